This design comes from an exercise in tuning for small area on the open sky130 flow, not from production work.
At most, simulation tests tie the RTL to the original design; equivalence was not proved.
The runs stand in the order in which they began. Some may have run side by side, so a run need not build on the results above it, and the first need not be the original design.
Not every run is shown, and edits may drop behaviour that the tests do not exercise.
For runs 2 to 4 and 9, only the layout was checked, not whether the RTL still works.
Power figures rest on the tool's default switching activity, not on a simulated workload.

File: flow/design.v
module pattern_comparator #(
    parameter WIDTH = 32
)(
    input i_clk,
    input i_rst_n,
    input i_Type_comp,
    input [1:0] i_state,
    input i_enable_buffer,
    input enable_pattern_comparitor,
    input wire [WIDTH-1:0] i_local_gen_0, i_local_gen_1, i_local_gen_2, i_local_gen_3,
    input wire [WIDTH-1:0] i_local_gen_4, i_local_gen_5, i_local_gen_6, i_local_gen_7,
    input wire [WIDTH-1:0] i_local_gen_8, i_local_gen_9, i_local_gen_10, i_local_gen_11,
    input wire [WIDTH-1:0] i_local_gen_12, i_local_gen_13, i_local_gen_14, i_local_gen_15,
    input wire [WIDTH-1:0] i_Data_by_0, i_Data_by_1, i_Data_by_2, i_Data_by_3,
    input wire [WIDTH-1:0] i_Data_by_4, i_Data_by_5, i_Data_by_6, i_Data_by_7,
    input wire [WIDTH-1:0] i_Data_by_8, i_Data_by_9, i_Data_by_10, i_Data_by_11,
    input wire [WIDTH-1:0] i_Data_by_12, i_Data_by_13, i_Data_by_14, i_Data_by_15,
    input [11:0] i_Max_error_Threshold_per_lane,
    input [15:0] i_Max_error_Threshold_aggregate,
    output reg [15:0] o_per_lane_error,
    output wire o_error_done
);
    reg [15:0] DONE_PATTERN;
    reg [15:0] o_error_counter;
    reg [4:0] lane_success_count [15:0];  
    integer i, j;
    reg [11:0] bit_mismatch_temp [15:0];
    reg [11:0] mismatch_count [15:0];
    wire [15:0] lane_mismatch_part_1;
    wire [15:0] lane_mismatch_part_2;
    reg [WIDTH-1:0] bit_mismatch_or;
    reg [5:0] comb_bit_count;
    reg [15:0] o_per_lane_error_reg;
    reg i_enable_buffer_reg;
    localparam IDLE         = 2'b00;
    localparam CLEAR_LFSR   = 2'b01;
    localparam PATTERN_LFSR = 2'b10;
    localparam PER_LANE_IDE = 2'b11;
    assign lane_mismatch_part_1[0]  = enable_pattern_comparitor ? ((i_Data_by_0[15:0]  == i_local_gen_0[15:0])  ? 1 : 0) : 0;
    assign lane_mismatch_part_1[1]  = enable_pattern_comparitor ? ((i_Data_by_1[15:0]  == i_local_gen_1[15:0])  ? 1 : 0) : 0;
    assign lane_mismatch_part_1[2]  = enable_pattern_comparitor ? ((i_Data_by_2[15:0]  == i_local_gen_2[15:0])  ? 1 : 0) : 0;
    assign lane_mismatch_part_1[3]  = enable_pattern_comparitor ? ((i_Data_by_3[15:0]  == i_local_gen_3[15:0])  ? 1 : 0) : 0;
    assign lane_mismatch_part_1[4]  = enable_pattern_comparitor ? ((i_Data_by_4[15:0]  == i_local_gen_4[15:0])  ? 1 : 0) : 0;
    assign lane_mismatch_part_1[5]  = enable_pattern_comparitor ? ((i_Data_by_5[15:0]  == i_local_gen_5[15:0])  ? 1 : 0) : 0;
    assign lane_mismatch_part_1[6]  = enable_pattern_comparitor ? ((i_Data_by_6[15:0]  == i_local_gen_6[15:0])  ? 1 : 0) : 0;
    assign lane_mismatch_part_1[7]  = enable_pattern_comparitor ? ((i_Data_by_7[15:0]  == i_local_gen_7[15:0])  ? 1 : 0) : 0;
    assign lane_mismatch_part_1[8]  = enable_pattern_comparitor ? ((i_Data_by_8[15:0]  == i_local_gen_8[15:0])  ? 1 : 0) : 0;
    assign lane_mismatch_part_1[9]  = enable_pattern_comparitor ? ((i_Data_by_9[15:0]  == i_local_gen_9[15:0])  ? 1 : 0) : 0;
    assign lane_mismatch_part_1[10] = enable_pattern_comparitor ? ((i_Data_by_10[15:0] == i_local_gen_10[15:0]) ? 1 : 0) : 0;
    assign lane_mismatch_part_1[11] = enable_pattern_comparitor ? ((i_Data_by_11[15:0] == i_local_gen_11[15:0]) ? 1 : 0) : 0;
    assign lane_mismatch_part_1[12] = enable_pattern_comparitor ? ((i_Data_by_12[15:0] == i_local_gen_12[15:0]) ? 1 : 0) : 0;
    assign lane_mismatch_part_1[13] = enable_pattern_comparitor ? ((i_Data_by_13[15:0] == i_local_gen_13[15:0]) ? 1 : 0) : 0;
    assign lane_mismatch_part_1[14] = enable_pattern_comparitor ? ((i_Data_by_14[15:0] == i_local_gen_14[15:0]) ? 1 : 0) : 0;
    assign lane_mismatch_part_1[15] = enable_pattern_comparitor ? ((i_Data_by_15[15:0] == i_local_gen_15[15:0]) ? 1 : 0) : 0;
    assign lane_mismatch_part_2[0]  = enable_pattern_comparitor ? ((i_Data_by_0[31:16]  == i_local_gen_0[31:16])  ? 1 : 0) : 0;
    assign lane_mismatch_part_2[1]  = enable_pattern_comparitor ? ((i_Data_by_1[31:16]  == i_local_gen_1[31:16])  ? 1 : 0) : 0;
    assign lane_mismatch_part_2[2]  = enable_pattern_comparitor ? ((i_Data_by_2[31:16]  == i_local_gen_2[31:16])  ? 1 : 0) : 0;
    assign lane_mismatch_part_2[3]  = enable_pattern_comparitor ? ((i_Data_by_3[31:16]  == i_local_gen_3[31:16])  ? 1 : 0) : 0;
    assign lane_mismatch_part_2[4]  = enable_pattern_comparitor ? ((i_Data_by_4[31:16]  == i_local_gen_4[31:16])  ? 1 : 0) : 0;
    assign lane_mismatch_part_2[5]  = enable_pattern_comparitor ? ((i_Data_by_5[31:16]  == i_local_gen_5[31:16])  ? 1 : 0) : 0;
    assign lane_mismatch_part_2[6]  = enable_pattern_comparitor ? ((i_Data_by_6[31:16]  == i_local_gen_6[31:16])  ? 1 : 0) : 0;
    assign lane_mismatch_part_2[7]  = enable_pattern_comparitor ? ((i_Data_by_7[31:16]  == i_local_gen_7[31:16])  ? 1 : 0) : 0;
    assign lane_mismatch_part_2[8]  = enable_pattern_comparitor ? ((i_Data_by_8[31:16]  == i_local_gen_8[31:16])  ? 1 : 0) : 0;
    assign lane_mismatch_part_2[9]  = enable_pattern_comparitor ? ((i_Data_by_9[31:16]  == i_local_gen_9[31:16])  ? 1 : 0) : 0;
    assign lane_mismatch_part_2[10] = enable_pattern_comparitor ? ((i_Data_by_10[31:16] == i_local_gen_10[31:16]) ? 1 : 0) : 0;
    assign lane_mismatch_part_2[11] = enable_pattern_comparitor ? ((i_Data_by_11[31:16] == i_local_gen_11[31:16]) ? 1 : 0) : 0;
    assign lane_mismatch_part_2[12] = enable_pattern_comparitor ? ((i_Data_by_12[31:16] == i_local_gen_12[31:16]) ? 1 : 0) : 0;
    assign lane_mismatch_part_2[13] = enable_pattern_comparitor ? ((i_Data_by_13[31:16] == i_local_gen_13[31:16]) ? 1 : 0) : 0;
    assign lane_mismatch_part_2[14] = enable_pattern_comparitor ? ((i_Data_by_14[31:16] == i_local_gen_14[31:16]) ? 1 : 0) : 0;
    assign lane_mismatch_part_2[15] = enable_pattern_comparitor ? ((i_Data_by_15[31:16] == i_local_gen_15[31:16]) ? 1 : 0) : 0;
    assign o_error_done = enable_pattern_comparitor ? ((o_error_counter > i_Max_error_Threshold_aggregate) ? 0 : 1) : 1;
    always @(*) begin
        if (enable_pattern_comparitor && i_Type_comp) begin
            for (i = 0; i < 16; i = i + 1) begin
                mismatch_count[i] = 0;
                for (j = 0; j < WIDTH; j = j + 1) begin
                    case (i)
                        0:  mismatch_count[i] = mismatch_count[i] + (i_Data_by_0[j]  ^ i_local_gen_0[j]);
                        1:  mismatch_count[i] = mismatch_count[i] + (i_Data_by_1[j]  ^ i_local_gen_1[j]);
                        2:  mismatch_count[i] = mismatch_count[i] + (i_Data_by_2[j]  ^ i_local_gen_2[j]);
                        3:  mismatch_count[i] = mismatch_count[i] + (i_Data_by_3[j]  ^ i_local_gen_3[j]);
                        4:  mismatch_count[i] = mismatch_count[i] + (i_Data_by_4[j]  ^ i_local_gen_4[j]);
                        5:  mismatch_count[i] = mismatch_count[i] + (i_Data_by_5[j]  ^ i_local_gen_5[j]);
                        6:  mismatch_count[i] = mismatch_count[i] + (i_Data_by_6[j]  ^ i_local_gen_6[j]);
                        7:  mismatch_count[i] = mismatch_count[i] + (i_Data_by_7[j]  ^ i_local_gen_7[j]);
                        8:  mismatch_count[i] = mismatch_count[i] + (i_Data_by_8[j]  ^ i_local_gen_8[j]);
                        9:  mismatch_count[i] = mismatch_count[i] + (i_Data_by_9[j]  ^ i_local_gen_9[j]);
                        10: mismatch_count[i] = mismatch_count[i] + (i_Data_by_10[j] ^ i_local_gen_10[j]);
                        11: mismatch_count[i] = mismatch_count[i] + (i_Data_by_11[j] ^ i_local_gen_11[j]);
                        12: mismatch_count[i] = mismatch_count[i] + (i_Data_by_12[j] ^ i_local_gen_12[j]);
                        13: mismatch_count[i] = mismatch_count[i] + (i_Data_by_13[j] ^ i_local_gen_13[j]);
                        14: mismatch_count[i] = mismatch_count[i] + (i_Data_by_14[j] ^ i_local_gen_14[j]);
                        15: mismatch_count[i] = mismatch_count[i] + (i_Data_by_15[j] ^ i_local_gen_15[j]);
                    endcase
                end
            end
        end else begin
            for (i = 0; i < 16; i = i + 1) begin
                mismatch_count[i] = 0;
            end
        end
    end
    always @(*) begin
        if (enable_pattern_comparitor) begin
            comb_bit_count = 0;
            for (j = 0; j < WIDTH; j = j + 1) begin
                bit_mismatch_or[j] = (i_Data_by_0[j]  ^ i_local_gen_0[j])  |
                                     (i_Data_by_1[j]  ^ i_local_gen_1[j])  |
                                     (i_Data_by_2[j]  ^ i_local_gen_2[j])  |
                                     (i_Data_by_3[j]  ^ i_local_gen_3[j])  |
                                     (i_Data_by_4[j]  ^ i_local_gen_4[j])  |
                                     (i_Data_by_5[j]  ^ i_local_gen_5[j])  |
                                     (i_Data_by_6[j]  ^ i_local_gen_6[j])  |
                                     (i_Data_by_7[j]  ^ i_local_gen_7[j])  |
                                     (i_Data_by_8[j]  ^ i_local_gen_8[j])  |
                                     (i_Data_by_9[j]  ^ i_local_gen_9[j])  |
                                     (i_Data_by_10[j] ^ i_local_gen_10[j]) |
                                     (i_Data_by_11[j] ^ i_local_gen_11[j]) |
                                     (i_Data_by_12[j] ^ i_local_gen_12[j]) |
                                     (i_Data_by_13[j] ^ i_local_gen_13[j]) |
                                     (i_Data_by_14[j] ^ i_local_gen_14[j]) |
                                     (i_Data_by_15[j] ^ i_local_gen_15[j]);
                comb_bit_count = comb_bit_count + bit_mismatch_or[j];
            end
        end else begin
            comb_bit_count = 0;
            for (j = 0; j < WIDTH; j = j + 1) begin
                bit_mismatch_or[j] = 0;
            end
        end
    end
    always @(posedge i_clk or negedge i_rst_n) begin
        if (!i_rst_n) begin
            for (i = 0; i < 16; i = i + 1) begin
                bit_mismatch_temp[i] <= 0;
            end
        end else if (i_state == CLEAR_LFSR) begin
            for (i = 0; i < 16; i = i + 1) begin
                bit_mismatch_temp[i] <= 0;
            end
        end else if (enable_pattern_comparitor) begin
            for (i = 0; i < 16; i = i + 1) begin
                bit_mismatch_temp[i] <= bit_mismatch_temp[i] + mismatch_count[i];
            end
        end else begin
            for (i = 0; i < 16; i = i + 1) begin
                bit_mismatch_temp[i] <= bit_mismatch_temp[i];
            end
        end
    end
    always @(posedge i_clk or negedge i_rst_n) begin
        if (!i_rst_n) begin
            o_error_counter    <= 0;
            o_per_lane_error_reg   <= 16'hFFFF;
            DONE_PATTERN       <=0;
            for (i = 0; i < 16; i = i + 1) begin
                lane_success_count[i] <= 0;  
            end
        end else if (enable_pattern_comparitor) begin
            case (i_state)
                IDLE: begin
                    for (i = 0; i < 16; i = i + 1) begin
                        lane_success_count[i] <= 0;  
                    end
                    if (i_Type_comp) begin
                        for (i = 0; i < 16; i = i + 1) begin
                            if (o_per_lane_error_reg[i] == 0) begin
                                o_per_lane_error_reg[i] <= 0;
                            end else if (bit_mismatch_temp[i] > i_Max_error_Threshold_per_lane) begin
                                o_per_lane_error_reg[i] <= 0;
                            end else begin
                                o_per_lane_error_reg[i] <= 1;
                            end
                        end
                    end else begin
                        o_error_counter <= o_error_counter + comb_bit_count;
                    end
                end
                CLEAR_LFSR: begin
                    o_error_counter    <= 0;
                    o_per_lane_error_reg   <= 16'hFFFF;
                    for (i = 0; i < 16; i = i + 1) begin
                        lane_success_count[i] <= 0;  
                    end
                end
                PATTERN_LFSR: begin
                    if (i_Type_comp) begin
                        for (i = 0; i < 16; i = i + 1) begin
                            if (o_per_lane_error_reg[i] == 0) begin
                                o_per_lane_error_reg[i] <= 0;
                            end else if (bit_mismatch_temp[i] > i_Max_error_Threshold_per_lane) begin
                                o_per_lane_error_reg[i] <= 0;
                            end else begin
                                o_per_lane_error_reg[i] <= 1;
                            end
                        end
                    end else begin
                        o_error_counter <= o_error_counter + comb_bit_count;
                    end
                end
                PER_LANE_IDE: begin
                    if (i_enable_buffer) begin
                        for (i = 0; i < 16; i = i + 1) begin
                            if (!lane_mismatch_part_2[i]) begin
                                lane_success_count[i] <= 0;
                            end else if (lane_success_count[i] == 15) begin
                                if (lane_mismatch_part_1[i]) begin
                                    lane_success_count[i] <= 16;
                                end else begin
                                    lane_success_count[i] <= 0;
                                end
                            end else if (!lane_mismatch_part_1[i] && lane_mismatch_part_2[i]) begin
                                lane_success_count[i] <= 1;
                            end else begin
                                lane_success_count[i] <= lane_success_count[i] + 
                                                        (lane_mismatch_part_1[i] & lane_mismatch_part_2[i]);
                            end
                            if (lane_success_count[i] >= 16 ) begin 
                                DONE_PATTERN[i]<=1;
                            end
                            if (DONE_PATTERN[i]) begin
                                o_per_lane_error_reg[i]<=1;
                            end else begin 
                                o_per_lane_error_reg[i]<=0;   
                            end
                        end
                    end
                end
                default: begin
                    o_error_counter   <= o_error_counter;
                    o_per_lane_error_reg  <= o_per_lane_error_reg;
                    for (i = 0; i < 16; i = i + 1) begin
                        lane_success_count[i] <= lane_success_count[i];
                    end
                end
            endcase
        end else begin
            o_error_counter   <= o_error_counter;
            o_per_lane_error_reg  <= o_per_lane_error_reg;
            for (i = 0; i < 16; i = i + 1) begin
                lane_success_count[i] <= lane_success_count[i];  
            end
        end
    end
always @ (posedge i_clk or negedge i_rst_n) begin
    if (!i_rst_n) begin
        i_enable_buffer_reg <= 0;
    end else begin
        i_enable_buffer_reg <= i_enable_buffer;
    end
end
assign negedge_enable_buffer_detected = (!i_enable_buffer && i_enable_buffer_reg);
wire cond_1 = negedge_enable_buffer_detected && (i_state == PATTERN_LFSR || i_state == PER_LANE_IDE);
always @ (posedge i_clk or negedge i_rst_n) begin
    if (!i_rst_n) begin
        o_per_lane_error <= 0;
    end else if (cond_1) begin
        o_per_lane_error <= o_per_lane_error_reg;
    end
end
endmodule
File: flow/run.sh
#!/bin/bash
# synth_recipe.tcl (not shown) runs the flow's synth.tcl, then flattens the netlist and writes it again
# the make line also repeats each setting of config.mk as NAME=value (left out here)
make -C /OpenROAD-flow-scripts/flow DESIGN_CONFIG=/design/flow/config.mk WORK_HOME=/design/flow/orfs CLKGATE_MAP_FILE= SYNTH_SCRIPT=/design/flow/synth_recipe.tcl finish
File: flow/config.mk
export PLATFORM = sky130hd
export DESIGN_NAME = pattern_comparator
export DESIGN_NICKNAME = pattern_comparator
export VERILOG_FILES = /design/flow/design.v
export SDC_FILE = /design/flow/constraint.sdc
export NUM_CORES = 4
export LEC_CHECK = 0
export CAP_MARGIN = 20
export CORE_MARGIN = 2
export CORE_UTILIZATION = 40
export SLEW_MARGIN = 20
File: flow/constraint.sdc
create_clock -name core_clock -period 18.0 [get_ports {i_clk}]
set_input_delay 3.6000 -clock core_clock [delete_from_list [all_inputs] [get_ports {i_clk}]]
set_output_delay 3.6000 -clock core_clock [all_outputs]
set_load 0.01 [all_outputs]
==> summary.txt, run 1 <==
* Status: finished clean
* Full die area at 0.261 mm2
* Setup Crit Path Kind: in2reg
* Vias in the first global route at 95,000
* Clk buf depth at 3
* Die X at 511 um
* Arr. time, crit path at between 15 and 20 ns
* Synth-to-Final Area Change at 18.6%
* Clock sinks at 337
* Synth Area in Adders at 19.1%
* Reg2Reg Depth at 14
* Clock latency on the worst-skew pair at 0.66 ns
* XOR/XNOR Fraction of Synth Area at about a quarter
* Max-slew violations at 0
* Post-detail-place hpwl at 373,000 um
* DR vias/cell at 5.80
* Post-Synth Simple-Gate Area at 23.0%
* Buffers on Ports at 1,075
* Hold Path Class: reg2reg
* CORE AREA at around 0.26 mm2
* Num ports at 1,076
* DIE HEIGHT at about 500 um
* Final min period at between 15 and 20 ns
* Hold path endpoint: DONE_PATTERN[10]$_DFFE_PN0P_
* Reg-to-Reg End: bit_mismatch_temp[0][11]$_DFFE_PN0P_
* Final setup viols at 0
* Drt initial violations at 9,166
* Post-Synthesis Cells at 13,000
* EDFF count, synth at 0
* Worst Tran Pin Value at ~1.4 ns
* Max-cap viol count at 0
* # nets final at 16,800
* CP max-delay cell: fa_1
* Reg2Reg Setup Slack at roughly 15 ns
* Post-synthesis cell area at slightly above 0.1 mm2
* Layout cells sized above 1 at 6.74%
* First-pass GRT wire length at 627,000 um
* Most frequent cells in the layout: 1,419 x ha_1, 1,161 x nand2_1, 1,126 x nor2_1, 1,106 x xnor2_1, 1,088 x xor2_1
* Setup TNS at 0 ns
* Commonest non-fill, non-tap cell in the layout: ha_1
* Global Route Usage Sum at 32.1%
* Fin area at 0.122 mm2
* Gr ovfl total at 0
* Hold Vio Cnt, Final at 0
* DR pass1 iterations at 9
* Largest register FFs at ~190
* GPL Wtd Cong at between 1 and 1.5
* Drt drc at 0
* Slew headroom at approximately 6.7%
* Via count at 103,000
* Utilization after layout at 47.6%
* Mux cell area share after synthesis at 4.93%
* # rows at 186
* Crit end category: flop
* Post-DRT Antenna Nets at 0
* Routed wire length at roughly 440,000 um
* Post-Syn Area per Cell at 7.89 um2
* Max stage delay on crit path at roughly 0.55 ns
* CTS Buf Count at 44
* Hold Path Cell Cnt at 1
* WP data required at 18.51 ns
* Top FF cell, synth: dfrtp_1
* Clk Tree Root Cell: clkbuf_16
* Area fraction in compound gates after synthesis at 16.4%
* Fmax at slightly below 0.06 GHz
* Worst Clk Skew at 0.0314 ns
* Yosys warnings at 5
* WL/cell at about 25 um
* Non-filler cells, final at approximately 18,000
* Hold_sp: DONE_PATTERN[10]$_DFFE_PN0P_
* Crit start category: input port
* Combinational family with the most area after synthesis: XOR/XNOR gates
* Critical-path maximum fanout at 4
* Hold-fix buffers, CTS at 0
* Dpl cells at 17,600
* CTS tree: built
* #FFs+latches synth at 337
* Area post-placement at about 0.12 mm2
* Clock-pin slew on the worst setup and hold paths at 0.06 ns
* Async SR Flop Fraction at 100%
* Period Utilization, post-route at 96.2%
* Largest net degree at the start of global routing at about 130
* Post-synth cell types at 127
* Reg-to-Reg Start: bit_mismatch_temp[0][1]$_DFFE_PN0P_
* Most used cell, CP: ha_1
* Starting Density at 40.1%
* Initial antenna violation count at between 70 and 80
* Seq/Total Area, Yosys at around 8.2%
* CTS H-tree lvls at 2
==> logic make-up after synthesis <==
group                      count (synthesis)
DFF                                      337
other                                      1
buffers and inverters                    688
muxes                                    493
adders and majority gates               1546
and+or+nand+nor                         4751
AOI/OAI and AO/OA                       2616
xor gates and xnor gates                2594
==> metrics by stage <==
| stage | hold WS (ns) | setup slack [ns] |
|---|---|---|
| after floorplan | 0.423 | 1.56 |
| after global placement | 0.440 | -0.0135 |
| after detailed placement | 0.445 | -0.0993 |
| after CTS | 0.459 | 0.559 |
| after global routing | 0.474 | -0.0164 |
| final | 0.456 | 0.690 |
==> cell usage after synthesis, types with 218 or more instances <==
cell / number / area (um2)
a21o_1: 243 / 1820
a21oi_1: 673 / 3370
and3_1: 218 / 1360
dfrtp_1: 321 / 8030
ha_1: 1419 / 17800
inv_1: 410 / 1540
mux2i_1: 399 / 3990
nand2_1: 1162 / 4360
nand3_1: 509 / 2550
nand4_1: 219 / 1370
nor2_1: 1129 / 4240
nor3_1: 353 / 1770
nor4_1: 247 / 1550
o21ai_0: 634 / 3170
xnor2_1: 1140 / 9980
xor2_1: 1131 / 9910
==> layer usage <==
layer  global-route usage, %  wire (um)  vias up  share of wire [%]
li1                        -          -    49700                  -
met1                    40.1     180000    48300                 41
met2                    51.1     190000     3840                 44
met3                    4.55      30200      710                6.9
met4                    22.0      35500       20                8.1
met5                       0        126        -              0.029
==> area by class of cell <==
| class | count | area (um2) |
|---|---|---|
| multi-input combinational | 12000 | 92500 |
| clock inverter | 24 | 287 |
| timing repair buffer | 1429 | 13500 |
| sequential | 337 | 8450 |
| clock buffer | 57 | 1210 |
| tap | 3384 | 4230 |
| antenna | 41 | 103 |
| inverter | 410 | 1540 |
| fill | 25600 | 134000 |
==> what timing repair did <==
item | 4_1_cts | 5_1_grt
gates resized for setup | 0 | 76
buffers inserted | 0 | 3
endpoints found under the setup margin | 0 | 20
==> worst max-delay path: cells and delay by family <==
family	cells	cell delay, ns
adders and majority gates	28	9.32
AOI/OAI and AO/OA	9	1.46
xor gates and xnor gates	7	1.45
and+or+nand+nor	6	1.07
buffers and inverters	4	0.90
==> worst max-delay path by stage <==
stage | from | slack (ns) | to | cells past startpoint
6_report | i_Data_by_11[2] | 0.69 | bit_mismatch_temp[11][11]$_DFFE_PN0P_ | 54
5_1_grt | i_Data_by_13[1] | -0.02 | bit_mismatch_temp[13][11]$_DFFE_PN0P_ | 55
4_1_cts | i_Data_by_13[1] | 0.56 | bit_mismatch_temp[13][11]$_DFFE_PN0P_ | 54
3_5_place_dp | i_Data_by_13[1] | -0.1 | bit_mismatch_temp[13][11]$_DFFE_PN0P_ | 54
3_3_place_gp | i_Data_by_13[1] | -0.01 | bit_mismatch_temp[13][11]$_DFFE_PN0P_ | 54
2_1_floorplan | i_local_gen_14[2] | 1.56 | bit_mismatch_temp[14][11]$_DFFE_PN0P_ | 51
Power of run 1 is not shown: default switching activity piles up to over one toggle a cycle in this logic, so the estimate is an artifact.
==> inputs of run 2 (changes only) <==
==> flow/design.v (replaced) <==
module pc_fa (input a, input b, input c, output s, output co);
    assign s  = a ^ b ^ c;
    assign co = (a & b) | (c & (a ^ b));
endmodule
module pc_ha (input a, input b, output s, output co);
    assign s  = a ^ b;
    assign co = a & b;
endmodule
module pc_pop7 (input [6:0] x, output [2:0] y);
    wire [1:0] a, b;
    wire c1;
    pc_fa f0 (.a(x[0]), .b(x[1]), .c(x[2]), .s(a[0]), .co(a[1]));
    pc_fa f1 (.a(x[3]), .b(x[4]), .c(x[5]), .s(b[0]), .co(b[1]));
    pc_fa f2 (.a(a[0]), .b(b[0]), .c(x[6]), .s(y[0]), .co(c1));
    pc_fa f3 (.a(a[1]), .b(b[1]), .c(c1),   .s(y[1]), .co(y[2]));
endmodule
module pc_pop15 (input [14:0] x, output [3:0] y);
    wire [2:0] a, b;
    wire [1:0] c;
    pc_pop7 p0 (.x(x[6:0]),  .y(a));
    pc_pop7 p1 (.x(x[13:7]), .y(b));
    pc_fa f0 (.a(a[0]), .b(b[0]), .c(x[14]), .s(y[0]), .co(c[0]));
    pc_fa f1 (.a(a[1]), .b(b[1]), .c(c[0]),  .s(y[1]), .co(c[1]));
    pc_fa f2 (.a(a[2]), .b(b[2]), .c(c[1]),  .s(y[2]), .co(y[3]));
endmodule
module pc_pop32 (input [31:0] x, output [4:0] y, output zlo, output zhi);
    wire [3:0] a, b;
    wire [2:0] c;
    pc_pop15 p0 (.x(x[14:0]),  .y(a));
    pc_pop15 p1 (.x(x[30:16]), .y(b));
    pc_fa f0 (.a(a[0]), .b(b[0]), .c(x[15]), .s(y[0]), .co(c[0]));
    pc_fa f1 (.a(a[1]), .b(b[1]), .c(c[0]),  .s(y[1]), .co(c[1]));
    pc_fa f2 (.a(a[2]), .b(b[2]), .c(c[1]),  .s(y[2]), .co(c[2]));
    pc_fa f3 (.a(a[3]), .b(b[3]), .c(c[2]),  .s(y[3]), .co(y[4]));
    assign zlo = ~(|a | x[15]);
    assign zhi = ~(|b | x[31]);
endmodule
module pc_acc #(parameter W = 12) (
    input [W-1:0] acc, input [4:0] p, input ci, input g, input clr, output [W-1:0] s);
    wire          ge = g & ~clr;
    wire [W-1:0]  a  = acc & {W{~clr}};
    wire [4:0]    pg = p & {5{ge}};
    wire [W:0]    c;
    assign c[0] = ci & ge;
    genvar k;
    generate
        for (k = 0; k < 5; k = k + 1) begin : g_fa
            pc_fa f (.a(a[k]), .b(pg[k]), .c(c[k]), .s(s[k]), .co(c[k+1]));
        end
        for (k = 5; k < W - 1; k = k + 1) begin : g_ha
            pc_ha h (.a(a[k]), .b(c[k]), .s(s[k]), .co(c[k+1]));
        end
    endgenerate
    assign s[W-1] = a[W-1] ^ c[W-1];
endmodule
module pc_gt #(parameter W = 12) (input [W-1:0] a, input [W-1:0] bn, output gt);
    wire [W:0] c;
    assign c[1] = a[0] & bn[0];
    genvar k;
    generate
        for (k = 1; k < W; k = k + 1) begin : g_c
            assign c[k+1] = (a[k] & bn[k]) | (c[k] & (a[k] | bn[k]));
        end
    endgenerate
    assign gt = c[W];
endmodule
module pc_lane_next (
    input  [11:0] acc,
    input  [4:0]  p,
    input         pc,
    input         acc_en,    
    input         acc_clr,   
    input  [11:0] thr_n,     
    input         hi,        
    input         lo,        
    input  [4:0]  id,
    input         r,
    input         r_set,     
    input         r_chk,     
    input         id_upd,    
    input         id_clr,    
    output [11:0] acc_d,
    output reg [4:0] id_d,
    output reg    r_d
);
    pc_acc #(.W(12)) u_acc (.acc(acc), .p(p), .ci(pc), .g(acc_en), .clr(acc_clr), .s(acc_d));
    wire over;
    pc_gt #(.W(12)) u_gt (.a(acc), .bn(thr_n), .gt(over));
    wire done = id[4] & id[0];
    always @(*) begin
        if (id_upd) begin
            if (id[4])
                id_d = 5'd17;
            else if (hi & lo)
                id_d = id + 5'd1;
            else if (hi & (id[3:0] != 4'hf))
                id_d = 5'd1;
            else
                id_d = 5'd0;
        end else if (id_clr & ~done)
            id_d = 5'd0;
        else
            id_d = id;
    end
    always @(*) begin
        if (r_set)
            r_d = 1'b1;
        else if (r_chk)
            r_d = r & ~over;
        else if (id_upd)
            r_d = done;
        else
            r_d = r;
    end
endmodule
module pattern_comparator #(
    parameter WIDTH = 32
)(
    input i_clk,
    input i_rst_n,
    input i_Type_comp,
    input [1:0] i_state,
    input i_enable_buffer,
    input enable_pattern_comparitor,
    input wire [WIDTH-1:0] i_local_gen_0, i_local_gen_1, i_local_gen_2, i_local_gen_3,
    input wire [WIDTH-1:0] i_local_gen_4, i_local_gen_5, i_local_gen_6, i_local_gen_7,
    input wire [WIDTH-1:0] i_local_gen_8, i_local_gen_9, i_local_gen_10, i_local_gen_11,
    input wire [WIDTH-1:0] i_local_gen_12, i_local_gen_13, i_local_gen_14, i_local_gen_15,
    input wire [WIDTH-1:0] i_Data_by_0, i_Data_by_1, i_Data_by_2, i_Data_by_3,
    input wire [WIDTH-1:0] i_Data_by_4, i_Data_by_5, i_Data_by_6, i_Data_by_7,
    input wire [WIDTH-1:0] i_Data_by_8, i_Data_by_9, i_Data_by_10, i_Data_by_11,
    input wire [WIDTH-1:0] i_Data_by_12, i_Data_by_13, i_Data_by_14, i_Data_by_15,
    input [11:0] i_Max_error_Threshold_per_lane,
    input [15:0] i_Max_error_Threshold_aggregate,
    output reg [15:0] o_per_lane_error,
    output wire o_error_done
);
    wire en = enable_pattern_comparitor;
    wire [31:0] x [0:15];
    assign x[0] = i_Data_by_0 ^ i_local_gen_0;
    assign x[1] = i_Data_by_1 ^ i_local_gen_1;
    assign x[2] = i_Data_by_2 ^ i_local_gen_2;
    assign x[3] = i_Data_by_3 ^ i_local_gen_3;
    assign x[4] = i_Data_by_4 ^ i_local_gen_4;
    assign x[5] = i_Data_by_5 ^ i_local_gen_5;
    assign x[6] = i_Data_by_6 ^ i_local_gen_6;
    assign x[7] = i_Data_by_7 ^ i_local_gen_7;
    assign x[8] = i_Data_by_8 ^ i_local_gen_8;
    assign x[9] = i_Data_by_9 ^ i_local_gen_9;
    assign x[10] = i_Data_by_10 ^ i_local_gen_10;
    assign x[11] = i_Data_by_11 ^ i_local_gen_11;
    assign x[12] = i_Data_by_12 ^ i_local_gen_12;
    assign x[13] = i_Data_by_13 ^ i_local_gen_13;
    assign x[14] = i_Data_by_14 ^ i_local_gen_14;
    assign x[15] = i_Data_by_15 ^ i_local_gen_15;
    wire [31:0] rest = x[1] | x[2] | x[3] | x[4] | x[5] | x[6] | x[7] | x[8] | x[9] | x[10] | x[11] | x[12] | x[13] | x[14] | x[15];
    wire [31:0] x0m = x[0] | (rest & {32{~i_Type_comp}});
    wire acc_en  = en & i_Type_comp;
    wire acc_clr = (i_state == 2'b01);
    wire r_set   = en & (i_state == 2'b01);
    wire r_chk   = en & ~i_state[0] & i_Type_comp;
    wire id_upd  = en & (i_state == 2'b11) & i_enable_buffer;
    wire id_clr  = en & ~i_state[1];
    wire e_add   = en & ~i_state[0] & ~i_Type_comp;
    wire [11:0] thr_n = ~i_Max_error_Threshold_per_lane;
    reg  [11:0] acc [0:15];
    reg  [4:0]  id  [0:15];
    reg  [15:0] r;
    wire [11:0] acc_d [0:15];
    wire [4:0]  id_d  [0:15];
    wire [15:0] r_d;
    wire [4:0]  pcnt  [0:15];
    wire [15:0] zlo, zhi, hi, lo;
    assign hi[0] = ~|x[0][31:16];
    assign lo[0] = ~|x[0][15:0];
    assign hi[15:1] = zhi[15:1];
    assign lo[15:1] = zlo[15:1];
    genvar n;
    generate
        for (n = 0; n < 16; n = n + 1) begin : g_lane
            wire [31:0] xp = (n == 0) ? x0m : x[n];
            pc_pop32 u_pop (.x(xp), .y(pcnt[n]), .zlo(zlo[n]), .zhi(zhi[n]));
            pc_lane_next u_next (
                .acc(acc[n]), .p(pcnt[n]), .pc(xp[31]),
                .acc_en(acc_en), .acc_clr(acc_clr), .thr_n(thr_n),
                .hi(hi[n]), .lo(lo[n]), .id(id[n]), .r(r[n]),
                .r_set(r_set), .r_chk(r_chk), .id_upd(id_upd), .id_clr(id_clr),
                .acc_d(acc_d[n]), .id_d(id_d[n]), .r_d(r_d[n])
            );
            always @(posedge i_clk or negedge i_rst_n) begin
                if (!i_rst_n) begin
                    acc[n] <= 12'd0;
                    id[n]  <= 5'd0;
                    r[n]   <= 1'b1;
                end else begin
                    acc[n] <= acc_d[n];
                    id[n]  <= id_d[n];
                    r[n]   <= r_d[n];
                end
            end
        end
    endgenerate
    reg  [15:0] err_cnt;
    wire [15:0] err_d;
    pc_acc #(.W(16)) u_eacc (.acc(err_cnt), .p(pcnt[0]), .ci(x0m[31]), .g(e_add), .clr(r_set), .s(err_d));
    always @(posedge i_clk or negedge i_rst_n) begin
        if (!i_rst_n)
            err_cnt <= 16'd0;
        else
            err_cnt <= err_d;
    end
    wire err_over;
    pc_gt #(.W(16)) u_egt (.a(err_cnt), .bn(~i_Max_error_Threshold_aggregate), .gt(err_over));
    assign o_error_done = ~(en & err_over);
    reg enbuf_q;
    always @(posedge i_clk or negedge i_rst_n) begin
        if (!i_rst_n)
            enbuf_q <= 1'b0;
        else
            enbuf_q <= i_enable_buffer;
    end
    always @(posedge i_clk or negedge i_rst_n) begin
        if (!i_rst_n)
            o_per_lane_error <= 16'd0;
        else if (~i_enable_buffer & enbuf_q & i_state[1])
            o_per_lane_error <= r;
    end
endmodule
--- a/flow/config.mk
+++ b/flow/config.mk
@@ -6,6 +6,8 @@
 export NUM_CORES = 4
 export LEC_CHECK = 0
+export ABC_CLOCK_PERIOD_IN_PS = 18000
 export CAP_MARGIN = 20
 export CORE_MARGIN = 2
 export CORE_UTILIZATION = 40
 export SLEW_MARGIN = 20
+export SYNTH_HIERARCHICAL = 1
==> summary.txt, run 2 <==
* # rows at 106
* Fail Step: I/O pin placement
* Yosys warnings at 12
* Post-Syn Area per Cell at 11.6 um2
* Starting Density at between 40% and 50%
* Tool error: [ERROR PPL-0024] Number of IO pins (1076) exceeds maximum number of available positions (1062). Increase the die perimeter from 1178.68um to 1463.36um.
* DIE HEIGHT at between 200 and 300 um
* Post-synthesis cell area at 0.0338 mm2
* Die X at 295 um
* Status: stopped before the end
* Post-Synthesis Cells at about 2,900
==> inputs of run 3 (changes only) <==
--- a/flow/config.mk
+++ b/flow/config.mk
@@ -8,6 +8,6 @@
 export ABC_CLOCK_PERIOD_IN_PS = 18000
 export CAP_MARGIN = 20
-export CORE_MARGIN = 2
-export CORE_UTILIZATION = 40
+export CORE_AREA = 3 3 557 137
+export DIE_AREA = 0 0 560 140
 export SLEW_MARGIN = 20
 export SYNTH_HIERARCHICAL = 1
==> summary.txt, run 3 <==
* Status: stopped before the end
* Fail Step: global routing
* Tool error: [ERROR GRT-0116] Global routing finished with congestion. Check the congestion regions in the DRC Viewer.
* Post-Syn Area per Cell at between 10 and 15 um2
* Num ports at about 1,100
* Gr ovfl total at 17
* Dpl cells at 4,987
* CTS resizes at 0
* Post-detail-place hpwl at 200,000 um
* # rows at 48
* GPL Wtd Cong at ~1.7
* Clock sinks at 321
* Starting Density at 46.8%
* Vias in the first global route at 35,800
* DIE HEIGHT at between 100 and 150 um
* Clk buf depth at 3
* Placement Setup Slack at 5.45 ns
* Global Route Usage Sum at about 58%
* CTS H-tree lvls at 1
* Clk Tree Root Cell: clkbuf_16
* CTS Buf Count at 26
* Largest net degree at the start of global routing at 94
* Post-CTS Setup Inserts at 0
* First-pass GRT wire length at 300,000 um
* Buffers on Ports at 1,075
* Yosys warnings at 12
* Post-synthesis cell area at 0.0338 mm2
* Die X at between 500 and 600 um
* Post-Synthesis Cells at 2,911
* Hold-fix buffers, CTS at 0
-- run 3: per-layer routing --
metal,GRT usage [%],overflow
met1,70.2,10
met2,66.5,0
met3,54.5,7
met4,13.7,0
met5,42.1,0
-- run 3: per-stage QoR --
step | cell area [um2] | utilization, % | hold slack, ns
after floorplan | 33800 | - | 0.497
after global placement | 45900 | 63.5 | 0.489
after detailed placement | 45900 | 63.5 | 0.498
after CTS | 46800 | 64.8 | 0.513
-- run 3: how the worst max path moves through the flow --
stage / from / end / slack, ns / cells after the start
floorplan: i_local_gen_7[0] / err_cnt[15]$_DFF_PN0_ / 7.61 / 25
global placement: i_local_gen_7[3] / err_cnt[15]$_DFF_PN0_ / 5.50 / 26
detailed placement: i_local_gen_7[0] / err_cnt[15]$_DFF_PN0_ / 5.45 / 26
CTS: i_local_gen_7[0] / err_cnt[15]$_DFF_PN0_ / 6.04 / 26
==> inputs of run 4 (changes only) <==
==> flow/flow/run.sh (new file) <==
#!/bin/bash
# Standard ORFS layout with the port buffers made from the smallest buffer cell.
set -uo pipefail
export BUFFER_PORTS_ARGS="-buffer_cell sky130_fd_sc_hd__buf_1"
bash standard.sh synth > make_synth.log 2>&1 || exit 1
bash standard.sh finish > make_finish.log 2>&1 || exit 1
==> flow/standard.sh (new file) <==
#!/bin/bash
# synth_recipe.tcl (not shown) runs the flow's synth.tcl, then flattens the netlist and writes it again
# the make line also repeats each setting of config.mk as NAME=value (left out here)
make -C /OpenROAD-flow-scripts/flow DESIGN_CONFIG=/design/flow/config.mk WORK_HOME=/design/flow/orfs CLKGATE_MAP_FILE= SYNTH_SCRIPT=/design/flow/synth_recipe.tcl "${@:-finish}"
--- a/flow/config.mk
+++ b/flow/config.mk
@@ -8,6 +8,6 @@
 export ABC_CLOCK_PERIOD_IN_PS = 18000
 export CAP_MARGIN = 20
-export CORE_AREA = 3 3 557 137
-export DIE_AREA = 0 0 560 140
+export CORE_AREA = 3 3 477 197
+export DIE_AREA = 0 0 480 200
 export SLEW_MARGIN = 20
 export SYNTH_HIERARCHICAL = 1
removed: flow/run.sh
==> summary.txt, run 4 <==
* Most flop-heavy register: acc
* DR vias/cell at 5.85
* Setup Crit Path Kind: in2reg
* Clock latency on the worst-skew pair at 0.63 ns
* Clock power frac at 11.8%
* Power Density at 145 mW/mm2
* Die X at 480 um
* End point of the critical path: err_cnt[15]$_DFF_PN0_
* Largest net degree at the start of global routing at 93
* Synth-to-Final Area Change at 20.7%
* Worst Clk Skew at 0.0176 ns
* Max-cap viol count at 0
* Post-DRT Antenna Nets at 1
* Num ports at about 1,100
* Routed wire length at 214,000 um
* CTS H-tree lvls at 1
* Initial antenna violation count at 65
* Worst Tran Pin Value at about 1.4 ns
* Placement Setup Slack at around 6.0 ns
* Hold-fix buffers, CTS at 0
* Most frequent cells in the layout: 1,073 x buf_1, 501 x fa_1, 481 x xor2_1, 305 x dfrtp_1, 188 x nor2b_1
* Clock sinks at 321
* LEAKAGE at 16.8 nW
* Clk buf depth at 3
* WL/cell at 39.7 um
* Hold Vio Cnt, Final at 0
* Full die area at 0.0960 mm2
* Slew headroom at roughly 9.0%
* Post-CTS Setup Inserts at 0
* CORE AREA at approximately 0.09 mm2
* Worst setup margin at 6.30 ns
* Reg2Reg Setup Slack at around 13 ns
* Worst Setup SP: i_local_gen_8[3]
* Reg-to-Reg Start: err_cnt[0]$_DFF_PN0_
* Reg-to-Reg End: err_cnt[15]$_DFF_PN0_
* Post-Syn Area per Cell at 11.6 um2
* Via count at between 30,000 and 40,000
* # nets final at ~5,700
* Commonest non-fill, non-tap cell in the layout: buf_1
* Final min period at between 10 and 15 ns
* Biggest regs: acc x192, id x80
* Drt drc at 0
* CTS Buf Count at 31
* Vias in the first global route at 30,000
* CTS resizes at 0
* Status: failed layout checks
* Period Utilization, post-route at 65.0%
* DIE HEIGHT at approximately 200 um
* First-pass GRT wire length at 272,000 um
* Max-slew violations at 0
* Failed Checks: antenna rules
* Comb pwr share at a little under three quarters
* Crit end category: flop
* Hold Path Class: reg2reg
* Gr ovfl total at 0
* WP data required at 18.51 ns
* Post-detail-place hpwl at 192,000 um
* Worst vdd ir at ~0.14 mV
* Critical-path maximum fanout at 2
* Psw at approximately 3.1 mW
* RSZ-0062 raised after global routing: false
* Internal Power at 2.83 mW
* Setup TNS at 0 ns
* Starting Density at 37.5%
* Reg2Reg Depth at 17
* Buffers on Ports at between 1,000 and 1,500
* Clk Tree Root Cell: clkbuf_16
* Post-synthesis cell area at ~0.034 mm2
* Drt initial violations at 3,962
* Utilization after layout at a little under half
* Fmax at 0.0855 GHz
* Largest register FFs at 192
* Layout cells sized above 1 at under 10%
* Post-Synthesis Cells at between 2,000 and 3,000
* Reg power frac at 16.6%
* Final setup viols at 0
* Arr. time, crit path at about 12 ns
* Yosys warnings at 12
* Sw Share at 52.3%
* GPL Wtd Cong at 1.11
* CTS tree: built
* DR pass1 iterations at 7
* Clock-pin slew on the worst setup and hold paths at 0.07 ns
* Global Route Usage Sum at 43.2%
* Crit start category: input port
* # rows at 70
## run 4: layout make-up
class | instances | area, um2
inverter | 29 | 109
clock inverter | 11 | 113
fill | 8643 | 49300
sequential | 321 | 8050
timing repair buffer | 1100 | 4240
multi-input combinational | 2540 | 25500
clock buffer | 47 | 916
tap | 1224 | 1530
antenna | 115 | 288
## run 4: worst min path at each step
stage	startpoint	end	slack [ns]	depth (start not counted)
2_1_floorplan	id[0][3]$_DFF_PN0_	id[0][3]$_DFF_PN0_	0.50	1
3_3_place_gp	o_per_lane_error[15]$_DFFE_PN0P_	o_per_lane_error[15]$_DFFE_PN0P_	0.49	1
3_5_place_dp	o_per_lane_error[10]$_DFFE_PN0P_	o_per_lane_error[10]$_DFFE_PN0P_	0.50	1
4_1_cts	o_per_lane_error[15]$_DFFE_PN0P_	o_per_lane_error[15]$_DFFE_PN0P_	0.51	1
5_1_grt	o_per_lane_error[15]$_DFFE_PN0P_	o_per_lane_error[15]$_DFFE_PN0P_	0.53	1
6_report	o_per_lane_error[15]$_DFFE_PN0P_	o_per_lane_error[15]$_DFFE_PN0P_	0.51	1
## run 4: power groups by stage
| stage | registers [mW] | clock network, mW | logic, mW |
|---|---|---|---|
| 2_1_floorplan | 0.957 | 0 | 2.26 |
| 3_3_place_gp | 0.988 | 0 | 3.97 |
| 3_5_place_dp | 0.993 | 0 | 4.10 |
| 4_1_cts | 0.981 | 0.706 | 4.10 |
| 5_1_grt | 1.00 | 0.735 | 4.57 |
| 6_report | 0.985 | 0.700 | 4.25 |
## run 4: per-layer routing
metal | routed length [um] | GRT usage (%) | vias up
met1 | 89700 | 59.2 | 16400
met4 | 6500 | 12.0 | 36
met2 | 82600 | 55.8 | 2077
li1 | - | - | 12700
met5 | 1290 | 8.06 | -
met3 | 33800 | 25.8 | 308
## run 4: worst max-delay path: stages
cell      delay (ns)
buf_1           0.54
xor2_1          0.28
nor4_1          0.69
nand4_1         0.15
a21boi_0        0.19
fa_1            0.56
fa_1            0.43
fa_1            0.51
fa_1            0.95
fa_1            0.52
and2_1          0.17
fa_1            0.41
fa_1            0.40
fa_1            0.45
fa_1            0.40
ha_1            0.19
ha_1            0.18
ha_1            0.18
ha_1            0.18
ha_1            0.18
ha_1            0.18
ha_1            0.18
ha_1            0.18
ha_1            0.18
ha_1            0.18
xnor2_1         0.12
## run 4: metrics by stage
stage	instances	hold slack [ns]	instance area [um2]	power, mW
5_1_grt	5323	0.525	40600	6.30
4_1_cts	5272	0.514	40500	5.79
3_3_place_gp	5214	0.495	39400	4.96
6_report	5387	0.513	40800	5.93
2_1_floorplan	2911	0.497	33800	3.22
3_5_place_dp	5214	0.495	39500	5.09
==> inputs of run 5 (changes only) <==
--- a/flow/design.v
+++ b/flow/design.v
@@ -74,5 +74,6 @@
     input         hi,        
     input         lo,        
-    input  [4:0]  id,
+    input  [3:0]  q,
+    input         f,
     input         r,
     input         r_set,     
@@ -81,36 +82,21 @@
     input         id_clr,    
     output [11:0] acc_d,
-    output reg [4:0] id_d,
-    output reg    r_d
+    output [3:0]  q_d,
+    output        f_d,
+    output        r_d
 );
     pc_acc #(.W(12)) u_acc (.acc(acc), .p(p), .ci(pc), .g(acc_en), .clr(acc_clr), .s(acc_d));
     wire over;
     pc_gt #(.W(12)) u_gt (.a(acc), .bn(thr_n), .gt(over));
-    wire done = id[4] & id[0];
-    always @(*) begin
-        if (id_upd) begin
-            if (id[4])
-                id_d = 5'd17;
-            else if (hi & lo)
-                id_d = id + 5'd1;
-            else if (hi & (id[3:0] != 4'hf))
-                id_d = 5'd1;
-            else
-                id_d = 5'd0;
-        end else if (id_clr & ~done)
-            id_d = 5'd0;
-        else
-            id_d = id;
-    end
-    always @(*) begin
-        if (r_set)
-            r_d = 1'b1;
-        else if (r_chk)
-            r_d = r & ~over;
-        else if (id_upd)
-            r_d = done;
-        else
-            r_d = r;
-    end
+    wire [15:0] fbt  = 16'h02fd;       
+    wire        fb   = fbt[q];
+    wire        is15 = (q == 4'b1000);
+    wire        done = f & q[0];
+    wire        ok   = hi & lo;
+    wire        hold = ~id_upd & ~(id_clr & ~done);
+    assign q_d[3:1] = ({3{id_upd & ok}} & q[2:0]) | ({3{hold}} & q[3:1]);
+    assign q_d[0]   = (id_upd & (f | (hi & (lo ? fb : ~is15)))) | (hold & q[0]);
+    assign f_d      = (id_upd & (f | (ok & is15))) | (hold & f);
+    assign r_d      = r_set | (r_chk ? (r & ~over) : (id_upd ? done : r));
 endmodule
 module pattern_comparator #(
@@ -165,8 +151,10 @@
     wire [11:0] thr_n = ~i_Max_error_Threshold_per_lane;
     reg  [11:0] acc [0:15];
-    reg  [4:0]  id  [0:15];
+    reg  [3:0]  idq [0:15];
+    reg  [15:0] idf;
     reg  [15:0] r;
     wire [11:0] acc_d [0:15];
-    wire [4:0]  id_d  [0:15];
+    wire [3:0]  idq_d [0:15];
+    wire [15:0] idf_d;
     wire [15:0] r_d;
     wire [4:0]  pcnt  [0:15];
@@ -184,16 +172,18 @@
                 .acc(acc[n]), .p(pcnt[n]), .pc(xp[31]),
                 .acc_en(acc_en), .acc_clr(acc_clr), .thr_n(thr_n),
-                .hi(hi[n]), .lo(lo[n]), .id(id[n]), .r(r[n]),
+                .hi(hi[n]), .lo(lo[n]), .q(idq[n]), .f(idf[n]), .r(r[n]),
                 .r_set(r_set), .r_chk(r_chk), .id_upd(id_upd), .id_clr(id_clr),
-                .acc_d(acc_d[n]), .id_d(id_d[n]), .r_d(r_d[n])
+                .acc_d(acc_d[n]), .q_d(idq_d[n]), .f_d(idf_d[n]), .r_d(r_d[n])
             );
             always @(posedge i_clk or negedge i_rst_n) begin
                 if (!i_rst_n) begin
                     acc[n] <= 12'd0;
-                    id[n]  <= 5'd0;
+                    idq[n] <= 4'd0;
+                    idf[n] <= 1'b0;
                     r[n]   <= 1'b1;
                 end else begin
                     acc[n] <= acc_d[n];
-                    id[n]  <= id_d[n];
+                    idq[n] <= idq_d[n];
+                    idf[n] <= idf_d[n];
                     r[n]   <= r_d[n];
                 end
==> flow/flow/run.sh (replaced) <==
#!/bin/bash
# Own layout flow: the standard ORFS flow (standard.sh) with
#  - a synthesis script derived from synth_recipe.tcl: yosys synth without its
#    internal ABC pass (so extract_fa sees the full adders as written), full
#    adders extracted before half adders, and an area-oriented ABC script
#    (flow/abc_area.script) for the final mapping; registers are untouched;
#  - port buffers made from the smallest buffer cell;
#  - clock tree synthesis without dummy loads, from small clock buffers;
#  - more antenna repair iterations after detailed routing.
set -uo pipefail
W=$(pwd)
F=$W/flow
{
  echo 'proc extract_fa {args} { yosys extract_fa -fa {*}$args; yosys opt_clean; yosys extract_fa -ha {*}$args; yosys opt_clean }'
  echo "proc abc {args} { set i [lsearch -exact \$args -script]; if {\$i >= 0} { lset args [expr {\$i + 1}] $F/abc_area.script }; yosys abc {*}\$args }"
  sed '1s/.*/proc synth {args} { yosys synth -nofsm -noshare -noabc {*}$args }/' synth_recipe.tcl
} > my_synth.tcl
sed "s#SYNTH_SCRIPT=[^ ]*#SYNTH_SCRIPT=$W/my_synth.tcl#" standard.sh > my_standard.sh
export BUFFER_PORTS_ARGS="-buffer_cell sky130_fd_sc_hd__buf_1"
export CTS_ARGS="-sink_clustering_enable -repair_clock_nets -dont_use_dummy_load -buf_list {sky130_fd_sc_hd__clkbuf_4 sky130_fd_sc_hd__clkbuf_8}"
export MAX_REPAIR_ANTENNAS_ITER_DRT=10
bash my_standard.sh finish > make_finish.log 2>&1
==> flow/flow/abc_area.script (new file) <==
strash
&get -n
&st
&syn2
&dch -f
&nf -R 1000 -a
&st
&syn2
&dch -f
&nf -R 1000 -a
&st
&dch -f
&nf -R 1000 -a
&put
topo
dnsize
--- a/flow/config.mk
+++ b/flow/config.mk
@@ -8,6 +8,5 @@
 export ABC_CLOCK_PERIOD_IN_PS = 18000
 export CAP_MARGIN = 20
-export CORE_AREA = 3 3 477 197
-export DIE_AREA = 0 0 480 200
+export CORE_AREA = 3 3 397 167
+export DIE_AREA = 0 0 400 170
 export SLEW_MARGIN = 20
-export SYNTH_HIERARCHICAL = 1
==> summary.txt, run 5 <==
* Status: stopped before the end
* Fail Step: global routing
* Tool error: [ERROR GRT-0116] Global routing finished with congestion. Check the congestion regions in the DRC Viewer.
* EDFF count, synth at 0
* Num ports at 1,076
* Post-detail-place hpwl at 230,000 um
* Share of the synthesized area in the top cell type at a little under a third
* Clock sinks at 321
* Buffers on Ports at around 1,100
* Post-synthesis cell area at 0.0316 mm2
* Top FF cell, synth: dfrtp_1
* # rows at around 60
* Async SR Flop Fraction at 100%
* Largest net degree at the start of global routing at 173
* #FFs+latches synth at ~320
* Clk Tree Root Cell: clkbuf_8
* Gr ovfl total at 6,761
* Most frequent cell after synthesis: fa_1
* Top cell type by total area after synthesis: fa_1
* GPL Wtd Cong at 1.74
* Vias in the first global route at 39,400
* Clk buf depth at 3
* DIE HEIGHT at 170 um
* Die X at 400 um
* Dpl cells at about 4,600
* Synth cell count leaders: 501 x fa_1, 459 x xor2_1, 305 x dfrtp_1
* Yosys warnings at 5
* Post-CTS Setup Inserts at 0
* First-pass GRT wire length at 412,000 um
* Global Route Usage Sum at 92.9%
* Post-Synthesis Cells at 2,697
* Post-Syn Area per Cell at 11.7 um2
* CTS resizes at 0
* CTS H-tree lvls at 2
* CTS Buf Count at 52
* Hold-fix buffers, CTS at 0
* Area contributors post-synth: fa_1 32%, dfrtp_1 24%, xor2_1 13%
* Post-synth cell types at between 40 and 50
* Starting Density at 50.0%
* Seq/Total Area, Yosys at 25.5%
run 5: stage by stage:
| step | worst slack (ns) | area [um2] | hold WS (ns) |
|---|---|---|---|
| detailed placement | 5.61 | 36900 | 0.479 |
| CTS | 6.25 | 37600 | 0.449 |
| floorplan | 7.15 | 31600 | 0.477 |
| global placement | 5.73 | 36900 | 0.472 |
run 5: cell families after synthesis:
group / share of synthesized area [%]
simple gates: 13.0
buf+inv: 0.451
compound gates: 9.31
fa+ha+maj: 36.5
xor+xnor: 14.7
flops: 25.5
mux: 0.570
run 5: worst min path at each step:
stage	startpoint	end	slack, ns	cells after the start
2_1_floorplan	r[12]$_DFF_PN1_	r[12]$_DFF_PN1_	0.48	2
3_3_place_gp	o_per_lane_error[10]$_DFFE_PN0P_	o_per_lane_error[10]$_DFFE_PN0P_	0.47	1
3_5_place_dp	o_per_lane_error[4]$_DFFE_PN0P_	o_per_lane_error[4]$_DFFE_PN0P_	0.48	1
4_1_cts	idq[6][1]$_DFF_PN0_	idq[6][2]$_DFF_PN0_	0.45	1
run 5: layer usage:
layer	GRT usage, %	overflow
met1	94.6	2450
met2	111	2495
met3	78.7	1128
met4	79.5	590
met5	69.1	98
==> inputs of run 6 (changes only) <==
--- a/flow/flow/run.sh
+++ b/flow/flow/run.sh
@@ -6,6 +6,5 @@
 #    (flow/abc_area.script) for the final mapping; registers are untouched;
 #  - port buffers made from the smallest buffer cell;
-#  - clock tree synthesis without dummy loads, from small clock buffers;
-#  - more antenna repair iterations after detailed routing.
+#  - clock tree synthesis without dummy loads.
 set -uo pipefail
 W=$(pwd)
@@ -18,5 +17,4 @@
 sed "s#SYNTH_SCRIPT=[^ ]*#SYNTH_SCRIPT=$W/my_synth.tcl#" standard.sh > my_standard.sh
 export BUFFER_PORTS_ARGS="-buffer_cell sky130_fd_sc_hd__buf_1"
-export CTS_ARGS="-sink_clustering_enable -repair_clock_nets -dont_use_dummy_load -buf_list {sky130_fd_sc_hd__clkbuf_4 sky130_fd_sc_hd__clkbuf_8}"
-export MAX_REPAIR_ANTENNAS_ITER_DRT=10
+export CTS_ARGS="-sink_clustering_enable -repair_clock_nets -dont_use_dummy_load"
 bash my_standard.sh finish > make_finish.log 2>&1
--- a/flow/config.mk
+++ b/flow/config.mk
@@ -8,5 +8,5 @@
 export ABC_CLOCK_PERIOD_IN_PS = 18000
 export CAP_MARGIN = 20
-export CORE_AREA = 3 3 397 167
-export DIE_AREA = 0 0 400 170
+export CORE_AREA = 3 3 477 197
+export DIE_AREA = 0 0 480 200
 export SLEW_MARGIN = 20
==> summary.txt, run 6 <==
* CTS Buf Count at 29
* Final setup viols at 0
* Hold Path Class: reg2reg
* Most flop-heavy register: acc
* Seq/Total Area, Yosys at 25.5%
* Arr. time, crit path at 12.53 ns
* DR pass1 iterations at 5
* Crit-path leading delay family: adder cells
* CTS H-tree lvls at 1
* Via count at 30,400
* Clk buf depth at 3
* Post-synthesis cell area at 0.0316 mm2
* Yosys warnings at 5
* Most frequent cells in the layout: 1,073 x buf_1, 501 x fa_1, 459 x xor2_1, 305 x dfrtp_1, 264 x and2_0
* Area post-placement at 0.0375 mm2
* Starting Density at 35.1%
* Critical-path maximum fanout at 2
* Vias in the first global route at a little under 30,000
* # rows at 70
* Hold-fix buffers, CTS at 0
* Clock-pin slew on the worst setup and hold paths at 0.07 ns
* Power Density at 150 mW/mm2
* Post-CTS Setup Inserts at 0
* DIE HEIGHT at 200 um
* CP Buf/Inv Count at 1
* Commonest non-fill, non-tap cell in the layout: buf_1
* Post-DRT Antenna Nets at 0
* First-pass GRT wire length at 290,000 um
* Most used cell, CP: ha_1
* Synth cell count leaders: 501 x fa_1, 459 x xor2_1, 305 x dfrtp_1
* CTS tree: built
* Clk Tree Root Cell: clkbuf_16
* CTS resizes at 0
* Full die area at 0.0960 mm2
* EDFF count, synth at 0
* Setup TNS at 0 ns
* Setup Crit Path Kind: in2reg
* CP max-delay cell: fa_1
* Final min period at about 12 ns
* RSZ-0062 raised after global routing: false
* Top FF cell, synth: dfrtp_1
* DR vias/cell at 5.86
* Num ports at ~1,100
* Crit end category: flop
* LEAKAGE at 15.2 nW
* Synth-to-Final Area Change at 22.0%
* Die X at around 480 um
* CORE AREA at between 0.09 and 0.1 mm2
* Max stage delay on crit path at 0.86 ns
* Utilization after layout at 42.8%
* Post-synth cell types at 46
* GPL Wtd Cong at 1.16
* Drt drc at 0
* Buffers on Ports at about 1,100
* Worst vdd ir at roughly 0.19 mV
* Hold Vio Cnt, Final at 0
* Status: finished clean
* Share of the synthesized area in the top cell type at around a third
* Largest register FFs at about 190
* #FFs+latches synth at approximately 320
* Most frequent cell after synthesis: fa_1
* Fin area at 0.0385 mm2
* Clock sinks at approximately 320
* Post-Syn Area per Cell at ~12 um2
* Period Utilization, post-route at ~67%
* Post-Synthesis Cells at 2,697
* Top cell type by total area after synthesis: fa_1
* Reg2Reg Setup Slack at 13.19 ns
* # nets final at 5,501
* Max-slew violations at 0
* Slew headroom at 8.08%
* Gr ovfl total at 0
* Post-detail-place hpwl at 209,000 um
* Largest net degree at the start of global routing at 173
* Worst Tran Pin Value at 1.37 ns
* Fmax at between 0.08 and 0.09 GHz
* Initial antenna violation count at around 150
* Biggest regs: acc x192, idq x64
* Worst Clk Skew at 0.0559 ns
* Async SR Flop Fraction at 100%
* Routed wire length at 231,000 um
* Area contributors post-synth: fa_1 32%, dfrtp_1 24%, xor2_1 13%
* Global Route Usage Sum at 47.0%
* Max-cap viol count at 0
* Drt initial violations at 4,402
* Crit start category: input port
* WL/cell at around 45 um
* WP data required at 18.50 ns
* Clock latency on the worst-skew pair at 0.61 ns
* Layout cells sized above 1 at 2.32%
-- run 6: cell type report --
cell class                 count  area [um2]
antenna                      133         333
fill                        8769       51600
timing repair buffer        1107        4300
sequential                   321        8050
multi-input combinational   2338       23500
inverter                      38         143
clock buffer                  29         726
tap                         1224        1530
-- run 6: path summary, 6_finish.rpt --
path,startpoint,endpoint,cells after the start
worst max-delay path,i_local_gen_6[1],err_cnt[15]$_DFF_PN0_,27
worst min-delay path,o_per_lane_error[10]$_DFFE_PN0P_,o_per_lane_error[10]$_DFFE_PN0P_,1
worst max register to register,err_cnt[0]$_DFF_PN0_,err_cnt[15]$_DFF_PN0_,18
worst min register to register,o_per_lane_error[10]$_DFFE_PN0P_,o_per_lane_error[10]$_DFFE_PN0P_,1
max in group asynchronous,i_rst_n,acc[2][4]$_DFF_PN0_,3
min in group asynchronous,i_rst_n,o_per_lane_error[5]$_DFFE_PN0P_,1
-- run 6: per-layer routing --
layer  vias to the layer above  part of all wire, %  track usage, %  wire length, um
li1                      11800                    -               -                -
met1                     15900                   42            62.5            96400
met2                      2258                   38            60.4            87700
met3                       390                   17            31.6            39700
met4                        44                  2.9            12.1             6800
met5                         -                 0.29            10.7              678
-- run 6: metrics by stage --
step	power, mW	setup slack [ns]	std cells	hold slack [ns]
floorplan	3.17	7.15	2697	0.477
global placement	4.92	5.55	5027	0.473
detailed placement	5.04	5.55	5027	0.484
CTS	5.61	6.19	5056	0.497
global route	6.17	5.84	5154	0.507
finish	5.79	5.97	5190	0.493
-- run 6: cell families (layout without fill, tap and decap cells) --
family	after synthesis	count (layout)	synth area share [%]
XOR/XNOR	529	529	14.7
flip-flops	321	321	25.5
multiplexers	16	16	0.570
adder cells (fa/ha/maj)	624	624	36.5
buffers and inverters	38	1174	0.451
AND/OR/NAND/NOR	735	735	13.0
AO/OA/AOI/OAI	434	434	9.31
other	0	133	0
-- run 6: report_power, final --
part           internal (mW)  switching, mW  total (mW)
Sequential             0.875         0.0934       0.968
Combinational           1.56           2.70        4.25
Clock                  0.281          0.284       0.566
==> inputs of run 7 (changes only) <==
--- a/flow/design.v
+++ b/flow/design.v
@@ -37,10 +37,8 @@
 endmodule
 module pc_acc #(parameter W = 12) (
-    input [W-1:0] acc, input [4:0] p, input ci, input g, input clr, output [W-1:0] s);
-    wire          ge = g & ~clr;
-    wire [W-1:0]  a  = acc & {W{~clr}};
-    wire [4:0]    pg = p & {5{ge}};
+    input [W-1:0] a, input [4:0] p, input ci, input g, output [W-1:0] s);
+    wire [4:0]    pg = p & {5{g}};
     wire [W:0]    c;
-    assign c[0] = ci & ge;
+    assign c[0] = ci & g;
     genvar k;
     generate
@@ -66,9 +64,9 @@
 endmodule
 module pc_lane_next (
-    input  [11:0] acc,
+    input  [11:0] acc,       
+    input         z,         
     input  [4:0]  p,
     input         pc,
     input         acc_en,    
-    input         acc_clr,   
     input  [11:0] thr_n,     
     input         hi,        
@@ -77,5 +75,4 @@
     input         f,
     input         r,
-    input         r_set,     
     input         r_chk,     
     input         id_upd,    
@@ -86,7 +83,8 @@
     output        r_d
 );
-    pc_acc #(.W(12)) u_acc (.acc(acc), .p(p), .ci(pc), .g(acc_en), .clr(acc_clr), .s(acc_d));
+    wire [11:0] a = acc & {12{~z}};
+    pc_acc #(.W(12)) u_acc (.a(a), .p(p), .ci(pc), .g(acc_en), .s(acc_d));
     wire over;
-    pc_gt #(.W(12)) u_gt (.a(acc), .bn(thr_n), .gt(over));
+    pc_gt #(.W(12)) u_gt (.a(a), .bn(thr_n), .gt(over));
     wire [15:0] fbt  = 16'h02fd;       
     wire        fb   = fbt[q];
@@ -98,5 +96,5 @@
     assign q_d[0]   = (id_upd & (f | (hi & (lo ? fb : ~is15)))) | (hold & q[0]);
     assign f_d      = (id_upd & (f | (ok & is15))) | (hold & f);
-    assign r_d      = r_set | (r_chk ? (r & ~over) : (id_upd ? done : r));
+    assign r_d      = r_chk ? (r & ~over) : (id_upd ? done : r);
 endmodule
 module pattern_comparator #(
@@ -150,8 +148,19 @@
     wire e_add   = en & ~i_state[0] & ~i_Type_comp;
     wire [11:0] thr_n = ~i_Max_error_Threshold_per_lane;
+    reg acc_z, cnt_z;
+    always @(posedge i_clk or negedge i_rst_n) begin
+        if (!i_rst_n) begin
+            acc_z <= 1'b1;
+            cnt_z <= 1'b1;
+        end else begin
+            acc_z <= acc_clr;
+            cnt_z <= r_set;
+        end
+    end
     reg  [11:0] acc [0:15];
     reg  [3:0]  idq [0:15];
     reg  [15:0] idf;
-    reg  [15:0] r;
+    reg  [15:0] r_q;
+    wire [15:0] r = r_q | {16{cnt_z}};
     wire [11:0] acc_d [0:15];
     wire [3:0]  idq_d [0:15];
@@ -170,34 +179,31 @@
             pc_pop32 u_pop (.x(xp), .y(pcnt[n]), .zlo(zlo[n]), .zhi(zhi[n]));
             pc_lane_next u_next (
-                .acc(acc[n]), .p(pcnt[n]), .pc(xp[31]),
-                .acc_en(acc_en), .acc_clr(acc_clr), .thr_n(thr_n),
+                .acc(acc[n]), .z(acc_z), .p(pcnt[n]), .pc(xp[31]),
+                .acc_en(acc_en), .thr_n(thr_n),
                 .hi(hi[n]), .lo(lo[n]), .q(idq[n]), .f(idf[n]), .r(r[n]),
-                .r_set(r_set), .r_chk(r_chk), .id_upd(id_upd), .id_clr(id_clr),
+                .r_chk(r_chk), .id_upd(id_upd), .id_clr(id_clr),
                 .acc_d(acc_d[n]), .q_d(idq_d[n]), .f_d(idf_d[n]), .r_d(r_d[n])
             );
+            always @(posedge i_clk) begin
+                acc[n] <= acc_d[n];
+                r_q[n] <= r_d[n];
+            end
             always @(posedge i_clk or negedge i_rst_n) begin
                 if (!i_rst_n) begin
-                    acc[n] <= 12'd0;
                     idq[n] <= 4'd0;
                     idf[n] <= 1'b0;
-                    r[n]   <= 1'b1;
                 end else begin
-                    acc[n] <= acc_d[n];
                     idq[n] <= idq_d[n];
                     idf[n] <= idf_d[n];
-                    r[n]   <= r_d[n];
                 end
             end
         end
     endgenerate
-    reg  [15:0] err_cnt;
+    reg  [15:0] err_q;
+    wire [15:0] err_cnt = err_q & {16{~cnt_z}};
     wire [15:0] err_d;
-    pc_acc #(.W(16)) u_eacc (.acc(err_cnt), .p(pcnt[0]), .ci(x0m[31]), .g(e_add), .clr(r_set), .s(err_d));
-    always @(posedge i_clk or negedge i_rst_n) begin
-        if (!i_rst_n)
-            err_cnt <= 16'd0;
-        else
-            err_cnt <= err_d;
-    end
+    pc_acc #(.W(16)) u_eacc (.a(err_cnt), .p(pcnt[0]), .ci(x0m[31]), .g(e_add), .s(err_d));
+    always @(posedge i_clk)
+        err_q <= err_d;
     wire err_over;
     pc_gt #(.W(16)) u_egt (.a(err_cnt), .bn(~i_Max_error_Threshold_aggregate), .gt(err_over));
--- a/flow/flow/run.sh
+++ b/flow/flow/run.sh
@@ -6,5 +6,6 @@
 #    (flow/abc_area.script) for the final mapping; registers are untouched;
 #  - port buffers made from the smallest buffer cell;
-#  - clock tree synthesis without dummy loads.
+#  - clock tree synthesis without dummy loads, from small clock buffers;
+#  - more antenna repair iterations after detailed routing.
 set -uo pipefail
 W=$(pwd)
@@ -17,4 +18,5 @@
 sed "s#SYNTH_SCRIPT=[^ ]*#SYNTH_SCRIPT=$W/my_synth.tcl#" standard.sh > my_standard.sh
 export BUFFER_PORTS_ARGS="-buffer_cell sky130_fd_sc_hd__buf_1"
-export CTS_ARGS="-sink_clustering_enable -repair_clock_nets -dont_use_dummy_load"
+export CTS_ARGS="-sink_clustering_enable -repair_clock_nets -dont_use_dummy_load -sink_clustering_size 24 -sink_clustering_max_diameter 70 -buf_list {sky130_fd_sc_hd__clkbuf_16}"
+export MAX_REPAIR_ANTENNAS_ITER_DRT=10
 bash my_standard.sh finish > make_finish.log 2>&1
==> summary.txt, run 7 <==
* CORE AREA at 0.0901 mm2
* Post-Synthesis Cells at 2,851
* Footprint of the multi-input gates at 0.0233 mm2
* Post-synthesis cell area at 0.0307 mm2
* DIE HEIGHT at 200 um
* Worst vdd ir at 0.120 mV
* Drt drc at 0
* Full die area at 0.0960 mm2
* DR pass1 iterations at 7
* Hold Vio Cnt, Final at 0
* Global Route Usage Sum at 44.5%
* Layout cells sized above 1 at 1.53%
* Clk buf depth at 3
* Placement Setup Slack at ~5.4 ns
* Filler instances at 9,138
* RSZ-0062 raised after global routing: false
* Crit start category: input port
* Critical-path maximum fanout at 2
* CTS resizes at 0
* DR vias/cell at 5.79
* Starting Density at around 34%
* Via count at 30,400
* WL/cell at 41.8 um
* Biggest regs: acc x192, idq x64
* Gr ovfl total at 0
* Post-CTS Setup Inserts at 0
* Largest net degree at the start of global routing at 83
* Area occupied by registers at 0.00696 mm2
* Area contributors post-synth: fa_1 33%, dfxtp_1 15%, xor2_1 13%
* Clk Tree Root Cell: clkbuf_16
* Largest register FFs at 192
* Max-cap viol count at 0
* Die X at 480 um
* Crit end category: flop
* Hold-fix buffers, CTS at 0
* Buffers on Ports at 1,075
* Period Utilization, post-route at a little under 70%
* Initial antenna violation count at 85
* First-pass GRT wire length at 277,000 um
* Setup Crit Path Kind: in2reg
* Most frequent cell after synthesis: fa_1
* WP data required at 18.42 ns
* GPL Wtd Cong at 1.21
* Synth cell count leaders: 501 x fa_1, 461 x xor2_1, 224 x dfxtp_1
* Share of the synthesized area in the top cell type at 32.7%
* CTS tree: built
* Arr. time, crit path at 12.57 ns
* Status: finished clean
* Power Density at 154 mW/mm2
* Seq/Total Area, Yosys at 22.7%
* Commonest non-fill, non-tap cell in the layout: buf_1
* Routed wire length at 219,000 um
* #FFs+latches synth at 323
* Num ports at 1,076
* Drt initial violations at 3,887
* Post-detail-place hpwl at 199,000 um
* Post-synth cell types at 46
* EDFF count, synth at 0
* Worst Tran Pin Value at 1.37 ns
* Hold Path Class: reg2reg
* Max-slew violations at 0
* Worst Clk Skew at 0.0533 ns
* Final min period at 12.15 ns
* Final setup viols at 0
* Post-DRT Antenna Nets at 0
* Clock latency on the worst-skew pair at between 0.5 and 0.6 ns
* # rows at 70
* Yosys warnings at 5
* Most flop-heavy register: acc
* CTS H-tree lvls at 1
* LEAKAGE at 14.6 nW
* Final Hold Slack at 0.486 ns
* Clock-pin slew on the worst setup and hold paths at 0.10 ns
* CTS Buf Count at 17
* Slew headroom at 8.67%
* # nets final at around 5,600
* Worst setup margin at 5.85 ns
* Top cell type by total area after synthesis: fa_1
* Most frequent cells in the layout: 1,072 x buf_1, 501 x fa_1, 461 x xor2_1, 224 x dfxtp_1, 187 x nand2_1
* Clock sinks at 323
* Async SR Flop Fraction at between 30% and 40%
* Hold Path Cell Cnt at 2
* Vias in the first global route at 29,200
* Post-Syn Area per Cell at 10.8 um2
* Synth-to-Final Area Change at 20.7%
* Setup TNS at 0 ns
* Fmax at 0.0823 GHz
* Top FF cell, synth: dfxtp_1
* Reg2Reg Depth at 18
## run 7: cell count changes in the layout (fill, tap and decap cells not counted), moves of 65 or more
cell,change
dfrtp_1,-208
and2_0,-242
clkinv_1,+93
nor2b_1,+74
diode_2,-88
dfxtp_1,+224
nand2_1,+104
and3_1,+78
nor2_1,+65
## run 7: worst paths after layout
kind	from	endpoint	slack [ns]
max	i_local_gen_4[28]	err_q[15]$_DFF_P_	5.85
min	o_per_lane_error[1]$_DFFE_PN0P_	o_per_lane_error[1]$_DFFE_PN0P_	0.49
max reg2reg	cnt_z$_DFF_PN1_	err_q[15]$_DFF_P_	12.15
min reg2reg	o_per_lane_error[1]$_DFFE_PN0P_	o_per_lane_error[1]$_DFFE_PN0P_	0.49
max in group asynchronous	i_rst_n	idq[14][2]$_DFF_PN0_	13.54
min in group asynchronous	i_rst_n	o_per_lane_error[1]$_DFFE_PN0P_	3.09
## run 7: area by class of cell
class                           instances  share of cell area, %
Multi-Input combinational cell       2397                   62.8
Sequential cell                       323                   18.8
Timing Repair Buffer                 1106                   11.5
Tap cell                             1224                   4.13
Inverter                              131                   1.33
Clock buffer                           17                   1.15
Antenna cell                           45                  0.304
## run 7: through the flow
stage          instance area (um2)  cells  util (%)  power, mW
3_5_place_dp                 36500   5181      40.5       5.14
3_3_place_gp                 36500   5181      40.5       5.02
6_report                     37100   5243      41.1       5.71
5_1_grt                      37000   5211      41.1       6.10
4_1_cts                      37000   5198      41.0       5.56
2_1_floorplan                30700   2851         -       3.29
## run 7: logic make-up (layout without fill, tap and decap cells)
family	after synthesis	count (layout)	synth area share [%]
compound gates	439	439	9.83
xor+xnor	529	529	15.1
other cells	0	45	0
flops	323	323	22.7
buf+inv	131	1254	1.60
simple gates	818	818	13.7
fa+ha+maj	611	611	37.1
## run 7: worst max-delay path, stage by stage
cell and delay, ns:
buf_1 0.32, xor2_1 0.22, or4_1 0.53, nor4_1 0.63
and3_1 0.28, o21ai_0 0.15, fa_1 0.58, fa_1 0.44
fa_1 0.43, fa_1 0.46, fa_1 0.80, fa_1 0.50
and2_0 0.18, fa_1 0.41, fa_1 0.53, fa_1 0.50
ha_1 0.22, ha_1 0.18, ha_1 0.18, ha_1 0.18
ha_1 0.17, ha_1 0.18, ha_1 0.18, ha_1 0.19
ha_1 0.19, ha_1 0.19, xnor2_1 0.12
## run 7: power breakdown
part           switching [mW]  total [mW]  internal (mW)  leakage, nW
clock network           0.263       0.435          0.171        0.210
registers              0.0483       0.927          0.879         3.18
logic                    2.72        4.35           1.63         11.2
total                    3.03        5.71           2.68         14.6
## run 7: layer usage
| metal | vias up | GRT usage [%] | wire length [um] |
|---|---|---|---|
| met4 | 40 | 20.4 | 12000 |
| met3 | 386 | 22.2 | 30200 |
| met2 | 2109 | 60.5 | 85900 |
| met5 | - | 1.28 | 436 |
| li1 | 12200 | - | - |
| met1 | 15600 | 58.8 | 90400 |
==> inputs of run 8 (changes only) <==
--- a/flow/flow/run.sh
+++ b/flow/flow/run.sh
@@ -6,5 +6,5 @@
 #    (flow/abc_area.script) for the final mapping; registers are untouched;
 #  - port buffers made from the smallest buffer cell;
-#  - clock tree synthesis without dummy loads, from small clock buffers;
+#  - clock tree synthesis without dummy loads;
 #  - more antenna repair iterations after detailed routing.
 set -uo pipefail
@@ -18,5 +18,5 @@
 sed "s#SYNTH_SCRIPT=[^ ]*#SYNTH_SCRIPT=$W/my_synth.tcl#" standard.sh > my_standard.sh
 export BUFFER_PORTS_ARGS="-buffer_cell sky130_fd_sc_hd__buf_1"
-export CTS_ARGS="-sink_clustering_enable -repair_clock_nets -dont_use_dummy_load -sink_clustering_size 24 -sink_clustering_max_diameter 70 -buf_list {sky130_fd_sc_hd__clkbuf_16}"
+export CTS_ARGS="-sink_clustering_enable -repair_clock_nets -dont_use_dummy_load"
 export MAX_REPAIR_ANTENNAS_ITER_DRT=10
 bash my_standard.sh finish > make_finish.log 2>&1
==> summary.txt, run 8 <==
* Clk buf depth at 3
* Commonest non-fill, non-tap cell in the layout: buf_1
* GPL Wtd Cong at 1.21
* Top layer in use: met5
* Gr ovfl total at 0
* Power Density at 157 mW/mm2
* CTS Buf Count at 28
* Initial antenna violation count at 79
* Crit-path leading delay family: adder cells
* Max-cap viol count at 0
* Largest register FFs at 192
* WL/cell at 41.9 um
* Die X at 480 um
* Final min period at 12.03 ns
* Setup TNS at 0 ns
* Status: finished clean
* Post-synth cell types at between 40 and 50
* Buffers on Ports at roughly 1,100
* Biggest regs: acc x192, idq x64
* Yosys warnings at 5
* Reg2Reg Depth at 18
* Layout cells sized above 1 at 1.81%
* Drt initial violations at about 3,700
* Post-Synthesis Cells at 2,851
* Slew headroom at 10.6%
* Full die area at 0.0960 mm2
* Hold Path Cell Cnt at 2
* Max stage delay on crit path at 0.77 ns
* Reg-to-Reg End: err_q[15]$_DFF_P_
* Starting Density at 34.1%
* Area contributors post-synth: fa_1 33%, dfxtp_1 15%, xor2_1 13%
* DR pass1 iterations at 6
* Hold_sp: o_per_lane_error[2]$_DFFE_PN0P_
* Num ports at ~1,100
* Async SR Flop Fraction at between 30% and 40%
* Synth-to-Final Area Change at 21.5%
* Worst Clk Skew at ~0.081 ns
* Most flop-heavy register: acc
* CTS H-tree lvls at 1
* Top FF cell, synth: dfxtp_1
* #FFs+latches synth at ~320
* Final setup viols at 0
* Routed wire length at approximately 220,000 um
* LEAKAGE at 14.8 nW
* WP data required at roughly 19 ns
* Worst vdd ir at 0.118 mV
* Metal1 wirelength at 89,500 um
* Post-CTS Setup Inserts at 0
* DR vias/cell at 5.74
* Largest net degree at the start of global routing at 83
* First-pass GRT wire length at 278,000 um
* Hold-fix buffers, CTS at 0
* CP max-delay cell: fa_1
* Synth cell count leaders: 501 x fa_1, 461 x xor2_1, 224 x dfxtp_1
* Share of the synthesized area in the top cell type at between 30% and 40%
* Seq/Total Area, Yosys at 22.7%
* # nets final at roughly 5,700
* Critical-path maximum fanout at 2
* Reg-to-Reg Start: cnt_z$_DFF_PN1_
* Vias in the first global route at 29,400
* Post-Syn Area per Cell at 10.8 um2
* Most used cell, CP: ha_1
* Metal2 WL at 85,600 um
* EDFF count, synth at 0
* Post-synthesis cell area at 0.0307 mm2
* Arr. time, crit path at 12.55 ns
* Total power at just under 6 mW
* Most frequent cells in the layout: 1,072 x buf_1, 501 x fa_1, 461 x xor2_1, 224 x dfxtp_1, 187 x nand2_1
* DIE HEIGHT at roughly 200 um
* Period Utilization, post-route at 66.9%
* Clk Tree Root Cell: clkbuf_16
* CTS resizes at 0
* Clock latency on the worst-skew pair at roughly 0.63 ns
* # rows at 70
* CP Buf/Inv Count at 1
* Most frequent cell after synthesis: fa_1
* Fmax at just over 0.08 GHz
* Reg2Reg Setup Slack at ~12 ns
* Drt drc at 0
* Via count at around 30,000
* Hold Path Class: reg2reg
* Post-DRT Antenna Nets at 0
* CTS tree: built
* Crit end category: flop
* Max-slew violations at 0
* CORE AREA at 0.0901 mm2
* Global Route Usage Sum at 44.7%
* Crit start category: input port
* Met3 WL at 31,700 um
* Top cell type by total area after synthesis: fa_1
* Setup Crit Path Kind: in2reg
* RSZ-0062 raised after global routing: false
* Post-detail-place hpwl at 199,000 um
* Filler instances at 9,127
* Clock-pin slew on the worst setup and hold paths at 0.06 ns
* WP depth at 27
* Hold path endpoint: o_per_lane_error[2]$_DFFE_PN0P_
* Hold Vio Cnt, Final at 0
* Worst Tran Pin Value at 1.34 ns
* Clock sinks at 323
==> run 8: cell count changes in the layout (fill, tap and decap cells not counted), sizes merged <==
cell,before,now
clkbuf,19,30
diode,45,31
==> run 8: cells by family after synthesis <==
logic type	share of synthesized area [%]
and+or+nand+nor	13.7
AOI/OAI and AO/OA	9.83
adders and majority gates	37.1
xor gates and xnor gates	15.1
DFF	22.7
buffers and inverters	1.60
==> run 8: worst max-delay path by stage <==
stage | from | end
floorplan | i_Data_by_15[26] | err_q[15]$_DFF_P_
global placement | i_local_gen_4[28] | err_q[15]$_DFF_P_
detailed placement | i_local_gen_4[28] | err_q[15]$_DFF_P_
CTS | i_local_gen_4[28] | err_q[15]$_DFF_P_
global route | i_local_gen_4[28] | err_q[15]$_DFF_P_
finish | i_local_gen_4[28] | err_q[15]$_DFF_P_
==> run 8: area by class of cell <==
cell class,count,area (um2),share of cell area [%]
well taps,1224,1530,4.10
repair buffers,1106,4270,11.5
inverters,131,492,1.32
clock buffers,28,701,1.88
flip-flops and latches,323,6960,18.7
multi-input cells,2397,23300,62.4
diodes,31,77.6,0.208
==> run 8: worst reg2reg max path, stage by stage, from the launching register on <==
cell and delay, ns:
dfstp_2 0.87, buf_4 0.42, nor2_1 0.16, fa_1 0.45, fa_1 0.39, fa_1 0.39, fa_1 0.53, fa_1 0.52
ha_1 0.23, ha_1 0.18, ha_1 0.18, ha_1 0.18, ha_1 0.17, ha_1 0.18, ha_1 0.18, ha_1 0.19
ha_1 0.19, ha_1 0.19, xnor2_1 0.12
==> run 8: report_power, final <==
group          switching, mW  internal [mW]  total [mW]
sequential            0.0481          0.880       0.928
combinational           2.72           1.63        4.35
clock                  0.293          0.273       0.566
==> run 8: metal layers <==
layer / vias to the layer above / global-route usage (%)
li1: 12200 / -
met1: 15400 / 58.6
met3: 433 / 22.9
met5: - / 1.76
met4: 56 / 20.1
met2: 1913 / 60.8
==> run 8: per-stage QoR <==
| stage | instance area (um2) | worst slack [ns] | hold WS (ns) | util (%) | cells |
|---|---|---|---|---|---|
| final | 37300 | 5.97 | 0.479 | 41.4 | 5240 |
| after global routing | 37300 | 6.00 | 0.506 | 41.4 | 5220 |
| after CTS | 37200 | 6.08 | 0.489 | 41.3 | 5209 |
| after detailed placement | 36500 | 5.42 | 0.472 | 40.5 | 5181 |
| after global placement | 36500 | 5.39 | 0.466 | 40.5 | 5181 |
| after floorplan | 30700 | 7.10 | 0.472 | - | 2851 |
==> inputs of run 9 (changes only) <==
--- a/flow/design.v
+++ b/flow/design.v
@@ -139,5 +139,5 @@
     assign x[15] = i_Data_by_15 ^ i_local_gen_15;
     wire [31:0] rest = x[1] | x[2] | x[3] | x[4] | x[5] | x[6] | x[7] | x[8] | x[9] | x[10] | x[11] | x[12] | x[13] | x[14] | x[15];
-    wire [31:0] x0m = x[0] | (rest & {32{~i_Type_comp}});
+    wire [31:0] x0m = x[0] | (rest & {32{~i_Type_comp & ~i_state[0]}});
     wire acc_en  = en & i_Type_comp;
     wire acc_clr = (i_state == 2'b01);
@@ -169,8 +169,6 @@
     wire [4:0]  pcnt  [0:15];
     wire [15:0] zlo, zhi, hi, lo;
-    assign hi[0] = ~|x[0][31:16];
-    assign lo[0] = ~|x[0][15:0];
-    assign hi[15:1] = zhi[15:1];
-    assign lo[15:1] = zlo[15:1];
+    assign hi = zhi;
+    assign lo = zlo;
     genvar n;
     generate
==> flow/flow/run.sh (replaced) <==
#!/bin/bash
# Own layout flow: the standard ORFS flow (standard.sh) with
#  - a synthesis script derived from synth_recipe.tcl: yosys synth without its
#    internal ABC pass (so extract_fa sees the full adders as written), full
#    adders extracted before half adders, and the final ABC mapping run with
#    each of flow/abc_*.script, keeping the smallest (flow/synth_procs.tcl);
#    registers are untouched;
#  - port buffers made from the smallest buffer cell;
#  - clock tree synthesis without dummy loads, with larger sink clusters;
#  - more antenna repair iterations after detailed routing.
set -uo pipefail
W=$(pwd)
export FLOW_FLOW_DIR=$W/flow
{
  echo "source $W/flow/synth_procs.tcl"
  sed '1s/.*/proc synth {args} { yosys synth -nofsm -noshare -noabc {*}$args }/' synth_recipe.tcl
} > my_synth.tcl
sed "s#SYNTH_SCRIPT=[^ ]*#SYNTH_SCRIPT=$W/my_synth.tcl#" standard.sh > my_standard.sh
export BUFFER_PORTS_ARGS="-buffer_cell sky130_fd_sc_hd__buf_1"
export CTS_ARGS="-sink_clustering_enable -repair_clock_nets -dont_use_dummy_load -sink_clustering_size 20 -sink_clustering_max_diameter 60 -buf_list {sky130_fd_sc_hd__clkbuf_16}"
export MAX_REPAIR_ANTENNAS_ITER_DRT=10
bash my_standard.sh finish > make_finish.log 2>&1
==> flow/flow/abc_1.script (new file) <==
strash
&get -n
&st
&syn2
&dch -f
&nf -R 1000 -a
&st
&syn2
&dch -f
&nf -R 1000 -a
&st
&dch -f
&nf -R 1000 -a
&put
topo
dnsize
==> flow/flow/abc_2.script (new file) <==
strash
&get -n
&st
&syn2
&dc2
&syn3
&dch -f
&nf -R 1000 -a
&st
&syn2
&dch -f
&nf -R 1000 -a
&st
&dch -f
&nf -R 1000 -a
&put
topo
dnsize
==> flow/flow/abc_3.script (new file) <==
strash
&get -n
&st
&syn2
&dch
&nf -R 1000 -a
&put
topo
dnsize
==> flow/flow/abc_4.script (new file) <==
strash
&get -n
&st
&dch
&nf -R 1000
&put
strash
&get -n
&st
&dch
&nf -R 1000
&put
topo
dnsize
==> flow/flow/synth_procs.tcl (new file) <==
# Overrides used by the flow's synthesis (sourced before synth_recipe.tcl's body).
# extract_fa: full adders first, then half adders from what is left.
proc extract_fa {args} {
  yosys extract_fa -fa {*}$args
  yosys opt_clean
  yosys extract_fa -ha {*}$args
  yosys opt_clean
}
# abc: map with each of the flow's area scripts and keep the smallest result.
proc abc {args} {
  set i [lsearch -exact $args -script]
  set libargs {}
  foreach lib $::env(LIB_FILES) { lappend libargs -liberty $lib }
  yosys design -save my_pre_abc
  set best -1
  foreach sc [lsort [glob $::env(FLOW_FLOW_DIR)/abc_*.script]] {
    yosys design -load my_pre_abc
    set a $args
    if {$i >= 0} { lset a [expr {$i + 1}] $sc }
    yosys abc {*}$a
    set txt [tee -q -s result.string stat {*}$libargs]
    if {![regexp {Chip area for module '[^']*': ([0-9.]+)} $txt -> area]} { set area 1e18 }
    puts "abc script [file tail $sc]: area $area"
    if {$best < 0 || $area < $best} {
      set best $area
      yosys design -save my_best_abc
    }
  }
  yosys design -load my_best_abc
  puts "abc: kept area $best"
}
removed: flow/flow/abc_area.script
==> summary.txt, run 9 <==
* Status: finished clean
* Worst Clk Skew at 0.0359 ns
* Reg2Reg Setup Slack at between 10 and 15 ns
* Post-synth cell types at 46
* # rows at 70
* Worst vdd ir at 0.110 mV
* Async SR Flop Fraction at 30.7%
* Setup TNS at 0 ns
* Post-Syn Area per Cell at roughly 11 um2
* Hold Vio Cnt, Final at 0
* Post-detail-place hpwl at 204,000 um
* Synth-to-Final Area Change at 21.3%
* Hold-fix buffers, CTS at 0
* Final min period at 12.01 ns
* Num ports at 1,076
* Top cell type by total area after synthesis: fa_1
* Routed wire length at ~220,000 um
* Slew headroom at 13.8%
* Clk buf depth at 3
* Crit-path leading delay family: adder cells
* Most flop-heavy register: acc
* Largest register FFs at about 190
* Initial antenna violation count at 115
* Most frequent cells in the layout: 1,072 x buf_1, 501 x fa_1, 463 x xor2_1, 224 x dfxtp_1, 215 x nor2_1
* Yosys warnings at 5
* CTS Buf Count at 20
* CTS resizes at 0
* LEAKAGE at ~15 nW
* DR pass1 iterations at 6
* Reg-to-Reg Start: acc_z$_DFF_PN1_
* CP Buf/Inv Count at 1
* Fmax at about 0.083 GHz
* Most used cell, CP: ha_1
* Max-slew violations at 0
* First-pass GRT wire length at 280,000 um
* Max stage delay on crit path at a little over 0.6 ns
* WL/cell at 42.5 um
* GPL Wtd Cong at approximately 1.2
* Clock-pin slew on the worst setup and hold paths at ~0.080 ns
* Post-DRT Antenna Nets at 0
* Starting Density at ~34%
* Gr ovfl total at 0
* CTS H-tree lvls at 1
* DR vias/cell at 5.78
* EDFF count, synth at 0
* Max-cap viol count at 0
* Arr. time, crit path at 12.45 ns
* # nets final at 5,601
* Drt initial violations at 4,088
* Most frequent cell after synthesis: fa_1
* Crit start category: input port
* Reg2Reg Depth at 15
* Area contributors post-synth: fa_1 33%, dfxtp_1 15%, xor2_1 13%
* Drt drc at 0
* Worst Tran Pin Value at ~1.3 ns
* Buffers on Ports at 1,075
* CORE AREA at 0.0901 mm2
* Hold path endpoint: o_per_lane_error[6]$_DFFE_PN0P_
* Clock latency on the worst-skew pair at 0.56 ns
* Vias in the first global route at 28,600
* Hold Path Cell Cnt at 2
* Post-Synthesis Cells at 2,811
* Post-CTS Setup Inserts at 0
* Share of the synthesized area in the top cell type at approximately 33%
* Via count at 30,400
* Synth cell count leaders: 501 x fa_1, 464 x xor2_1, 224 x dfxtp_1
* Hold Path Class: reg2reg
* Global Route Usage Sum at 45.2%
* Post-synthesis cell area at approximately 0.03 mm2
* CTS tree: built
* Crit end category: flop
* Largest net degree at the start of global routing at 84
* Period Utilization, post-route at 66.7%
* Clk Tree Root Cell: clkbuf_16
* Reg-to-Reg End: acc[13][11]$_DFF_P_
* Hold_sp: o_per_lane_error[6]$_DFFE_PN0P_
* Utilization after layout at between 40% and 50%
* RSZ-0062 raised after global routing: false
* Full die area at ~0.096 mm2
* #FFs+latches synth at 323
* Biggest regs: acc x192, idq x64
* Power Density at 157 mW/mm2
* Final setup viols at 0
* Seq/Total Area, Yosys at 22.6%
* Setup Crit Path Kind: in2reg
* Top FF cell, synth: dfxtp_1
* Clock sinks at roughly 320
* Die X at 480 um
* WP data required at around 18 ns
* Commonest non-fill, non-tap cell in the layout: buf_1
* DIE HEIGHT at ~200 um
* Critical-path maximum fanout at 2
* CP max-delay cell: fa_1
* Layout cells sized above 1 at 1.50%
-- run 9: changes by cell type in the layout (fill, tap and decap cells not counted), sizes merged, moves of 9 or more --
| cell | before | now |
|---|---|---|
| clkinv | 130 | 97 |
| nand2 | 187 | 88 |
| o22ai | 71 | 33 |
| nand4 | 13 | 4 |
| diode | 31 | 99 |
| nor2 | 178 | 216 |
| o21ai | 72 | 90 |
| nor2b | 82 | 111 |
| nand2b | 11 | 60 |
-- run 9: worst min-delay path: cells and delay by family (launching register included) --
family | cells | cell delay [ns]
compound gates | 1 | 0.06
flops | 1 | 0.35
simple gates | 1 | 0.05
-- run 9: how the worst max path moves through the flow --
stage                 startpoint  slack [ns]  cells past startpoint           endpoint
6_report        i_local_gen_2[7]        5.99                     27  err_q[15]$_DFF_P_
5_1_grt        i_local_gen_5[26]        5.90                     27  err_q[15]$_DFF_P_
3_5_place_dp         i_Type_comp        5.43                     25  err_q[15]$_DFF_P_
3_3_place_gp    i_local_gen_5[3]        5.48                     27  err_q[15]$_DFF_P_
4_1_cts              i_Type_comp        6.01                     25  err_q[15]$_DFF_P_
2_1_floorplan   i_Data_by_13[10]        7.08                     26  err_q[15]$_DFF_P_
-- run 9: routing by layer --
layer | track usage [%] | share of wire, % | routed length [um] | vias up
met5 | 7.02 | 0.34 | 768 | -
met4 | 10.7 | 2.9 | 6380 | 82
met3 | 34.4 | 18 | 41300 | 374
met2 | 56.0 | 36 | 81200 | 2106
met1 | 59.7 | 42 | 93700 | 15600
li1 | - | - | - | 12200
-- run 9: kinds of logic after synthesis --
group / count (synthesis) / share of synthesized area [%]
adders and majority gates: 611 / 37.0
DFF: 323 / 22.6
xor gates and xnor gates: 529 / 15.1
buffers and inverters: 97 / 1.18
AOI/OAI and AO/OA: 432 / 9.91
and+or+nand+nor: 819 / 14.2
-- run 9: power breakdown --
group	internal, mW	switching [mW]
combinational	1.68	2.78
sequential	0.881	0.0753
clock	0.199	0.265
total	2.76	3.12
-- run 9: metrics by stage --
step           power (mW)  cells  hold slack, ns  worst slack, ns  area, um2
2_1_floorplan        3.36   2811           0.480             7.08      30800
5_1_grt              6.22   5218           0.519             5.90      37200
3_5_place_dp         5.21   5137           0.475             5.43      36600
6_report             5.88   5256           0.490             5.99      37300
3_3_place_gp         5.06   5137           0.465             5.48      36600
4_1_cts              5.66   5157           0.495             6.01      37100
-- run 9: cell type report --
type                    count  area (um2)
clock buffers              20         500
repair buffers           1102        4240
inverters                  97         364
diodes                     99         248
flip-flops and latches    323        6970
fillers                  9078       52800
multi-input cells        2391       23500
well taps                1224        1530
==> inputs of run 10 (changes only) <==
--- a/flow/design.v
+++ b/flow/design.v
@@ -77,4 +77,7 @@
     input         r_chk,     
     input         id_upd,    
+    input         upd_v,     
+    input         upd_z,     
+    input         keep_v,    
     input         id_clr,    
     output [11:0] acc_d,
@@ -92,9 +95,9 @@
     wire        done = f & q[0];
     wire        ok   = hi & lo;
-    wire        hold = ~id_upd & ~(id_clr & ~done);
-    assign q_d[3:1] = ({3{id_upd & ok}} & q[2:0]) | ({3{hold}} & q[3:1]);
-    assign q_d[0]   = (id_upd & (f | (hi & (lo ? fb : ~is15)))) | (hold & q[0]);
-    assign f_d      = (id_upd & (f | (ok & is15))) | (hold & f);
-    assign r_d      = r_chk ? (r & ~over) : (id_upd ? done : r);
+    wire        hold = keep_v & ~(id_clr & ~done);
+    assign q_d[3:1] = ({3{upd_v & ok}} & q[2:0]) | ({3{hold}} & q[3:1]);
+    assign q_d[0]   = (upd_v & (f | (hi & (lo ? fb : ~is15)))) | (upd_z & hi) | (hold & q[0]);
+    assign f_d      = (upd_v & (f | (ok & is15))) | (hold & f);
+    assign r_d      = r_chk ? (r & ~over) : ((upd_v & done) | (~id_upd & r));
 endmodule
 module pattern_comparator #(
@@ -148,14 +151,19 @@
     wire e_add   = en & ~i_state[0] & ~i_Type_comp;
     wire [11:0] thr_n = ~i_Max_error_Threshold_per_lane;
-    reg acc_z, cnt_z;
+    reg acc_z, cnt_z, rst_z;
     always @(posedge i_clk or negedge i_rst_n) begin
         if (!i_rst_n) begin
             acc_z <= 1'b1;
             cnt_z <= 1'b1;
+            rst_z <= 1'b1;
         end else begin
             acc_z <= acc_clr;
             cnt_z <= r_set;
+            rst_z <= 1'b0;
         end
     end
+    wire upd_v  = id_upd & ~rst_z;
+    wire upd_z  = id_upd & rst_z;
+    wire keep_v = ~id_upd & ~rst_z;
     reg  [11:0] acc [0:15];
     reg  [3:0]  idq [0:15];
@@ -180,5 +188,6 @@
                 .acc_en(acc_en), .thr_n(thr_n),
                 .hi(hi[n]), .lo(lo[n]), .q(idq[n]), .f(idf[n]), .r(r[n]),
-                .r_chk(r_chk), .id_upd(id_upd), .id_clr(id_clr),
+                .r_chk(r_chk), .id_upd(id_upd), .upd_v(upd_v), .upd_z(upd_z), .keep_v(keep_v),
+                .id_clr(id_clr),
                 .acc_d(acc_d[n]), .q_d(idq_d[n]), .f_d(idf_d[n]), .r_d(r_d[n])
             );
@@ -186,13 +195,6 @@
                 acc[n] <= acc_d[n];
                 r_q[n] <= r_d[n];
-            end
-            always @(posedge i_clk or negedge i_rst_n) begin
-                if (!i_rst_n) begin
-                    idq[n] <= 4'd0;
-                    idf[n] <= 1'b0;
-                end else begin
-                    idq[n] <= idq_d[n];
-                    idf[n] <= idf_d[n];
-                end
+                idq[n] <= idq_d[n];
+                idf[n] <= idf_d[n];
             end
         end
@@ -208,14 +210,10 @@
     assign o_error_done = ~(en & err_over);
     reg enbuf_q;
-    always @(posedge i_clk or negedge i_rst_n) begin
-        if (!i_rst_n)
-            enbuf_q <= 1'b0;
-        else
-            enbuf_q <= i_enable_buffer;
-    end
+    always @(posedge i_clk)
+        enbuf_q <= i_enable_buffer;
     always @(posedge i_clk or negedge i_rst_n) begin
         if (!i_rst_n)
             o_per_lane_error <= 16'd0;
-        else if (~i_enable_buffer & enbuf_q & i_state[1])
+        else if (~i_enable_buffer & enbuf_q & ~rst_z & i_state[1])
             o_per_lane_error <= r;
     end
==> summary.txt, run 10 <==
* Status: finished clean
* Filler instances at 8,764
* Full die area at 0.0960 mm2
* Area contributors post-synth: fa_1 33%, dfxtp_1 20%, xor2_1 13%
* Fmax at 0.0803 GHz
* Post-DRT Antenna Nets at 0
* Arr. time, crit path at 12.87 ns
* Worst vdd ir at between 0.15 and 0.2 mV
* Max-cap viol count at 0
* Clk buf depth at 3
* Non-filler cells, final at 5,261
* # rows at 70
* Buffers on Ports at 1,075
* CTS resizes at 0
* Final Hold Slack at 0.510 ns
* Final setup viols at 0
* Setup Crit Path Kind: in2reg
* WL/cell at just under 50 um
* Most flop-heavy register: acc
* LEAKAGE at 14.3 nW
* Via count at 33,100
* Most frequent cell after synthesis: fa_1
* Top FF cell, synth: dfxtp_1
* Clk Tree Root Cell: clkbuf_16
* CTS H-tree lvls at 1
* DR pass1 iterations at 7
* Die X at approximately 480 um
* Yosys warnings at 5
* Layout cells sized above 1 at between 1.5 and 2%
* Worst Clk Skew at 0.0567 ns
* Period Utilization, post-route at 69.1%
* Post-synth cell types at between 40 and 50
* Biggest regs: acc x192, idq x64
* Synth cell count leaders: 501 x fa_1, 462 x xor2_1, 305 x dfxtp_1
* First-pass GRT wire length at between 300,000 and 400,000 um
* Top cell type by total area after synthesis: fa_1
* Routed wire length at approximately 250,000 um
* Post-detail-place hpwl at approximately 230,000 um
* Dpl cells at 5,157
* Drt drc at 0
* Slew headroom at 11.5%
* Crit end category: flop
* Global Route Usage Sum at 51.1%
* Critical-path maximum fanout at 2
* Largest net degree at the start of global routing at 84
* EDFF count, synth at 0
* Post-Synthesis Cells at ~2,800
* Power Density at between 150 and 200 mW/mm2
* Hold Path Class: reg2reg
* DIE HEIGHT at 200 um
* Post-synthesis cell area at 0.0303 mm2
* Vias in the first global route at 30,200
* Setup TNS at 0 ns
* Clock sinks at 324
* Gr ovfl total at 0
* Max-slew violations at 0
* CTS tree: built
* Starting Density at 33.6%
* Clock latency on the worst-skew pair at 0.58 ns
* Async SR Flop Fraction at roughly 5.9%
* Worst Tran Pin Value at about 1.3 ns
* Post-CTS Setup Inserts at 0
* #FFs+latches synth at 324
* Post-Syn Area per Cell at 10.7 um2
* Commonest non-fill, non-tap cell in the layout: buf_1
* Drt initial violations at 5,643
* Most frequent cells in the layout: 1,073 x buf_1, 501 x fa_1, 459 x xor2_1, 305 x dfxtp_1, 173 x nor2_1
* DR vias/cell at about 6.3
* Final min period at 12.45 ns
* RSZ-0062 raised after global routing: false
* Synth-to-Final Area Change at 21.9%
* Largest register FFs at between 150 and 200
* Share of the synthesized area in the top cell type at 33.1%
* Initial antenna violation count at 101
* CTS Buf Count at 23
* GPL Wtd Cong at 1.23
* Hold-fix buffers, CTS at 0
* Num ports at 1,076
* Seq/Total Area, Yosys at 21.7%
* Hold Vio Cnt, Final at 0
* Clock-pin slew on the worst setup and hold paths at 0.08 ns
* Crit start category: input port
* CORE AREA at 0.0901 mm2
* # nets final at 5,624
* Utilization after layout at around 40%
* WP data required at 18.42 ns
==> run 10: changes by cell type in the layout (fill, tap and decap cells not counted), moves of 33 or more <==
cell | previous run | this run
nand2_1 | 88 | 151
o22ai_1 | 33 | 81
nor2_1 | 215 | 173
nand2b_1 | 60 | 12
o21ai_0 | 89 | 56
nor3_1 | 28 | 70
dfrtp_1 | 97 | 16
dfxtp_1 | 224 | 305
==> run 10: final cells by class <==
type	instances	area, um2	area share, %
flip-flops and latches	324	6590	17.8
well taps	1224	1530	4.15
repair buffers	1106	4270	11.6
clock buffers	23	576	1.56
multi-input cells	2395	23400	63.3
diodes	81	203	0.549
inverters	108	405	1.10
==> run 10: per-layer routing <==
metal	routed length, um	up-vias	GRT usage [%]
met5	2920	-	20.8
met4	5880	56	8.46
met3	50800	479	39.6
met2	89400	3474	61.7
met1	106000	16900	68.3
li1	-	12300	-
==> run 10: per-stage QoR <==
| step | worst slack, ns | instance area [um2] | power (mW) |
|---|---|---|---|
| after floorplan | 7.08 | 30300 | 3.35 |
| after global placement | 5.36 | 36100 | 5.34 |
| after detailed placement | 5.32 | 36200 | 5.58 |
| after CTS | 5.89 | 36700 | 6.03 |
| after global routing | 5.63 | 36800 | 6.67 |
| final | 5.55 | 36900 | 6.52 |
==> run 10: report_power, final <==
part | total, mW | internal, mW | switching, mW | leakage (nW)
clock network | 0.487 | 0.226 | 0.261 | 0.284
logic | 5.10 | 1.77 | 3.33 | 11.3
registers | 0.928 | 0.879 | 0.0488 | 2.70
==> run 10: path summary, 6_finish.rpt <==
| kind | startpoint | to | slack, ns | depth (start not counted) |
|---|---|---|---|---|
| setup / recovery | i_local_gen_4[27] | err_q[15]$_DFF_P_ | 5.55 | 27 |
| hold / removal | idf[5]$_DFF_P_ | idf[5]$_DFF_P_ | 0.51 | 2 |
| setup reg to reg | acc_z$_DFF_PN1_ | acc[14][11]$_DFF_P_ | 11.52 | 15 |
| hold reg to reg | idf[5]$_DFF_P_ | idf[5]$_DFF_P_ | 0.51 | 2 |
| max in group asynchronous | i_rst_n | cnt_z$_DFF_PN1_ | 14.66 | 2 |
| min in group asynchronous | i_rst_n | o_per_lane_error[14]$_DFFE_PN0P_ | 2.99 | 2 |
==> run 10: cell families (layout without fill, tap and decap cells) <==
group	count (synthesis)	in the layout	synth area share, %
AO/OA/AOI/OAI	443	443	10.2
XOR/XNOR	529	529	15.3
adder cells (fa/ha/maj)	612	612	37.6
buffers and inverters	108	1237	1.34
flip-flops	324	324	21.7
other	1	82	0.0124
AND/OR/NAND/NOR	810	810	13.8
==> run 10: worst max-delay path, cell delays in order <==
cell,delay [ns]
buf_1,0.54
xor2_1,0.23
or4_1,0.57
nor4_1,0.74
and3_1,0.31
o21ai_0,0.12
fa_1,0.57
fa_1,0.44
fa_1,0.43
fa_1,0.46
fa_1,0.86
fa_1,0.54
and3_1,0.20
fa_1,0.42
fa_1,0.43
fa_1,0.40
ha_1,0.21
ha_1,0.19
ha_1,0.18
ha_1,0.18
ha_1,0.18
ha_1,0.19
ha_1,0.19
ha_1,0.19
ha_1,0.18
ha_1,0.18
xnor2_1,0.12
==> inputs of run 11 (changes only) <==
--- a/flow/flow/run.sh
+++ b/flow/flow/run.sh
@@ -7,5 +7,5 @@
 #    registers are untouched;
 #  - port buffers made from the smallest buffer cell;
-#  - clock tree synthesis without dummy loads, with larger sink clusters;
+#  - clock tree synthesis without dummy loads, from clkbuf_8 sink clusters;
 #  - more antenna repair iterations after detailed routing.
 set -uo pipefail
@@ -18,5 +18,5 @@
 sed "s#SYNTH_SCRIPT=[^ ]*#SYNTH_SCRIPT=$W/my_synth.tcl#" standard.sh > my_standard.sh
 export BUFFER_PORTS_ARGS="-buffer_cell sky130_fd_sc_hd__buf_1"
-export CTS_ARGS="-sink_clustering_enable -repair_clock_nets -dont_use_dummy_load -sink_clustering_size 20 -sink_clustering_max_diameter 60 -buf_list {sky130_fd_sc_hd__clkbuf_16}"
+export CTS_ARGS="-sink_clustering_enable -repair_clock_nets -dont_use_dummy_load -sink_clustering_size 16 -sink_clustering_max_diameter 40 -buf_list {sky130_fd_sc_hd__clkbuf_8}"
 export MAX_REPAIR_ANTENNAS_ITER_DRT=10
 bash my_standard.sh finish > make_finish.log 2>&1
==> flow/flow/abc_5.script (new file) <==
strash
&get -n
&st
&syn2
&dch -f
&nf -R 1000 -a -p
&st
&syn2
&dch -f
&nf -R 1000 -a -p
&put
topo
dnsize
==> summary.txt, run 11 <==
* Status: finished clean
* Post-detail-place hpwl at 228,000 um
* Hold_sp: idq[10][2]$_DFF_P_
* Reg-to-Reg Start: acc_z$_DFF_PN1_
* CORE AREA at 0.0901 mm2
* Largest register FFs at 192
* LEAKAGE at roughly 14 nW
* Setup Crit Path Kind: in2reg
* Num ports at 1,076
* DR pass1 iterations at 7
* WL/cell at 48.3 um
* Most used cell, CP: ha_1
* Gr ovfl total at 0
* First-pass GRT wire length at between 300,000 and 400,000 um
* Drt initial violations at 5,550
* Final setup viols at 0
* Share of the synthesized area in the top cell type at 33.1%
* Power Density at 175 mW/mm2
* Most frequent cells in the layout: 1,073 x buf_1, 501 x fa_1, 458 x xor2_1, 305 x dfxtp_1, 173 x nor2_1
* WP data required at 18.48 ns
* Initial antenna violation count at 103
* Fin area at approximately 0.037 mm2
* Area occupied by registers at 0.00659 mm2
* Post-synth cell types at 42
* Hold Path Cell Cnt at 1
* Fmax at 0.0798 GHz
* Synth-to-Final Area Change at 21.5%
* GPL Wtd Cong at 1.23
* Clk Tree Root Cell: clkbuf_8
* Arr. time, crit path at around 13 ns
* Global Route Usage Sum at 51.1%
* Area contributors post-synth: fa_1 33%, dfxtp_1 20%, xor2_1 13%
* Max-cap viol count at 0
* CTS Buf Count at 35
* Worst Clk Skew at approximately 0.092 ns
* Drt drc at 0
* Post-DRT Antenna Nets at 0
* Largest net degree at the start of global routing at 84
* Async SR Flop Fraction at 5.86%
* Seq/Total Area, Yosys at 21.7%
* #FFs+latches synth at 324
* Post-Synthesis Cells at 2,827
* Die X at ~480 um
* Reg2Reg Depth at 15
* Most flop-heavy register: acc
* WP depth at 27
* Max stage delay on crit path at 0.85 ns
* Reg2Reg Setup Slack at 11.59 ns
* # rows at 70
* Period Utilization, post-route at ~70%
* CP max-delay cell: fa_1
* GR Util met2 at 61.0%
* Buffers on Ports at 1,075
* Post-Syn Area per Cell at 10.7 um2
* Slew headroom at 9.33%
* Worst Tran Pin Value at 1.36 ns
* CP Buf/Inv Count at 1
* Worst vdd ir at 0.157 mV
* Hold path endpoint: idq[10][3]$_DFF_P_
* Post-synthesis cell area at 0.0303 mm2
* CTS resizes at 0
* Crit start category: input port
* Layout cells sized above 1 at 2.09%
* Clk buf depth at 3
* Setup TNS at 0 ns
* Clock sinks at roughly 320
* Top FF cell, synth: dfxtp_1
* EDFF count, synth at 0
* CTS tree: built
* DR vias/cell at 6.24
* DIE HEIGHT at roughly 200 um
* Crit end category: flop
* Full die area at 0.0960 mm2
* Hold Vio Cnt, Final at 0
* Max-slew violations at 0
* Vias in the first global route at 30,300
* Total power at ~6.4 mW
* Yosys warnings at 5
* Reg-to-Reg End: acc[15][11]$_DFF_P_
* Worst setup margin at between 5 and 6 ns
* Clock-pin slew on the worst setup and hold paths at approximately 0.1 ns
* # nets final at roughly 5,600
* Hold Path Class: reg2reg
* Filler instances at 8,790
* Footprint of the multi-input gates at 0.0234 mm2
* Area post-placement at 0.0362 mm2
* Most frequent cell after synthesis: fa_1
* Synth cell count leaders: 501 x fa_1, 462 x xor2_1, 305 x dfxtp_1
* Crit-path leading delay family: adder cells
* Met1 capacity usage during global routing at 67.9%
* Critical-path maximum fanout at 2
* Clock latency on the worst-skew pair at 0.61 ns
* RSZ-0062 raised after global routing: false
* Busiest grt layer: met1
* Starting Density at between 30% and 40%
* Top cell type by total area after synthesis: fa_1
* Final min period at 12.53 ns
* Routed wire length at about 250,000 um
* Met3 Usage GRT at 40.3%
* Post-CTS Setup Inserts at 0
* Via count at 32,800
* CTS H-tree lvls at 2
* Hold-fix buffers, CTS at 0
* Commonest non-fill, non-tap cell in the layout: buf_1
* Placement Setup Slack at 5.32 ns
* Biggest regs: acc x192, idq x64
==> run 11: cell counts after synthesis <==
No cell type changed its count.
==> run 11: cell families (layout without fill, tap and decap cells) <==
family                   after synthesis  in the layout  share of synthesized area [%]
AND/OR/NAND/NOR                      810            810                           13.8
adder cells (fa/ha/maj)              612            612                           37.6
XOR/XNOR                             529            529                           15.3
AO/OA/AOI/OAI                        443            443                           10.2
flip-flops                           324            324                           21.7
buffers and inverters                108           1249                           1.34
other                                  1             71                         0.0124
==> run 11: power by group <==
part	leakage, nW	switching, mW	internal [mW]
Clock	0.252	0.260	0.174
Sequential	2.70	0.0487	0.879
Combinational	11.3	3.31	1.76
Total	14.2	3.61	2.81
==> run 11: metrics by stage <==
stage                     hold slack [ns]  utilization [%]  instances
after floorplan                     0.459                -       2827
after global placement              0.471             40.1       5157
after detailed placement            0.486             40.1       5157
after CTS                           0.502             40.6       5192
after global routing                0.515             40.8       5234
final                               0.510             40.9       5262
==> run 11: worst reg2reg max path, stage by stage (launching register included) <==
cell,delay [ns]
dfstp_2,0.89
buf_4,0.47
buf_4,0.69
nor2b_1,0.22
fa_1,0.45
fa_1,0.48
fa_1,0.46
fa_1,0.60
fa_1,0.61
ha_1,0.28
ha_1,0.20
ha_1,0.21
ha_1,0.21
ha_1,0.20
ha_1,0.20
xnor2_1,0.13
==> run 11: worst max-delay path by stage <==
stage                           start                 to  slack, ns
finish              i_local_gen_4[19]  err_q[15]$_DFF_P_       5.47
floorplan            i_Data_by_13[10]  err_q[15]$_DFF_P_       7.08
detailed placement  i_local_gen_4[27]  err_q[15]$_DFF_P_       5.32
global route        i_local_gen_4[19]  err_q[15]$_DFF_P_       5.68
CTS                 i_local_gen_4[27]  err_q[15]$_DFF_P_       5.94
global placement    i_local_gen_4[27]  err_q[15]$_DFF_P_       5.36
==> run 11: final cells by class <==
class                           instances  area share [%]
Multi-Input combinational cell       2395            63.5
Sequential cell                       324            17.9
Timing Repair Buffer                 1106            11.6
Tap cell                             1224            4.16
Clock buffer                           35            1.31
Inverter                              108            1.10
Antenna cell                           70           0.476
==> run 11: routing by layer <==
| metal | vias to the layer above | wire length [um] |
|---|---|---|
| met3 | 497 | 50400 |
| li1 | 12300 | - |
| met2 | 3260 | 88900 |
| met5 | - | 2680 |
| met4 | 60 | 5920 |
| met1 | 16700 | 106000 |

==> afterwards: timing with drivers on the ports <==
The results above use ideal ports. As a check the final layouts listed here were re-extracted and re-timed, cells and wires unchanged. Step 1 sets driving cells, clkbuf_16 on the clock port and buf_2 on the other inputs (assumed; they add their load-dependent delay and slew). Step 2 times the ports against the registers' clock, not the clock port: input delays grow and output delays shrink by t, the midpoint of the rising clock arrivals with the driver on. a / b / c = no drivers / after step 1 / after step 2; a / b = the first two.
| run | t (ns) | setup WS [ns] | clock arrival spread, ns |
|---|---|---|---|
| run 1 | 0.714 | 0.690 / 0.729 / 0.016 | 0.047 / 0.047 |
| run 4 | 0.696 | 6.300 / 6.346 / 5.650 | 0.018 / 0.018 |
| run 6 | 0.638 | 5.975 / 5.967 / 5.329 | 0.056 / 0.056 |
| run 7 | 0.603 | 5.848 / 5.882 / 5.278 | 0.054 / 0.055 |
| run 8 | 0.655 | 5.965 / 6.000 / 5.344 | 0.086 / 0.085 |
| run 9 | 0.599 | 5.993 / 6.004 / 5.405 | 0.036 / 0.037 |
| run 10 | 0.598 | 5.554 / 5.546 / 4.948 | 0.058 / 0.058 |
| run 11 | 0.603 | 5.465 / 5.466 / 4.863 | 0.100 / 0.100 |
The setup slack of run 1, which loses most, moves by +0.039 ns with the drivers and by -0.674 ns with both steps.
